This design comes from an exercise in tuning for small area, a short achievable clock period and few clock cycles on the open sky130 flow, not from production work.
In this exercise RTL edits were held to simulation tests only and were not proved equivalent to the original.
The runs stand in the order in which they began. Some may have run side by side, so a run need not build on the results above it, and the first need not be the original design.
The series may have gaps, and a smaller design here may also do less where the tests do not look.
Power figures rest on the tool's default switching activity, not on a simulated workload.

==> flow/design.v <==
module multiplexer #(
    parameter  WIDTH    = 32,
    parameter  CHANNELS = 2) (
        input  [(CHANNELS * WIDTH) - 1:0]   in_bus,
        input  [$clog2(CHANNELS) - 1:0]     sel,
        output [WIDTH - 1:0]                out
);
    genvar ig;
    logic  [WIDTH - 1:0] input_array [0:CHANNELS - 1];
    assign out = input_array[sel];
    for(ig = 0; ig < CHANNELS; ig = ig + 1) begin: array_assignments
        assign input_array[(CHANNELS - 1) - ig] = in_bus[(ig * WIDTH) +: WIDTH];
    end
endmodule
module multiplexer2 #(
    parameter  WIDTH = 32
) (
    input  [WIDTH-1:0] in0,
    input  [WIDTH-1:0] in1,
    input              sel,
    output [WIDTH-1:0] out
);
    multiplexer #(
        .WIDTH(WIDTH),
        .CHANNELS(2)
    ) multiplexer (
        .in_bus({in0, in1}),
        .sel(sel),
        .out(out)
    );
endmodule
module multiplexer4 #(
    parameter  WIDTH = 32
) (
    input  [WIDTH-1:0] in0,
    input  [WIDTH-1:0] in1,
    input  [WIDTH-1:0] in2,
    input  [WIDTH-1:0] in3,
    input  [1:0]       sel,
    output [WIDTH-1:0] out
);
    multiplexer #(
        .WIDTH(WIDTH),
        .CHANNELS(4)
    ) multiplexer (
        .in_bus({in0, in1, in2, in3}),
        .sel(sel),
        .out(out)
    );
endmodule
module multiplexer8 #(
    parameter  WIDTH = 32
) (
    input  [WIDTH-1:0] in0,
    input  [WIDTH-1:0] in1,
    input  [WIDTH-1:0] in2,
    input  [WIDTH-1:0] in3,
    input  [WIDTH-1:0] in4,
    input  [WIDTH-1:0] in5,
    input  [WIDTH-1:0] in6,
    input  [WIDTH-1:0] in7,
    input  [2:0]       sel,
    output [WIDTH-1:0] out
);
    multiplexer #(
        .WIDTH(WIDTH),
        .CHANNELS(8)
    ) multiplexer (
        .in_bus({in0, in1, in2, in3, in4, in5, in6, in7}),
        .sel(sel),
        .out(out)
    );
endmodule
module alu (
    input        [4:0]  alu_function,
    input signed [31:0] operand_a,
    input signed [31:0] operand_b,
    output logic [31:0] result,
    output              result_equal_zero
);
    assign result_equal_zero = (result == 32'b0);
    always_comb begin
        result = 32'b0;
        case (alu_function)
            5'b00001:   result = operand_a +    operand_b;
            5'b00010:   result = operand_a -    operand_b;
            5'b00011:   result = operand_a <<   operand_b[4:0];
            5'b00100:   result = operand_a >>   operand_b[4:0];
            5'b00101:   result = operand_a >>>  operand_b[4:0];
            5'b00110:   result = {31'b0, operand_a == operand_b};
            5'b00111:   result = {31'b0, operand_a < operand_b};
            5'b01000:  result = {31'b0, $unsigned(operand_a) < $unsigned(operand_b)};
            5'b01001:   result = operand_a ^    operand_b;
            5'b01010:    result = operand_a |    operand_b;
            5'b01011:   result = operand_a &    operand_b;
            default:
                result = 32'b0;
        endcase
    end
endmodule
module alu_control (
    input        [1:0] alu_op_type,
    input        [2:0] inst_funct3,
    input        [6:0] inst_funct7,
    output logic [4:0] alu_function
);
    logic [4:0] default_funct;
    logic [4:0] secondary_funct;
    logic [4:0] op_funct;
    logic [4:0] op_imm_funct;
    logic [4:0] branch_funct;
    always_comb
        case (alu_op_type)
            2'b00:           alu_function = 5'b00001;
            2'b10:            alu_function = op_funct;
            2'b11:        alu_function = op_imm_funct;
            2'b01:        alu_function = branch_funct;
            default:                alu_function = 5'bx;
        endcase
    always_comb
        if (inst_funct7[5])     op_funct = secondary_funct;
        else                    op_funct = default_funct;
    always_comb
        if (inst_funct7[5] && inst_funct3[1:0] == 2'b01)
                op_imm_funct = secondary_funct;
        else    op_imm_funct = default_funct;
    always_comb
        case (inst_funct3)
            3'b000:    default_funct = 5'b00001;
            3'b001:        default_funct = 5'b00011;
            3'b010:        default_funct = 5'b00111;
            3'b011:       default_funct = 5'b01000;
            3'b100:        default_funct = 5'b01001;
            3'b101:     default_funct = 5'b00100;
            3'b110:         default_funct = 5'b01010;
            3'b111:        default_funct = 5'b01011;
            default:                default_funct = 5'bx;
        endcase
    always_comb
        case (inst_funct3)
            3'b000:    secondary_funct = 5'b00010;
            3'b101:     secondary_funct = 5'b00101;
            default:                secondary_funct = 5'bx;
        endcase
    always_comb
        case (inst_funct3)
            3'b000:  branch_funct = 5'b00110;
            3'b001:  branch_funct = 5'b00110;
            3'b100:  branch_funct = 5'b00111;
            3'b101:  branch_funct = 5'b00111;
            3'b110: branch_funct = 5'b01000;
            3'b111: branch_funct = 5'b01000;
            default:            branch_funct = 5'bx;
        endcase
endmodule
module control_transfer (
    input  result_equal_zero,
    input  [2:0] inst_funct3,
    output logic take_branch
);
    always_comb
        case (inst_funct3)
            3'b000:  take_branch = !result_equal_zero;
            3'b001:  take_branch = result_equal_zero;
            3'b100:  take_branch = !result_equal_zero;
            3'b101:  take_branch = result_equal_zero;
            3'b110: take_branch = !result_equal_zero;
            3'b111: take_branch = result_equal_zero;
            default: take_branch = 1'bx;
        endcase
endmodule
module immediate_generator (
    input        [31:0] inst,
    output logic [31:0] immediate
);
    always_comb begin
        immediate = 32'b0;
        case (inst[6:0])  
            7'b0000011,
            7'b0000111,
            7'b0010011,
            7'b1100111:    
                immediate = { {21{inst[31]}}, inst[30:25], inst[24:20] };
            7'b0100111,
            7'b0100011:   
                immediate = { {21{inst[31]}}, inst[30:25], inst[11:7] };
            7'b1100011:  
                immediate = { {20{inst[31]}}, inst[7], inst[30:25], inst[11:8], 1'b0 };
            7'b0010111,
            7'b0110111:     
                immediate = { {1{inst[31]}}, inst[30:20], inst[19:12], 12'b0 };
            7'b1101111:     
                immediate = { {12{inst[31]}}, inst[19:12], inst[20], inst[30:25], inst[24:21], 1'b0 };
            default: immediate = 32'b0;
        endcase
    end
endmodule
module instruction_decoder(
    input [31:0] inst,
    output [6:0] inst_opcode,
    output [2:0] inst_funct3,
    output [6:0] inst_funct7,
    output [4:0] inst_rd,
    output [4:0] inst_rs1,
    output [4:0] inst_rs2
);
    assign inst_opcode = inst[6:0];
    assign inst_funct3 = inst[14:12];
    assign inst_funct7 = inst[31:25];
    assign inst_rd     = inst[11:7];
    assign inst_rs1    = inst[19:15];
    assign inst_rs2    = inst[24:20];
endmodule
module regfile (
    input  clock,
    input  write_enable,
    input  [4:0] rd_address,
    input  [4:0] rs1_address,
    input  [4:0] rs2_address,
    input  [31:0] rd_data,
    output [31:0] rs1_data,
    output [31:0] rs2_data
);
    logic [31:0] register [1:31];
    assign rs1_data = rs1_address == 5'b0 ? 32'b0 : register[rs1_address];
    assign rs2_data = rs2_address == 5'b0 ? 32'b0 : register[rs2_address];
    always_ff @(posedge clock)
        if (write_enable)
            if (rd_address != 5'b0) register[rd_address] <= rd_data;
endmodule
module register #(
    parameter  WIDTH    = 32,
    parameter  INITIAL  = 0
) (
    input  clock,
    input  reset,
    input  write_enable,
    input  [WIDTH-1:0] next,
    output logic [WIDTH-1:0] value
);
   always_ff @ (posedge clock or posedge reset)
       if (reset) value <= INITIAL;
       else if (write_enable) value <= next;
endmodule
module data_memory_interface (
    input  clock,
    input  read_enable,
    input  write_enable,
    input  [2:0]  data_format,
    input  [31:0] address,
    input  [31:0] write_data,
    output [31:0] read_data,
    output       [31:0] bus_address,
    input        [31:0] bus_read_data,
    output       [31:0] bus_write_data,
    output logic [3:0]  bus_byte_enable,
    output              bus_read_enable,
    output              bus_write_enable
);
    logic [31:0] position_fix;
    logic [31:0] sign_fix;
    assign bus_address      = address;
    assign bus_write_enable = write_enable;
    assign bus_read_enable  = read_enable;
    assign bus_write_data   = write_data << (8*address[1:0]);
    always_comb begin
       bus_byte_enable = 4'b0000;
       case (data_format[1:0])
           2'b00:   bus_byte_enable = 4'b0001 << address[1:0];
           2'b01:   bus_byte_enable = 4'b0011 << address[1:0];
           2'b10:   bus_byte_enable = 4'b1111 << address[1:0];
           default: bus_byte_enable = 4'b0000;
       endcase
    end
    always_comb begin
       position_fix = bus_read_data >> (8*address[1:0]);
    end
    always_comb begin
       case (data_format[1:0])
           2'b00:   sign_fix = {{24{~data_format[2] & position_fix[7]}}, position_fix[7:0]};
           2'b01:   sign_fix = {{16{~data_format[2] & position_fix[15]}}, position_fix[15:0]};
           2'b10:   sign_fix = position_fix[31:0];
           default: sign_fix = 32'bx;
       endcase
    end
    assign read_data = sign_fix;
endmodule
module multicycle_control (
    input  clock,
    input  reset,
    input [6:0] inst_opcode,
    input take_branch,
    output logic [1:0] alu_op_type,
    output logic [1:0] alu_operand_a_select,
    output logic [1:0] alu_operand_b_select,
    output logic pc_write_enable,
    output logic last_pc_write_enable,
    output logic alu_out_write_enable,
    output logic inst_write_enable,
    output logic data_write_enable,
    output logic regfile_write_enable,
    output logic mem_write_enable,
    output logic mem_read_enable,
    output logic [2:0] reg_writeback_select,
    output logic inst_or_data,
    output logic next_pc_select
);
    logic [3:0] state;
    always_ff @(posedge clock or posedge reset)
        if (reset) state <= 4'd0;
        else case (state)
            4'd0: state <= 4'd1;
            4'd1:
                case (inst_opcode)
                    7'b0000011, 7'b0100011: state <= 4'd4;
                    7'b1100011: state <= 4'd8;
                    7'b1101111: state <= 4'd10;
                    7'b1100111: state <= 4'd11;
                    7'b0110011: state <= 4'd2;
                    7'b0010011: state <= 4'd12;
                    7'b0110111: state <= 4'd9;
                    7'b0010111: state <= 4'd3;
                    7'b0001111: state <= 4'd0;
                    default: state <= 4'bx;
                endcase
            4'd2: state <= 4'd3;
            4'd12: state <= 4'd3;
            4'd9: state <= 4'd0;
            4'd10: state <= 4'd0;
            4'd11: state <= 4'd0;
            4'd3: state <= 4'd0;
            4'd4: 
                case (inst_opcode)
                    7'b0000011: state <= 4'd5;
                    7'b0100011: state <= 4'd6;
                    default: state <= 4'bx;
                endcase
            4'd5: state <= 4'd7;
            4'd6: state <= 4'd0;
            4'd7: state <= 4'd0;
            4'd8: state <= 4'd0;
            default: state <= 4'bx;
        endcase
    always_comb
        case (state)
            4'd0:  pc_write_enable = 1'b1;
            4'd8: pc_write_enable = take_branch;
            4'd10:    pc_write_enable = 1'b1;
            4'd11:   pc_write_enable = 1'b1;
            default: pc_write_enable = 1'b0;
        endcase
    always_comb begin
        alu_op_type             = 2'bx;
        last_pc_write_enable    = 1'b0;
        alu_out_write_enable    = 1'b0;
        inst_write_enable       = 1'b0;
        data_write_enable       = 1'b0;
        regfile_write_enable    = 1'b0;
        mem_read_enable         = 1'b0;
        mem_write_enable        = 1'b0;
        reg_writeback_select    = 3'bx;
        inst_or_data            = 1'bx;
        alu_operand_a_select    = 2'bx;
        alu_operand_b_select    = 2'bx;
        next_pc_select          = 1'bx;
        case (state)
            4'd0: begin
                mem_read_enable         = 1'b1;
                inst_or_data            = 1'b0;
                inst_write_enable       = 1'b1;
                alu_op_type             = 2'b00;
                alu_operand_a_select    = 2'b01;
                alu_operand_b_select    = 2'b10;
                last_pc_write_enable    = 1'b1;
                next_pc_select          = 1'b0;
            end
            4'd1: begin
                alu_op_type             = 2'b00;
                alu_operand_a_select    = 2'b10;
                alu_operand_b_select    = 2'b01;
                alu_out_write_enable    = 1'b1;
            end
            4'd2: begin
                alu_out_write_enable    = 1'b1;
                alu_op_type             = 2'b10;
                alu_operand_a_select    = 2'b00;
                alu_operand_b_select    = 2'b00;
            end
            4'd12: begin
                alu_out_write_enable    = 1'b1;
                alu_op_type             = 2'b11;
                alu_operand_a_select    = 2'b00;
                alu_operand_b_select    = 2'b01;
            end
            4'd9: begin
                regfile_write_enable    = 1'b1;
                reg_writeback_select    = 3'b011;
            end
            4'd3: begin
                regfile_write_enable    = 1'b1;
                reg_writeback_select    = 3'b000;
            end
            4'd4: begin
                alu_out_write_enable    = 1'b1;
                alu_op_type             = 2'b00;
                alu_operand_a_select    = 2'b00;
                alu_operand_b_select    = 2'b01;
            end
            4'd6: begin
                inst_or_data            = 1'b1;
                mem_write_enable        = 1'b1;
            end
            4'd5: begin
                inst_or_data            = 1'b1;
                mem_read_enable         = 1'b1;
                data_write_enable       = 1'b1;
            end
            4'd7: begin
                regfile_write_enable    = 1'b1;
                reg_writeback_select    = 3'b001;
            end
            4'd8: begin
                alu_op_type             = 2'b01;
                alu_operand_a_select    = 2'b00;
                alu_operand_b_select    = 2'b00;
                next_pc_select          = 1'b1;
            end
            4'd10: begin
                regfile_write_enable    = 1'b1;
                reg_writeback_select    = 3'b010;
                next_pc_select          = 1'b1;
            end
            4'd11: begin
                regfile_write_enable    = 1'b1;
                reg_writeback_select    = 3'b010;
                alu_op_type             = 2'b00;
                alu_operand_a_select    = 2'b00;
                alu_operand_b_select    = 2'b01;
                next_pc_select          = 1'b0;
            end
            default: begin
                alu_out_write_enable    = 1'bx;
                inst_write_enable       = 1'bx;
                data_write_enable       = 1'bx;
                regfile_write_enable    = 1'bx;
            end
        endcase
    end
endmodule
module multicycle_ctlpath (
    input  clock,
    input  reset,
    input [6:0] inst_opcode,
    input [2:0] inst_funct3,
    input [6:0] inst_funct7,
    input alu_result_equal_zero,
    output [4:0] alu_function,
    output [1:0] alu_operand_a_select,
    output [1:0] alu_operand_b_select,
    output next_pc_select,
    output pc_write_enable,
    output last_pc_write_enable,
    output alu_out_write_enable,
    output inst_write_enable,
    output data_write_enable,
    output regfile_write_enable,
    output mem_read_enable,
    output mem_write_enable,
    output [2:0] reg_writeback_select,
    output inst_or_data,
    output [2:0] data_format
);
    logic [1:0] alu_op_type;
    logic take_branch;
    multicycle_control multicycle_control(
        .clock                  (clock),
        .reset                  (reset),
        .inst_opcode            (inst_opcode),
        .pc_write_enable        (pc_write_enable),
        .last_pc_write_enable   (last_pc_write_enable),
        .alu_out_write_enable   (alu_out_write_enable),
        .alu_operand_a_select   (alu_operand_a_select),
        .alu_operand_b_select   (alu_operand_b_select),
        .inst_write_enable      (inst_write_enable),
        .data_write_enable      (data_write_enable),
        .regfile_write_enable   (regfile_write_enable),
        .mem_read_enable        (mem_read_enable),
        .mem_write_enable       (mem_write_enable),
        .reg_writeback_select   (reg_writeback_select),
        .inst_or_data           (inst_or_data),
        .alu_op_type            (alu_op_type),
        .next_pc_select         (next_pc_select),
        .take_branch            (take_branch)
    );
    control_transfer control_transfer (
        .result_equal_zero  (alu_result_equal_zero),
        .inst_funct3        (inst_funct3),
        .take_branch        (take_branch)
    );
    alu_control alu_control(
        .alu_op_type        (alu_op_type),
        .inst_funct3        (inst_funct3),
        .inst_funct7        (inst_funct7),
        .alu_function       (alu_function)
    );
    assign data_format = inst_or_data ? inst_funct3 : 3'b010;
endmodule
module multicycle_datapath (
    input  clock,
    input  reset,
    input  [31:0] mem_read_data,
    output [31:0] mem_address,
    output [31:0] mem_write_data,
    output [31:0] inst,
    output [31:0] pc,
    output [6:0] inst_opcode,
    output [2:0] inst_funct3,
    output [6:0] inst_funct7,
    output alu_result_equal_zero,
    input [4:0] alu_function,
    input [1:0] alu_operand_a_select,
    input [1:0] alu_operand_b_select,
    input next_pc_select,
    input pc_write_enable,
    input last_pc_write_enable,
    input alu_out_write_enable,
    input inst_write_enable,
    input data_write_enable,
    input regfile_write_enable,
    input [2:0] reg_writeback_select,
    input inst_or_data
);
    logic [31:0] immediate;
    logic [31:0] alu_operand_a;
    logic [31:0] alu_operand_b;
    logic [31:0] alu_result;
    logic [31:0] alu_out;
    logic [4:0] inst_rd;
    logic [4:0] inst_rs1;
    logic [4:0] inst_rs2;
    logic [31:0] rd_data;
    logic [31:0] rs1_data;
    logic [31:0] rs2_data;
    logic [31:0] rs1_out;
    logic [31:0] rs2_out;
    logic [31:0] next_pc;
    logic [31:0] last_pc;
    logic [31:0] data;
    assign mem_write_data = rs2_out;
    immediate_generator immediate_generator(
        .inst                   (inst),
        .immediate              (immediate)
    );
    instruction_decoder instruction_decoder(
        .inst                   (inst),
        .inst_opcode            (inst_opcode),
        .inst_funct7            (inst_funct7),
        .inst_funct3            (inst_funct3),
        .inst_rd                (inst_rd),
        .inst_rs1               (inst_rs1),
        .inst_rs2               (inst_rs2)
    );
    alu alu(
        .alu_function       (alu_function),
        .operand_a          (alu_operand_a),
        .operand_b          (alu_operand_b),
        .result             (alu_result),
        .result_equal_zero  (alu_result_equal_zero)
    );
    register #(
        .WIDTH(32),
        .INITIAL(32'h00400000)
    ) program_counter(
        .clock              (clock),
        .reset              (reset),
        .write_enable       (pc_write_enable),
        .next               (next_pc),
        .value              (pc)
    );
    register #(
        .WIDTH(32),
        .INITIAL(32'h00400000)
    ) last_pc_register(
        .clock              (clock),
        .reset              (reset),
        .write_enable       (last_pc_write_enable),
        .next               (pc),
        .value              (last_pc)
    );
    register #(
        .WIDTH(32)
    ) alu_out_register(
        .clock              (clock),
        .reset              (reset),
        .write_enable       (alu_out_write_enable),
        .next               (alu_result),
        .value              (alu_out)
    );
    register #(
        .WIDTH(32)
    ) inst_register(
        .clock              (clock),
        .reset              (reset),
        .write_enable       (inst_write_enable),
        .next               (mem_read_data),
        .value              (inst)
    );
    register #(
        .WIDTH(32)
    ) data_register(
        .clock              (clock),
        .reset              (reset),
        .write_enable       (data_write_enable),
        .next               (mem_read_data),
        .value              (data)
    );
    register #(
        .WIDTH(32)
    ) rs1_register(
        .clock              (clock),
        .reset              (reset),
        .write_enable       (1'b1),
        .next               (rs1_data),
        .value              (rs1_out)
    );
    register #(
        .WIDTH(32)
    ) rs2_register(
        .clock              (clock),
        .reset              (reset),
        .write_enable       (1'b1),
        .next               (rs2_data),
        .value              (rs2_out)
    );
    multiplexer2 #(
        .WIDTH(32)
    ) mux_mem_address (
        .in0                (pc),
        .in1                (alu_out),
        .sel                (inst_or_data),
        .out                (mem_address)
    );
    multiplexer8 #(
        .WIDTH(32)
    ) mux_mem_to_reg (
        .in0                (alu_out),
        .in1                (data),
        .in2                (pc),
        .in3                (immediate),
        .in4                (32'b0),
        .in5                (32'b0),
        .in6                (32'b0),
        .in7                (32'b0),
        .sel                (reg_writeback_select),
        .out                (rd_data)
    );
    multiplexer4 #(
        .WIDTH(32)
    ) mux_alu_operand_a (
        .in0                (rs1_out),
        .in1                (pc),
        .in2                (last_pc),
        .in3                (32'b0),
        .sel                (alu_operand_a_select),
        .out                (alu_operand_a)
    );
    multiplexer4 #(
        .WIDTH(32)
    ) mux_alu_operand_b (
        .in0                (rs2_out),
        .in1                (immediate),
        .in2                (32'd4),
        .in3                (32'd0),
        .sel                (alu_operand_b_select),
        .out                (alu_operand_b)
    );
    multiplexer2 #(
        .WIDTH(32)
    ) mux_next_pc (
        .in0                ({alu_result[31:1], 1'b0}),
        .in1                (alu_out),
        .sel                (next_pc_select),
        .out                (next_pc)
    );
    regfile regfile(
        .clock              (clock),
        .write_enable       (regfile_write_enable),
        .rd_address         (inst_rd),
        .rs1_address        (inst_rs1),
        .rs2_address        (inst_rs2),
        .rd_data            (rd_data),
        .rs1_data           (rs1_data),
        .rs2_data           (rs2_data)
    );
endmodule
module riscv_core (
    input  clock,
    input  reset,
    output [31:0] bus_address,
    input  [31:0] bus_read_data,
    output [31:0] bus_write_data,
    output [3:0]  bus_byte_enable,
    output        bus_read_enable,
    output        bus_write_enable,
    output [31:0] inst,
    output [31:0] pc
);
    logic [4:0] alu_function;
    logic pc_write_enable;
    logic last_pc_write_enable;
    logic next_pc_select;
    logic alu_out_write_enable;
    logic [1:0] alu_operand_a_select;
    logic [1:0] alu_operand_b_select;
    logic inst_write_enable;
    logic data_write_enable;
    logic regfile_write_enable;
    logic [2:0] reg_writeback_select;
    logic inst_or_data;
    logic [6:0] inst_opcode;
    logic [2:0] inst_funct3;
    logic [6:0] inst_funct7;
    logic alu_result_equal_zero;
    logic [31:0] address;
    logic [31:0] read_data;
    logic [31:0] write_data;
    logic [2:0] data_format;
    logic read_enable;
    logic write_enable;
    multicycle_datapath multicycle_datapath (
        .clock                  (clock),
        .reset                  (reset),
        .alu_function           (alu_function),
        .alu_operand_a_select   (alu_operand_a_select),
        .alu_operand_b_select   (alu_operand_b_select),
        .next_pc_select         (next_pc_select),
        .pc_write_enable        (pc_write_enable),
        .last_pc_write_enable   (last_pc_write_enable),
        .alu_out_write_enable   (alu_out_write_enable),
        .inst_write_enable      (inst_write_enable),
        .data_write_enable      (data_write_enable),
        .regfile_write_enable   (regfile_write_enable),
        .reg_writeback_select   (reg_writeback_select),
        .inst_or_data           (inst_or_data),
        .mem_address            (address),
        .mem_read_data          (read_data),
        .mem_write_data         (write_data),
        .pc                     (pc),
        .inst                   (inst),
        .inst_opcode            (inst_opcode),
        .inst_funct3            (inst_funct3),
        .inst_funct7            (inst_funct7),
        .alu_result_equal_zero  (alu_result_equal_zero)
    );
    multicycle_ctlpath multicycle_ctlpath(
        .clock                  (clock),
        .reset                  (reset),
        .alu_function           (alu_function),
        .alu_operand_a_select   (alu_operand_a_select),
        .alu_operand_b_select   (alu_operand_b_select),
        .next_pc_select         (next_pc_select),
        .pc_write_enable        (pc_write_enable),
        .last_pc_write_enable   (last_pc_write_enable),
        .alu_out_write_enable   (alu_out_write_enable),
        .inst_write_enable      (inst_write_enable),
        .data_write_enable      (data_write_enable),
        .regfile_write_enable   (regfile_write_enable),
        .reg_writeback_select   (reg_writeback_select),
        .inst_or_data           (inst_or_data),
        .inst_opcode            (inst_opcode),
        .inst_funct3            (inst_funct3),
        .inst_funct7            (inst_funct7),
        .alu_result_equal_zero  (alu_result_equal_zero),
        .mem_read_enable        (read_enable),
        .mem_write_enable       (write_enable),
        .data_format            (data_format)
    );
    data_memory_interface data_memory_interface (
        .clock                  (clock),
        .read_enable            (read_enable),
        .write_enable           (write_enable),
        .data_format            (data_format),
        .address                (address),
        .write_data             (write_data),
        .read_data              (read_data),
        .bus_address            (bus_address),
        .bus_read_data          (bus_read_data),
        .bus_write_data         (bus_write_data),
        .bus_read_enable        (bus_read_enable),
        .bus_write_enable       (bus_write_enable),
        .bus_byte_enable        (bus_byte_enable)
    );
endmodule
module riscv_multicycle (
    input  clock,
    input  reset,
    output [31:0] bus_address,
    input  [31:0] bus_read_data,
    output [31:0] bus_write_data,
    output [3:0]  bus_byte_enable,
    output        bus_read_enable,
    output        bus_write_enable
);
    logic [31:0] inst;
    logic [31:0] pc;
    riscv_core riscv_core (
        .clock                  (clock),
        .reset                  (reset),
        .bus_address            (bus_address),
        .bus_read_data          (bus_read_data),
        .bus_write_data         (bus_write_data),
        .bus_byte_enable        (bus_byte_enable),
        .bus_read_enable        (bus_read_enable),
        .bus_write_enable       (bus_write_enable),
        .inst                   (inst),
        .pc                     (pc)
    );
endmodule
==> flow/run.sh <==
#!/bin/bash
# synth_recipe.tcl (not shown) runs the flow's synth.tcl, then flattens the netlist and writes it again
# the make line also repeats each setting of config.mk as NAME=value (left out here)
make -C /OpenROAD-flow-scripts/flow DESIGN_CONFIG=/design/flow/config.mk WORK_HOME=/design/flow/orfs CLKGATE_MAP_FILE= SYNTH_SCRIPT=/design/flow/synth_recipe.tcl finish
==> flow/config.mk <==
export PLATFORM = sky130hd
export DESIGN_NAME = riscv_multicycle
export DESIGN_NICKNAME = riscv_multicycle
export VERILOG_FILES = /design/flow/design.v
export SDC_FILE = /design/flow/constraint.sdc
export NUM_CORES = 8
export LEC_CHECK = 0
export CAP_MARGIN = 20
export CORE_MARGIN = 2
export CORE_UTILIZATION = 40
export SLEW_MARGIN = 20
==> flow/constraint.sdc <==
create_clock -name core_clock -period 9.0 [get_ports {clock}]
set_input_delay 1.8000 -clock core_clock [delete_from_list [all_inputs] [get_ports {clock}]]
set_output_delay 1.8000 -clock core_clock [all_outputs]
set_load 0.01 [all_outputs]
==> results of run 1 <==
registers in the layout (all words and copies together), names as in the netlist:
name,cells
riscv_core.multicycle_datapath.program_counter.value,32
riscv_core.multicycle_datapath.regfile.register,992
riscv_core.multicycle_datapath.alu_out_register.value,32
riscv_core.multicycle_datapath.last_pc_register.value,32
riscv_core.multicycle_datapath.rs2_register.value,32
riscv_core.multicycle_datapath.inst_register.value,32
riscv_core.multicycle_datapath.rs1_register.value,32
riscv_core.multicycle_datapath.data_register.value,32
riscv_core.multicycle_ctlpath.multicycle_control.state,4
layer usage:
layer,global-route usage,part of all wire,vias to the layer above
met5,0,0.00040,-
met4,0.144,0.051,18
met3,0.0732,0.11,580
met2,0.477,0.44,3191
met1,0.445,0.40,26152
li1,-,-,20214
cells in the mapped netlist (9+ instances only):
cell type and n:
sky130_fd_sc_hd__nor2_1 222, sky130_fd_sc_hd__a211oi_1 48, sky130_fd_sc_hd__a22oi_1 17, sky130_fd_sc_hd__o21ai_0 271, sky130_fd_sc_hd__a221oi_1 133, sky130_fd_sc_hd__edfxtp_1 992
sky130_fd_sc_hd__buf_6 12, sky130_fd_sc_hd__nand2_1 436, sky130_fd_sc_hd__nor2b_1 37, sky130_fd_sc_hd__a221o_1 38, sky130_fd_sc_hd__a211o_1 13, sky130_fd_sc_hd__a21oi_1 276
sky130_fd_sc_hd__mux2_4 29, sky130_fd_sc_hd__nor4_1 17, sky130_fd_sc_hd__buf_2 38, sky130_fd_sc_hd__nor3_1 121, sky130_fd_sc_hd__o31ai_1 15, sky130_fd_sc_hd__or3_1 13
sky130_fd_sc_hd__o22ai_1 22, sky130_fd_sc_hd__o21a_1 10, sky130_fd_sc_hd__mux2i_1 312, sky130_fd_sc_hd__a2111oi_0 9, sky130_fd_sc_hd__o211ai_1 25, sky130_fd_sc_hd__xnor2_1 12
sky130_fd_sc_hd__a31oi_1 31, sky130_fd_sc_hd__a22o_1 26, sky130_fd_sc_hd__ha_1 110, sky130_fd_sc_hd__inv_1 108, sky130_fd_sc_hd__mux4_2 448, sky130_fd_sc_hd__mux2_2 194
sky130_fd_sc_hd__buf_1 66, sky130_fd_sc_hd__o2111ai_1 10, sky130_fd_sc_hd__a21o_1 33, sky130_fd_sc_hd__o221ai_1 58, sky130_fd_sc_hd__o21bai_1 9, sky130_fd_sc_hd__nand3_1 53
sky130_fd_sc_hd__clkbuf_1 282, sky130_fd_sc_hd__dfrtp_1 226, sky130_fd_sc_hd__and2_1 36, sky130_fd_sc_hd__nand2b_1 24, sky130_fd_sc_hd__and3_1 49, sky130_fd_sc_hd__nand4_1 14
path summary, 6_finish.rpt:
path / startpoint / endpoint / slack, ps / depth (start not counted)
setup reg to reg: flip-flop / flip-flop / 530 / 25
hold / removal: flip-flop / flip-flop / 460 / 2
setup / recovery: flip-flop / flip-flop / 530 / 25
min in group asynchronous: reset / asynchronous set/reset pin / 1510 / 2
max in group asynchronous: reset / asynchronous set/reset pin / 5960 / 3
hold reg to reg: flip-flop / flip-flop / 460 / 2
cell usage in the layout (no fill, tap or decap), drive strengths merged, types with 103 or more instances in the layout:
| cell | netlist | final |
|---|---|---|
| edfxtp | 992 | 992 |
| mux4 | 448 | 448 |
| nand2 | 438 | 438 |
| mux2i | 318 | 318 |
| a21oi | 276 | 276 |
| o21ai | 273 | 273 |
| dfrtp | 226 | 226 |
| nor2 | 224 | 224 |
| mux2 | 223 | 223 |
| buf | 121 | 182 |
| clkbuf | 283 | 177 |
| a221oi | 133 | 133 |
| nor3 | 121 | 121 |
| inv | 113 | 118 |
| ha | 110 | 110 |
| clkdlybuf4s50 | 0 | 103 |
cells by family after synthesis:
| family | after synthesis | share of synthesized area |
|---|---|---|
| and+or+nand+nor | 1075 | 0.0738 |
| DFF | 1220 | 0.524 |
| xor gates and xnor gates | 13 | 0.00168 |
| AOI/OAI and AO/OA | 1127 | 0.112 |
| buffers and inverters | 521 | 0.0314 |
| adders and majority gates | 112 | 0.0209 |
| muxes | 989 | 0.235 |
metrics by stage:
stage | cells | hold WS [ps]
floorplan | 5057 | 438
global placement | 7141 | 449
detailed placement | 7141 | 457
CTS | 7390 | 465
global route | 7391 | 475
finish | 7393 | 463
cell type report:
class                      count  area, sq um  area share
inverter                     117          460     0.00604
sequential                  1220        35500       0.466
clock buffer                 177         3600      0.0472
timing repair buffer         285         2440      0.0321
multi-input combinational   3316        30600       0.401
tap                         2204         2760      0.0362
antenna                        2         5.00   0.0000656
clock inverter                72          897      0.0118
tightest hold or removal path, delay by kind of cell (launching register included):
family / cells / cell delay (ps)
and+or+nand+nor: 2 / 100
DFF: 1 / 370
==> summary.md, run 1 <==
| Metric | Value |
|---|---|
| Floorplan die area | `0.173 sq mm` |
| Buffers inserted during post-CTS setup optimization | `0` |
| CTS tree | `done` |
| Via Count | `50155` |
| Seq cells post-synth | `1220` |
| First-pass GRT wire length | `388000 um` |
| Die width | `415 um` |
| Placement Cell Area | `0.0717 sq mm` |
| CTS H-tree lvls | `4` |
| Routed WL per cell | `38.1 um` |
| PostCTS Resize Cnt | `0` |
| Hold bufs inserted after CTS | `0` |
| Number of standard cells after synthesis | `5057` |
| CTS Sinks | `1220` |
| Netlist cell types | `104` |
| Antenna violations before repair | `22` |
| Critical path class | `reg2reg` |
| Sum of buffers and inverters on the critical path | `5` |
| Most used flip-flop cell after synthesis | `sky130_fd_sc_hd__edfxtp_1` |
| Number of flops mapped to enable cells by yosys | `992` |
| Clock edge transition at the registers on the reported setup and hold paths | `60 ps` |
| Placeable Area | `0.168 sq mm` |
| Number of max-slew violations in the final report | `0` |
| Largest net degree at the start of global routing | `159` |
| Hold WC Path Type | `reg2reg` |
| Highest fanout seen on the critical path | `25` |
| Fraction of post-synthesis cell area in the top cell type by area | `0.440` |
| Crit path arrival time | `9110 ps` |
| FP Rows | `150` |
| Library cell occupying the most area in the post-synthesis netlist | `sky130_fd_sc_hd__edfxtp_1` |
| Placement-stage worst setup slack | `966 ps` |
| Clk buf depth | `3` |
| Final Net Count | `5221` |
| Minimum clock period | `8470 ps` |
| Part of the Yosys area used for sequential elements | `0.524` |
| Overflow left after global routing | `0` |
| Netlist area before placement | `0.0677 sq mm` |
| Effective utilization at floorplan | `0.404` |
| Share of layout cells above drive strength 1 | `0.227` |
| Count of antenna-violating nets left after detailed routing | `0` |
| Launching element type of the critical path | `flip-flop` |
| Setup crit end kind | `flip-flop` |
| Top cells by area, synth | `sky130_fd_sc_hd__edfxtp_1 44%, sky130_fd_sc_hd__mux4_2 15%, sky130_fd_sc_hd__dfrtp_1 8.4%` |
| Post-Route Utilization | `0.455` |
| Maximum clock frequency | `118 MHz` |
| # Max-Cap Violations | `0` |
| Setup TNS | `0 ps` |
| Total half-perimeter wirelength after legalization and detailed placement | `191000 um` |
| Setup repair after global routing missed its margin | `no` |
| Post-Syn Area per Cell | `13.4 sq um` |
| GR Util All Layers | `0.320` |
| Slew at the pin closest to its max-slew limit | `1280 ps` |
| Setup violations, final | `0` |
| Vias in the first global route | `48215` |
| Asr flop ratio synth | `0.187` |
| Fill count | `14926` |
| Count of port buffers added during placement | `103` |
| Library cell contributing the largest single delay on the critical path | `sky130_fd_sc_hd__nor3_1` |
| Outcome | `no timing/DRC/antenna violations` |
| Post-route fraction of the period consumed by the critical path | `0.941` |
| Number of warning messages in the yosys log | `15` |
| Final weighted congestion in routability-driven placement | `1.08` |
| Area of all placed cells without fillers | `0.0763 sq mm` |
| Count of pins on the block boundary | `104` |
| Clock tree root driver cell | `sky130_fd_sc_hd__clkbuf_16` |
| Worst path top cell family by delay | `simple AND/OR/NAND/NOR gates` |
| Clock insertion delay at the later pin of the skew report | `800 ps` |
| Worst-case setup margin in the final layout | `535 ps` |
| Remaining max-slew budget at the tightest pin | `0.140` |
| 1st-iter DRT viols | `7469` |
| DRT Pass-1 Iters | `6` |
| Die Y-Extent | `415 um` |
| Final wirelength | `282000 um` |
| Critical Path RT | `9650 ps` |
| DRC violations left | `0` |
| Layout area overhead | `12.6%` |
| Number of clock buffers inserted by TritonCTS | `135` |
| Final Hold Fails | `0` |
| Crit path largest cell delay | `880 ps` |
| Worst clock skew | `45.6 ps` |
| Vias per std cell | `6.78` |
Testbench counts, summed over its fixed seeds: cycles 454,543.
Power of run 1 is not shown: the default activity estimate is doubtful for this run.
==> inputs of run 2 (changes only) <==
==> flow/design.v (replaced) <==
module regfile (
    input  clock,
    input  write_enable,
    input  [4:0] rd_address,
    input  [4:0] rs1_address,
    input  [4:0] rs2_address,
    input  [31:0] rd_data,
    output [31:0] rs1_data,
    output [31:0] rs2_data
);
    logic [31:0] register [1:31];
    assign rs1_data = rs1_address == 5'b0 ? 32'b0 : register[rs1_address];
    assign rs2_data = rs2_address == 5'b0 ? 32'b0 : register[rs2_address];
    always_ff @(posedge clock)
        if (write_enable && rd_address != 5'b0) register[rd_address] <= rd_data;
endmodule
module riscv_multicycle (
    input  clock,
    input  reset,
    output [31:0] bus_address,
    input  [31:0] bus_read_data,
    output [31:0] bus_write_data,
    output [3:0]  bus_byte_enable,
    output        bus_read_enable,
    output        bus_write_enable
);
    logic [31:2] pc_f;
    logic [31:0] ir;
    logic [31:2] pc_d;
    logic        v_d;
    logic        v_e;
    logic [31:0] op_a, op_b, alt;
    logic [4:0]  rd_e;
    logic        e_wr;        
    logic        e_ldw;       
    logic        e_load, e_store, e_branch, e_jalr, e_pred;
    logic        e_sel_alt;   
    logic [2:0]  e_fn;        
    logic        e_sub;       
    logic        e_sra;       
    logic [2:0]  e_f3;        
    logic        fix_a, fix_b, fix_s;   
    logic        m_load, m_store;
    logic [31:2] m_addr;
    logic [1:0]  m_off;
    logic [2:0]  m_f3;
    logic [4:0]  m_rd;
    logic [3:0]  m_be;
    logic        w_we;
    logic [4:0]  w_rd;
    logic [31:0] w_val;
    wire m_act = m_load | m_store;
    wire adv = !m_act;
    assign bus_address      = m_act ? {m_addr, 2'b00} : {pc_f, 2'b00};
    assign bus_read_enable  = !m_store;
    assign bus_write_enable = m_store;
    assign bus_write_data   = w_val;
    assign bus_byte_enable  = m_be;
    logic [7:0]  ld_b;
    logic [15:0] ld_h;
    logic [31:0] ld_data;
    always_comb begin
        case (m_off)
            2'd0: ld_b = bus_read_data[7:0];
            2'd1: ld_b = bus_read_data[15:8];
            2'd2: ld_b = bus_read_data[23:16];
            default: ld_b = bus_read_data[31:24];
        endcase
        ld_h = m_off[1] ? bus_read_data[31:16] : bus_read_data[15:0];
        case (m_f3[1:0])
            2'b00:   ld_data = {{24{ld_b[7] & !m_f3[2]}}, ld_b};
            2'b01:   ld_data = {{16{ld_h[15] & !m_f3[2]}}, ld_h};
            default: ld_data = bus_read_data;
        endcase
    end
    wire [4:0] opc = ir[6:2];
    wire [4:0] rs1 = ir[19:15];
    wire [4:0] rs2 = ir[24:20];
    wire [4:0] rd  = ir[11:7];
    wire [2:0] f3  = ir[14:12];
    wire is_load   = opc == 5'b00000;
    wire is_opimm  = opc == 5'b00100;
    wire is_auipc  = opc == 5'b00101;
    wire is_store  = opc == 5'b01000;
    wire is_op     = opc == 5'b01100;
    wire is_lui    = opc == 5'b01101;
    wire is_branch = opc == 5'b11000;
    wire is_jalr   = opc == 5'b11001;
    wire is_jal    = opc == 5'b11011;
    wire [31:0] imm_i = {{21{ir[31]}}, ir[30:20]};
    wire [31:0] imm_s = {{21{ir[31]}}, ir[30:25], ir[11:7]};
    wire [31:0] imm_b = {{20{ir[31]}}, ir[7], ir[30:25], ir[11:8], 1'b0};
    wire [31:0] imm_u = {ir[31:12], 12'b0};
    wire [31:0] imm_j = {{12{ir[31]}}, ir[19:12], ir[20], ir[30:21], 1'b0};
    wire [31:0] t_imm  = is_branch ? imm_b : is_jal ? imm_j : imm_u;
    wire [31:2] t_base = is_lui ? 30'b0 : pc_d;
    wire [31:2] tadd   = t_base + t_imm[31:2];
    wire pred_taken = is_jal | (is_branch & ir[31]);
    logic [31:0] rf_rs1, rf_rs2;
    regfile regfile (
        .clock          (clock),
        .write_enable   (w_we),
        .rd_address     (w_rd),
        .rs1_address    (rs1),
        .rs2_address    (rs2),
        .rd_data        (w_val),
        .rs1_data       (rf_rs1),
        .rs2_data       (rf_rs2)
    );
    logic [31:0] e_result;
    wire e_fwd = v_e & e_wr;
    wire e_ldf = v_e & e_ldw;
    wire [31:0] byp1 = (e_fwd && rs1 == rd_e) ? e_result :
                       (w_we && rs1 == w_rd)  ? w_val : rf_rs1;
    wire [31:0] byp2 = (e_fwd && rs2 == rd_e) ? e_result :
                       (w_we && rs2 == w_rd)  ? w_val : rf_rs2;
    wire [32:0] as_sum = {1'b0, op_a} + {1'b0, op_b ^ {32{e_sub}}} + {32'b0, e_sub};
    wire [31:0] as_res = as_sum[31:0];
    wire ltu = !as_sum[32];
    wire lt  = (op_a[31] ^ op_b[31]) ? op_a[31] : as_sum[31];
    wire eq  = op_a == op_b;
    logic [31:0] sh_in, sh_rev, shl;
    always_comb
        for (int i = 0; i < 32; i++) sh_in[i] = e_fn[2] ? op_a[i] : op_a[31 - i];
    wire signed [32:0] sh_ext = {e_sra & e_fn[2] & op_a[31], sh_in};
    wire [32:0] shr = sh_ext >>> op_b[4:0];
    always_comb
        for (int i = 0; i < 32; i++) shl[i] = shr[31 - i];
    logic [31:0] alu;
    always_comb
        case (e_fn)
            3'b000:  alu = as_res;
            3'b001:  alu = shl;
            3'b010:  alu = {31'b0, lt};
            3'b011:  alu = {31'b0, ltu};
            3'b100:  alu = op_a ^ op_b;
            3'b101:  alu = shr[31:0];
            3'b110:  alu = op_a | op_b;
            default: alu = op_a & op_b;
        endcase
    wire [31:0] alt_v = !e_store     ? alt :
                        e_f3[1:0] == 2'b00 ? {4{alt[7:0]}} :
                        e_f3[1:0] == 2'b01 ? {2{alt[15:0]}} : alt;
    assign e_result = e_sel_alt ? alt_v : alu;
    wire cond  = e_f3[2] ? (e_f3[1] ? ltu : lt) : eq;
    wire taken = cond ^ e_f3[0];
    wire redir_e = adv & v_e & ((e_branch & (taken ^ e_pred)) | e_jalr);
    wire [31:2] e_target = e_jalr ? as_res[31:2] : alt[31:2];
    wire redir_d = adv & v_d & pred_taken;
    logic [3:0] st_be;
    always_comb
        case (e_f3[1:0])
            2'b00:   st_be = 4'b0001 << as_res[1:0];
            2'b01:   st_be = as_res[1] ? 4'b1100 : 4'b0011;
            default: st_be = 4'b1111;
        endcase
    always_ff @(posedge clock or posedge reset)
        if (reset) begin
            pc_f    <= 30'h00100000;    
            v_d     <= 1'b0;
            v_e     <= 1'b0;
            m_load  <= 1'b0;
            m_store <= 1'b0;
            w_we    <= 1'b0;
        end else begin
            if (adv) begin
                pc_f <= redir_e ? e_target : redir_d ? tadd : pc_f + 30'd1;
                v_d  <= !(redir_e | redir_d);
                v_e  <= v_d & !redir_e;
            end
            m_load  <= adv & v_e & e_load;
            m_store <= adv & v_e & e_store;
            w_we    <= adv ? e_fwd : (m_load && m_rd != 5'b0);
        end
    always_ff @(posedge clock)
        if (adv) begin
            ir   <= bus_read_data;
            pc_d <= pc_f;
        end
    always_ff @(posedge clock)
        if (adv) begin
            op_a      <= byp1;
            op_b      <= (is_op | is_branch) ? byp2 : is_store ? imm_s : imm_i;
            alt       <= is_store ? byp2 :
                         (is_jal | is_jalr | (is_branch & ir[31])) ? {pc_f, 2'b00} :
                         {tadd, 2'b00};
            rd_e      <= rd;
            e_wr      <= (is_op | is_opimm | is_lui | is_auipc | is_jal | is_jalr) && rd != 5'b0;
            e_ldw     <= is_load && rd != 5'b0;
            e_load    <= is_load;
            e_store   <= is_store;
            e_branch  <= is_branch;
            e_jalr    <= is_jalr;
            e_pred    <= ir[31];
            e_sel_alt <= is_lui | is_auipc | is_jal | is_jalr | is_store;
            e_fn      <= (is_op | is_opimm) ? f3 : 3'b000;
            e_sub     <= is_branch | ((is_op | is_opimm) & (f3 == 3'b010 || f3 == 3'b011)) |
                         (is_op & f3 == 3'b000 & ir[30]);
            e_sra     <= ir[30];
            e_f3      <= f3;
            fix_a     <= e_ldf && rs1 == rd_e;
            fix_b     <= e_ldf && rs2 == rd_e && (is_op | is_branch);
            fix_s     <= e_ldf && rs2 == rd_e && is_store;
        end else if (m_load) begin
            if (fix_a) op_a <= ld_data;
            if (fix_b) op_b <= ld_data;
            if (fix_s) alt  <= ld_data;
        end
    always_ff @(posedge clock)
        if (adv) begin
            m_addr <= as_res[31:2];
            m_off  <= as_res[1:0];
            m_f3   <= e_f3;
            m_rd   <= rd_e;
            m_be   <= st_be;
        end
    always_ff @(posedge clock)
        if (adv) begin
            w_rd  <= rd_e;
            w_val <= e_result;
        end else if (m_load) begin
            w_rd  <= m_rd;
            w_val <= ld_data;
        end
endmodule
==> run 2 against run 1 <==
Against the previous run: sequential cell count increased by 78; global-route usage shrank 3.9 points; first-iteration DRC count fell by 6.2%; die area is 4.3% higher; sequential share of layout area grew 2.3 points; final area increased by 3.9%; still clean on timing, DRC and antenna; via count is 3.6% lower; synthesized area is 4.3% higher; maximum frequency rose by 50%; wire length down 9.4%.
==> summary.md, run 2 <==
| Metric | Value |
|---|---|
| Placement Cell Area | `0.0746 sq mm` |
| Fill count | `15507` |
| Number of clock buffers inserted by TritonCTS | `143` |
| Maximum clock frequency | `177 MHz` |
| Vias per std cell | `6.53` |
| Largest net degree at the start of global routing | `104` |
| First-pass GRT wire length | `358000 um` |
| Most used flip-flop cell after synthesis | `sky130_fd_sc_hd__edfxtp_1` |
| Setup violations, final | `0` |
| Outcome | `no timing/DRC/antenna violations` |
| CTS Sinks | `1298` |
| Antenna violations before repair | `8` |
| Reg-to-Reg Start | `ir[4]` |
| Clock edge transition at the registers on the reported setup and hold paths | `60 ps` |
| Part of the Yosys area used for sequential elements | `0.548` |
| Clk buf depth | `3` |
| Critical Path RT | `7200 ps` |
| Setup repair after global routing missed its margin | `no` |
| Via Count | `48355` |
| Count of antenna-violating nets left after detailed routing | `0` |
| Hold bufs inserted after CTS | `0` |
| Proportion of synthesized area in mux cells | `0.232` |
| Asr flop ratio synth | `0.0270` |
| Crit path arrival time | `3860 ps` |
| DRT Pass-1 Iters | `8` |
| Start point of the critical path | `m_store` |
| Top reg by flops | `regfile.register` |
| Layout area overhead | `12.2%` |
| Total half-perimeter wirelength after legalization and detailed placement | `162000 um` |
| Number of max-slew violations in the final report | `0` |
| Setup TNS | `0 ps` |
| Number of flops mapped to enable cells by yosys | `1253` |
| Critical path class | `reg2out` |
| Area of all placed cells without fillers | `0.0793 sq mm` |
| Clock insertion delay at the later pin of the skew report | `810 ps` |
| PostCTS Resize Cnt | `0` |
| Number of standard cells after synthesis | `4913` |
| Top cells by area, synth | `sky130_fd_sc_hd__edfxtp_1 53%, sky130_fd_sc_hd__mux4_2 19%, sky130_fd_sc_hd__mux2i_1 3.1%` |
| Netlist area before placement | `0.0706 sq mm` |
| Adder and majority cell fraction of the synthesized area | `0.0227` |
| Count of pins on the block boundary | `104` |
| Largest family of logic cells by synthesized area | `multiplexers` |
| CTS H-tree lvls | `4` |
| Final wirelength | `255000 um` |
| Highest fanout seen on the critical path | `78` |
| Seq cells post-synth | `1298` |
| Die Y-Extent | `424 um` |
| Commonest cells post-synth | `1253 x sky130_fd_sc_hd__edfxtp_1, 607 x sky130_fd_sc_hd__mux4_2, 439 x sky130_fd_sc_hd__nand2_1` |
| Share of layout cells above drive strength 1 | `0.214` |
| Final weighted congestion in routability-driven placement | `1.02` |
| Launching element type of the critical path | `flip-flop` |
| Vias in the first global route | `46723` |
| Slew at the pin closest to its max-slew limit | `1240 ps` |
| Commonest cells after routing, fill and taps aside | `1253 x sky130_fd_sc_hd__edfxtp_1, 607 x sky130_fd_sc_hd__mux4_2, 438 x sky130_fd_sc_hd__nand2_1` |
| Count of port buffers added during placement | `101` |
| Fraction of post-synthesis cell area in the top cell type by area | `0.533` |
| Placeable Area | `0.176 sq mm` |
| Netlist cell types | `92` |
| DRC violations left | `0` |
| Most common cell after layout, fill and taps aside | `sky130_fd_sc_hd__edfxtp_1` |
| # Max-Cap Violations | `0` |
| Most common cell in the synthesized netlist | `sky130_fd_sc_hd__edfxtp_1` |
| Final Net Count | `5109` |
| CTS tree | `done` |
| Floorplan die area | `0.180 sq mm` |
| Startpoint of the most critical hold path | `e_store` |
| Setup crit end kind | `output port` |
| Library cell occupying the most area in the post-synthesis netlist | `sky130_fd_sc_hd__edfxtp_1` |
| Complex-gate fraction of the synthesized area | `0.0907` |
| Number of warning messages in the yosys log | `2` |
| Buffers inserted during post-CTS setup optimization | `0` |
| Overflow left after global routing | `0` |
| Post-route fraction of the period consumed by the critical path | `0.629` |
| Remaining max-slew budget at the tightest pin | `0.176` |
| Worst clock skew | `57.3 ps` |
| XOR/XNOR Fraction of Synth Area | `0.0155` |
| Flip-flop count of the largest register after layout | `992` |
| Clock tree root driver cell | `sky130_fd_sc_hd__clkbuf_16` |
| GR Util All Layers | `0.280` |
| FP Rows | `154` |
| Routed WL per cell | `34.5 um` |
| 1st-iter DRT viols | `7006` |
| Final Hold Fails | `0` |
| Effective utilization at floorplan | `0.402` |
| Hold WC Path Type | `reg2reg` |
| Die width | `424 um` |
| Post-Syn Area per Cell | `14.4 sq um` |
| Minimum clock period | `5660 ps` |
| Post-Synth Simple-Gate Area | `0.0641` |
run 2: cell types whose count changed after synthesis, moves of 51 or more:
| cell | delta |
|---|---|
| sky130_fd_sc_hd__xor2_1 | +79 |
| sky130_fd_sc_hd__edfxtp_1 | +261 |
| sky130_fd_sc_hd__mux2_2 | -154 |
| sky130_fd_sc_hd__mux4_2 | +159 |
| sky130_fd_sc_hd__mux2i_1 | -94 |
| sky130_fd_sc_hd__o21ai_0 | -53 |
| sky130_fd_sc_hd__dfrtp_1 | -192 |
| sky130_fd_sc_hd__nor2_1 | +68 |
| sky130_fd_sc_hd__nor3_1 | -86 |
| sky130_fd_sc_hd__a211oi_1 | +51 |
| sky130_fd_sc_hd__a221oi_1 | -113 |
run 2: cell type report:
type / count / area [sq um] / area share
Inverter: 117 / 447 / 0.00564
Multi-Input combinational cell: 3135 / 30300 / 0.382
Sequential cell: 1298 / 38700 / 0.489
Tap cell: 2340 / 2930 / 0.0369
Clock inverter: 77 / 768 / 0.00969
Timing Repair Buffer: 253 / 2240 / 0.0283
Clock buffer: 184 / 3840 / 0.0484
Antenna cell: 1 / 2.50 / 0.0000316
run 2: critical path, cell delays in order (launching register included):
cell	delay, ps
sky130_fd_sc_hd__dfrtp_1	540
sky130_fd_sc_hd__or2_4	510
sky130_fd_sc_hd__inv_8	470
sky130_fd_sc_hd__buf_4	630
sky130_fd_sc_hd__nand2_1	120
sky130_fd_sc_hd__nand2_1	160
sky130_fd_sc_hd__clkdlybuf4s50_1	560
run 2: layer usage:
metal / up-vias / global-route usage / share of wire
li1: 19772 / - / -
met1: 25066 / 0.372 / 0.38
met2: 2860 / 0.429 / 0.45
met3: 643 / 0.0634 / 0.099
met4: 14 / 0.152 / 0.064
met5: - / 0.00212 / 0.00051
run 2: cells by family after synthesis:
kind of cell / after synthesis
AOI/OAI and AO/OA: 993
xor gates and xnor gates: 125
adders and majority gates: 127
buffers and inverters: 481
DFF: 1298
muxes: 867
other: 1
and+or+nand+nor: 1021
run 2: final timing paths:
path | endpoint | slack (ps) | depth (start not counted)
setup / recovery | bus_address[29] | 3340 | 6
min in group asynchronous | pc_f[5] | 1440 | 3
hold reg to reg | m_store | 500 | 1
setup reg to reg | alt[29] | 3540 | 18
hold / removal | m_store | 500 | 1
max in group asynchronous | w_we | 7180 | 3
run 2: per-stage QoR:
step	util	setup slack, ps	cells	hold slack, ps
2_1_floorplan	-	3210	4914	420
3_3_place_gp	0.424	3600	7140	470
3_5_place_dp	0.424	3700	7141	480
4_1_cts	0.451	3360	7402	500
5_1_grt	0.451	3170	7404	531
6_report	0.451	3340	7405	496
Testbench counts for the RTL of run 2, summed over its fixed seeds: cycles 162,825.
Power of run 2 is not shown: the default activity estimate is doubtful for this run.
==> inputs of run 3 (changes only) <==
--- a/flow/design.v
+++ b/flow/design.v
@@ -26,6 +26,4 @@
 );
-    logic [31:2] pc_f;
-    logic [31:0] ir;
-    logic [31:2] pc_d;
-    logic        v_d;
+    logic [31:2] pc_f;        
+    logic [31:2] a_q;         
     logic        v_e;
@@ -43,3 +41,2 @@
     logic        m_load, m_store;
-    logic [31:2] m_addr;
     logic [1:0]  m_off;
@@ -53,3 +50,3 @@
     wire adv = !m_act;
-    assign bus_address      = m_act ? {m_addr, 2'b00} : {pc_f, 2'b00};
+    assign bus_address      = {a_q, 2'b00};
     assign bus_read_enable  = !m_store;
@@ -75,2 +72,3 @@
     end
+    wire [31:0] ir = bus_read_data;
     wire [4:0] opc = ir[6:2];
@@ -94,5 +92,5 @@
     wire [31:0] imm_j = {{12{ir[31]}}, ir[19:12], ir[20], ir[30:21], 1'b0};
-    wire [31:0] t_imm  = is_branch ? imm_b : is_jal ? imm_j : imm_u;
-    wire [31:2] t_base = is_lui ? 30'b0 : pc_d;
-    wire [31:2] tadd   = t_base + t_imm[31:2];
+    wire [31:0] t_imm = ir[6] ? (ir[3] ? imm_j : imm_b) : imm_u;
+    wire [31:2] tadd  = pc_f + t_imm[31:2];
+    wire [31:2] inc   = pc_f + 30'd1;
     wire pred_taken = is_jal | (is_branch & ir[31]);
@@ -121,3 +119,3 @@
     wire eq  = op_a == op_b;
-    logic [31:0] sh_in, sh_rev, shl;
+    logic [31:0] sh_in, shl;
     always_comb
@@ -146,5 +144,6 @@
     wire taken = cond ^ e_f3[0];
-    wire redir_e = adv & v_e & ((e_branch & (taken ^ e_pred)) | e_jalr);
+    wire redir_e = v_e & ((e_branch & (taken ^ e_pred)) | e_jalr);
     wire [31:2] e_target = e_jalr ? as_res[31:2] : alt[31:2];
-    wire redir_d = adv & v_d & pred_taken;
+    wire e_mem = v_e & (e_load | e_store);
+    wire [31:2] npc = redir_e ? e_target : pred_taken ? tadd : inc;
     logic [3:0] st_be;
@@ -159,3 +158,3 @@
             pc_f    <= 30'h00100000;    
-            v_d     <= 1'b0;
+            a_q     <= 30'h00100000;
             v_e     <= 1'b0;
@@ -166,6 +165,7 @@
             if (adv) begin
-                pc_f <= redir_e ? e_target : redir_d ? tadd : pc_f + 30'd1;
-                v_d  <= !(redir_e | redir_d);
-                v_e  <= v_d & !redir_e;
-            end
+                pc_f <= npc;
+                a_q  <= e_mem ? as_res[31:2] : npc;
+                v_e  <= !redir_e;
+            end else
+                a_q  <= pc_f;
             m_load  <= adv & v_e & e_load;
@@ -176,7 +176,2 @@
         if (adv) begin
-            ir   <= bus_read_data;
-            pc_d <= pc_f;
-        end
-    always_ff @(posedge clock)
-        if (adv) begin
             op_a      <= byp1;
@@ -184,4 +179,4 @@
             alt       <= is_store ? byp2 :
-                         (is_jal | is_jalr | (is_branch & ir[31])) ? {pc_f, 2'b00} :
-                         {tadd, 2'b00};
+                         (is_jal | is_jalr | (is_branch & ir[31])) ? {inc, 2'b00} :
+                         is_lui ? imm_u : {tadd, 2'b00};
             rd_e      <= rd;
@@ -208,18 +203,12 @@
         end
-    always_ff @(posedge clock)
-        if (adv) begin
-            m_addr <= as_res[31:2];
-            m_off  <= as_res[1:0];
-            m_f3   <= e_f3;
-            m_rd   <= rd_e;
-            m_be   <= st_be;
-        end
-    always_ff @(posedge clock)
-        if (adv) begin
-            w_rd  <= rd_e;
-            w_val <= e_result;
-        end else if (m_load) begin
-            w_rd  <= m_rd;
-            w_val <= ld_data;
-        end
+    always_ff @(posedge clock) begin
+        m_off <= as_res[1:0];
+        m_f3  <= e_f3;
+        m_rd  <= rd_e;
+        m_be  <= st_be;
+    end
+    always_ff @(posedge clock) begin
+        w_rd  <= adv ? rd_e : m_rd;
+        w_val <= adv ? e_result : ld_data;
+    end
 endmodule
--- a/flow/config.mk
+++ b/flow/config.mk
@@ -10,2 +10,3 @@
 export CORE_UTILIZATION = 40
+export SETUP_SLACK_MARGIN = 5
 export SLEW_MARGIN = 20
==> run 3 against run 2 <==
Against the previous run: still clean; maximum frequency grew 34%; final area is 3.8% higher; wire length up 4.8%; clock skew increased by 4.0 ps.
==> summary.md, run 3 <==
| Metric | Value |
|---|---|
| Launching element type of the critical path | `input port` |
| Final weighted congestion in routability-driven placement | `1.03` |
| Count of antenna-violating nets left after detailed routing | `0` |
| Setup repair after global routing missed its margin | `yes` |
| Post-Syn Area per Cell | `14.0 sq um` |
| Final Net Count | `5263` |
| Largest net degree at the start of global routing | `89` |
| FP Rows | `151` |
| CTS Sinks | `1227` |
| Fraction of post-synthesis cell area in the top cell type by area | `0.491` |
| Worst clock skew | `61.3 ps` |
| Met1 GRT Util | `0.408` |
| Cell leakage power | `28.4 nW` |
| First-pass GRT wire length | `370000 um` |
| Post-Route Utilization | `0.487` |
| Layout area overhead | `21.1%` |
| Final Hold Fails | `0` |
| Critical Path RT | `9650 ps` |
| CTS H-tree lvls | `4` |
| Most common cell after layout, fill and taps aside | `sky130_fd_sc_hd__edfxtp_1` |
| Antenna violations before repair | `9` |
| Total half-perimeter wirelength after legalization and detailed placement | `163000 um` |
| Placeable Area | `0.169 sq mm` |
| NetSw | `13.6 mW` |
| Gate power share | `0.527` |
| Part of the Yosys area used for sequential elements | `0.530` |
| 1st-iter DRT viols | `7403` |
| Remaining max-slew budget at the tightest pin | `0.227` |
| Setup TNS | `0 ps` |
| Minimum clock period | `4230 ps` |
| Met2 usage in global routing | `0.460` |
| Number of clock buffers inserted by TritonCTS | `137` |
| Most used flip-flop cell after synthesis | `sky130_fd_sc_hd__edfxtp_1` |
| Clk buf depth | `3` |
| Via Count | `49731` |
| DRC violations left | `0` |
| Number of flops mapped to enable cells by yosys | `1112` |
| Power density over the cells | `376 mW/mm^2` |
| Flip-flop count of the largest register after layout | `992` |
| Outcome | `no timing/DRC/antenna violations` |
| Die Y-Extent | `416 um` |
| Vias in the first global route | `47187` |
| Sequential cell area | `0.0360 sq mm` |
| Seq cells post-synth | `1227` |
| Number of max-slew violations in the final report | `0` |
| DRT Pass-1 Iters | `8` |
| Routed WL per cell | `36.0 um` |
| Overflow left after global routing | `0` |
| Fill count | `14371` |
| # Max-Cap Violations | `0` |
| Critical path class | `in2reg` |
| Most common cell in the synthesized netlist | `sky130_fd_sc_hd__edfxtp_1` |
| Hold WC Path Type | `reg2reg` |
| Sw Share | `0.440` |
| Vias per std cell | `6.69` |
| Asr flop ratio synth | `0.0522` |
| Commonest cells post-synth | `1112 x sky130_fd_sc_hd__edfxtp_1, 597 x sky130_fd_sc_hd__mux4_2, 383 x sky130_fd_sc_hd__nand2_1` |
| Met3 usage in global routing | `0.0642` |
| Library cell occupying the most area in the post-synthesis netlist | `sky130_fd_sc_hd__edfxtp_1` |
| Crit path largest cell delay | `420 ps` |
| Cell-internal power | `17.3 mW` |
| Maximum clock frequency | `236 MHz` |
| Peak supply drop | `0.286 mV` |
| Top cells by area, synth | `sky130_fd_sc_hd__edfxtp_1 49%, sky130_fd_sc_hd__mux4_2 20%, sky130_fd_sc_hd__mux2i_1 3.0%` |
| Setup violations, final | `0` |
| Clock tree root driver cell | `sky130_fd_sc_hd__clkbuf_16` |
| Power share of the sequential group | `0.286` |
| Floorplan die area | `0.173 sq mm` |
| GR Util All Layers | `0.302` |
| Highest fanout seen on the critical path | `7` |
| Post-route fraction of the period consumed by the critical path | `0.470` |
| Number of standard cells after synthesis | `4845` |
| Commonest cells after routing, fill and taps aside | `1112 x sky130_fd_sc_hd__edfxtp_1, 599 x sky130_fd_sc_hd__mux4_2, 362 x sky130_fd_sc_hd__nand2_1` |
| Netlist cell types | `99` |
| CP cell instances | `clkdlybuf4s18_2 -> o21ai_2 -> nand2_4 -> ha_4 -> and4_4 -> nand2_2 -> or3_4 -> a2111oi_4 -> o2111ai_4 -> a21bo_2 -> a31oi_4 -> xnor2_2 -> a221oi_2 -> o31ai_2` |
| Clock edge transition at the registers on the reported setup and hold paths | `60 ps` |
| Setup crit end kind | `flip-flop` |
| Clock Power Share | `0.187` |
| Netlist area before placement | `0.0679 sq mm` |
| CTS tree | `done` |
| Crit path arrival time | `4880 ps` |
| Top reg by flops | `regfile.register` |
| Count of port buffers added during placement | `101` |
| Clock insertion delay at the later pin of the skew report | `810 ps` |
| Count of pins on the block boundary | `104` |
| Slew at the pin closest to its max-slew limit | `1160 ps` |
| Die width | `416 um` |
| Worst Hold Margin | `437 ps` |
| Effective utilization at floorplan | `0.402` |
| Most Used Layer, Global Route | `met2` |
| Number of warning messages in the yosys log | `2` |
| Share of layout cells above drive strength 1 | `0.324` |
| Library cell contributing the largest single delay on the critical path | `sky130_fd_sc_hd__a2111oi_4` |
| Multi-input gate area in the final layout | `0.0330 sq mm` |
| Final wirelength | `267000 um` |
## run 3: cell types whose count changed after synthesis, moves of 19 or more
cell / previous run / this run
sky130_fd_sc_hd__edfxtp_1: 1253 / 1112
sky130_fd_sc_hd__nand2_1: 439 / 383
sky130_fd_sc_hd__a211oi_1: 99 / 57
sky130_fd_sc_hd__nor2b_1: 54 / 12
sky130_fd_sc_hd__dfxtp_1: 10 / 51
sky130_fd_sc_hd__dfrtp_1: 34 / 62
sky130_fd_sc_hd__a21oi_1: 299 / 326
sky130_fd_sc_hd__clkbuf_1: 243 / 220
sky130_fd_sc_hd__o31ai_1: 7 / 27
sky130_fd_sc_hd__o22ai_1: 8 / 27
## run 3: per-stage QoR
stage               std cells  power [mW]  cell area (sq um)  setup WS, ps
finish                   7431        30.9              82300          4770
global placement         6958        21.4              71800          2470
detailed placement       6958        21.5              71800          2410
global route             7427        31.9              82300          4680
CTS                      7332        29.0              80000          4690
floorplan                4846        16.1              68600          3860
## run 3: timing repair
item / CTS / global route
endpoints found under the setup margin: 194 / 145
pin swaps: 85 / 99
hold buffers: 0 / 0
gates cloned: 26 / 16
resized for setup: 492 / 277
setup buffers: 102 / 79
## run 3: power by group through the flow
stage | Clock [mW] | Sequential (mW) | Combinational (mW)
after CTS | 5.83 | 8.78 | 14.4
final | 5.79 | 8.85 | 16.3
after global routing | 6.06 | 8.84 | 17.0
after detailed placement | 0 | 9.03 | 12.5
after global placement | 0 | 9.03 | 12.4
after floorplan | 0 | 8.71 | 7.40
## run 3: routing by layer
layer | wire length (um) | vias to the layer above
met2 | 122000 | 3473
met3 | 30300 | 684
met4 | 15900 | 4
li1 | - | 19992
met1 | 99600 | 25578
met5 | 27 | -
## run 3: cell families after synthesis
group	count (synthesis)	synth area share
other	1	0.0000552
buffers and inverters	484	0.0295
multiplexers	854	0.239
flip-flops	1227	0.530
adder cells (fa/ha/maj)	127	0.0236
AO/OA/AOI/OAI	1060	0.0991
AND/OR/NAND/NOR	969	0.0624
XOR/XNOR	123	0.0159
## run 3: worst paths after layout
check,from,end,slack (ps),cells past startpoint
worst max-delay path,bus_read_data[13],a_q[31],4770,14
worst min-delay path,m_rd[1],w_rd[1],440,2
worst max register to register,e_sub,alt[19],4880,14
worst min register to register,m_rd[1],w_rd[1],440,2
max in group asynchronous,reset,a_q[27],6800,3
min in group asynchronous,reset,pc_f[15],1610,3
## run 3: layout make-up
type                    instances  share of cell area
flip-flops and latches       1227               0.438
multi-input cells            3137               0.401
repair buffers                469              0.0647
clock buffers                 169              0.0443
well taps                    2218              0.0337
clock inverters                77              0.0120
inverters                     130             0.00665
diodes                          4            0.000122
## run 3: critical path: cells and delay by family
family | cells | cell delay, ps
xor+xnor | 1 | 110
simple gates | 4 | 740
compound gates | 7 | 1590
fa+ha+maj | 1 | 270
buf+inv | 1 | 340
Testbench counts for the RTL of run 3, summed over its fixed seeds: cycles 139,551.
==> inputs of run 4 (changes only) <==
--- a/flow/design.v
+++ b/flow/design.v
@@ -37,2 +37,3 @@
     logic        e_sub;       
+    logic        e_add;       
     logic        e_sra;       
@@ -92,4 +93,5 @@
     wire [31:0] imm_j = {{12{ir[31]}}, ir[19:12], ir[20], ir[30:21], 1'b0};
-    wire [31:0] t_imm = ir[6] ? (ir[3] ? imm_j : imm_b) : imm_u;
-    wire [31:2] tadd  = pc_f + t_imm[31:2];
+    wire [31:2] tgt_b = pc_f + imm_b[31:2];
+    wire [31:2] tgt_j = pc_f + imm_j[31:2];
+    wire [31:2] tadd  = ir[3] ? tgt_j : tgt_b;
     wire [31:2] inc   = pc_f + 30'd1;
@@ -107,14 +109,21 @@
     );
-    logic [31:0] e_result;
+    logic [31:0] e_result, e_other, as_res;
     wire e_fwd = v_e & e_wr;
     wire e_ldf = v_e & e_ldw;
-    wire [31:0] byp1 = (e_fwd && rs1 == rd_e) ? e_result :
-                       (w_we && rs1 == w_rd)  ? w_val : rf_rs1;
-    wire [31:0] byp2 = (e_fwd && rs2 == rd_e) ? e_result :
-                       (w_we && rs2 == w_rd)  ? w_val : rf_rs2;
-    wire [32:0] as_sum = {1'b0, op_a} + {1'b0, op_b ^ {32{e_sub}}} + {32'b0, e_sub};
-    wire [31:0] as_res = as_sum[31:0];
-    wire ltu = !as_sum[32];
-    wire lt  = (op_a[31] ^ op_b[31]) ? op_a[31] : as_sum[31];
-    wire eq  = op_a == op_b;
+    wire e1 = e_fwd && rs1 == rd_e && !is_auipc;
+    wire e2 = e_fwd && rs2 == rd_e;
+    wire [31:0] nb1 = is_auipc ? {pc_f, 2'b00} : (w_we && rs1 == w_rd) ? w_val : rf_rs1;
+    wire [31:0] nb2 = (w_we && rs2 == w_rd) ? w_val : rf_rs2;
+    wire [31:0] byp1 = !e1 ? nb1 : e_add ? as_res : e_other;
+    wire [31:0] byp2 = !e2 ? nb2 : e_add ? as_res : e_other;
+    wire sub_next = is_op & f3 == 3'b000 & ir[30];
+    wire [31:0] imm_b_next = is_store ? imm_s : is_auipc ? imm_u : imm_i;
+    wire [31:0] opb_next = (is_op | is_branch) ? (byp2 ^ {32{sub_next}}) :
+                           (imm_b_next ^ {32{sub_next}});
+    assign as_res = op_a + op_b + {31'b0, e_sub};
+    wire lt31 = op_a[30:0] < op_b[30:0];
+    wire sdif = op_a[31] ^ op_b[31];
+    wire ltu  = sdif ? op_b[31] : lt31;
+    wire lt   = sdif ? op_a[31] : lt31;
+    wire eq   = op_a == op_b;
     logic [31:0] sh_in, shl;
@@ -129,3 +138,2 @@
         case (e_fn)
-            3'b000:  alu = as_res;
             3'b001:  alu = shl;
@@ -141,9 +149,13 @@
                         e_f3[1:0] == 2'b01 ? {2{alt[15:0]}} : alt;
-    assign e_result = e_sel_alt ? alt_v : alu;
+    assign e_other  = e_sel_alt ? alt_v : alu;
+    assign e_result = e_add ? as_res : e_other;
     wire cond  = e_f3[2] ? (e_f3[1] ? ltu : lt) : eq;
     wire taken = cond ^ e_f3[0];
-    wire redir_e = v_e & ((e_branch & (taken ^ e_pred)) | e_jalr);
-    wire [31:2] e_target = e_jalr ? as_res[31:2] : alt[31:2];
-    wire e_mem = v_e & (e_load | e_store);
-    wire [31:2] npc = redir_e ? e_target : pred_taken ? tadd : inc;
+    wire redir_b = v_e & e_branch & (taken ^ e_pred);
+    wire e_jr    = v_e & e_jalr;
+    wire e_mem   = v_e & (e_load | e_store);
+    wire redir_e = redir_b | e_jr;
+    wire [31:2] npc_f = e_jr ? as_res[31:2] : pred_taken ? tadd : inc;
+    wire [31:2] npc   = redir_b ? alt[31:2] : npc_f;
+    wire [31:2] na_q  = redir_b ? alt[31:2] : e_mem ? as_res[31:2] : npc_f;
     logic [3:0] st_be;
@@ -166,3 +178,3 @@
                 pc_f <= npc;
-                a_q  <= e_mem ? as_res[31:2] : npc;
+                a_q  <= na_q;
                 v_e  <= !redir_e;
@@ -177,6 +189,6 @@
             op_a      <= byp1;
-            op_b      <= (is_op | is_branch) ? byp2 : is_store ? imm_s : imm_i;
+            op_b      <= opb_next;
             alt       <= is_store ? byp2 :
                          (is_jal | is_jalr | (is_branch & ir[31])) ? {inc, 2'b00} :
-                         is_lui ? imm_u : {tadd, 2'b00};
+                         is_lui ? imm_u : {tgt_b, 2'b00};
             rd_e      <= rd;
@@ -189,9 +201,9 @@
             e_pred    <= ir[31];
-            e_sel_alt <= is_lui | is_auipc | is_jal | is_jalr | is_store;
-            e_fn      <= (is_op | is_opimm) ? f3 : 3'b000;
-            e_sub     <= is_branch | ((is_op | is_opimm) & (f3 == 3'b010 || f3 == 3'b011)) |
-                         (is_op & f3 == 3'b000 & ir[30]);
+            e_sel_alt <= is_lui | is_jal | is_jalr | is_store;
+            e_add     <= ((is_op | is_opimm) & f3 == 3'b000) | is_auipc;
+            e_fn      <= f3;
+            e_sub     <= sub_next;
             e_sra     <= ir[30];
             e_f3      <= f3;
-            fix_a     <= e_ldf && rs1 == rd_e;
+            fix_a     <= e_ldf && rs1 == rd_e && !is_auipc;
             fix_b     <= e_ldf && rs2 == rd_e && (is_op | is_branch);
@@ -200,3 +212,3 @@
             if (fix_a) op_a <= ld_data;
-            if (fix_b) op_b <= ld_data;
+            if (fix_b) op_b <= ld_data ^ {32{e_sub}};
             if (fix_s) alt  <= ld_data;
==> run 4 against run 3 <==
Against the previous run: power fell by 2.0%; register-to-register slack got worse by 90 ps; largest cell class unchanged; die area rose by 4.6%; combinational power fell by 2%.
==> summary.md, run 4 <==
| Metric | Value |
|---|---|
| Worst-case setup margin in the final layout | `4790 ps` |
| Cell leakage power | `29.0 nW` |
| Critical Path RT | `9590 ps` |
| CP cell instances | `inv_1 -> ha_4 -> o21ai_0 -> o21bai_2 -> a211oi_1 -> o31ai_2 -> mux2_2 -> nor4_4 -> a22oi_2 -> buf_4 -> a21oi_2 -> mux2_1 -> a22oi_2` |
| Netlist area before placement | `0.0711 sq mm` |
| Setup TNS | `0 ps` |
| Die Y-Extent | `426 um` |
| Library cell occupying the most area in the post-synthesis netlist | `sky130_fd_sc_hd__edfxtp_1` |
| Commonest cells after routing, fill and taps aside | `1110 x sky130_fd_sc_hd__edfxtp_1, 581 x sky130_fd_sc_hd__mux4_2, 385 x sky130_fd_sc_hd__a21oi_1` |
| Post-route fraction of the period consumed by the critical path | `0.468` |
| Antenna violations before repair | `9` |
| Minimum clock period | `4210 ps` |
| Clock insertion delay at the later pin of the skew report | `800 ps` |
| Peak supply drop | `0.226 mV` |
| FP Rows | `154` |
| Overall power after layout | `30.3 mW` |
| Layout area overhead | `19.4%` |
| Setup repair after global routing missed its margin | `yes` |
| DRC violations left | `0` |
| Hold WC Path Type | `reg2reg` |
| Power density over the cells | `357 mW/mm^2` |
| Placeable Area | `0.176 sq mm` |
| Largest net degree at the start of global routing | `67` |
| Vias in the first global route | `52445` |
| Number of standard cells after synthesis | `5400` |
| Number of max-slew violations in the final report | `0` |
| Fill count | `15164` |
| Finished Layout Cells | `8031` |
| Most common cell in the synthesized netlist | `sky130_fd_sc_hd__edfxtp_1` |
| Asr flop ratio synth | `0.0522` |
| Setup violations, final | `0` |
| Count of pins on the block boundary | `104` |
| 1st-iter DRT viols | `8635` |
| Die width | `426 um` |
| Highest fanout seen on the critical path | `13` |
| Number of clock buffers inserted by TritonCTS | `136` |
| Seq cells post-synth | `1225` |
| Top reg by flops | `regfile.register` |
| Placement Cell Area | `0.0751 sq mm` |
| Post-Route Utilization | `0.481` |
| Crit path largest cell delay | `540 ps` |
| Hold bufs inserted after CTS | `0` |
| # Max-Cap Violations | `0` |
| Critical path class | `reg2reg` |
| First-pass GRT wire length | `413000 um` |
| Netlist cell types | `99` |
| Count of placed standard cells including taps | `7585` |
| Final wirelength | `301000 um` |
| Crit path arrival time | `4790 ps` |
| Final Net Count | `5758` |
| Outcome | `no timing/DRC/antenna violations` |
| Final Hold Fails | `0` |
| CTS Sinks | `1225` |
| Effective utilization at floorplan | `0.403` |
| Worst clock skew | `49.9 ps` |
| Area of all placed cells without fillers | `0.0848 sq mm` |
| Share of layout cells above drive strength 1 | `0.284` |
| Top cells by area, synth | `sky130_fd_sc_hd__edfxtp_1 47%, sky130_fd_sc_hd__mux4_2 18%, sky130_fd_sc_hd__mux2i_1 3.1%` |
| Slew at the pin closest to its max-slew limit | `1090 ps` |
| Count of port buffers added during placement | `101` |
| CTS tree | `done` |
| DRT Pass-1 Iters | `9` |
| Final weighted congestion in routability-driven placement | `1.05` |
| Post-Syn Area per Cell | `13.2 sq um` |
| CTS H-tree lvls | `4` |
| Worst Hold Margin | `452 ps` |
| Number of flops mapped to enable cells by yosys | `1110` |
| Most used flip-flop cell after synthesis | `sky130_fd_sc_hd__edfxtp_1` |
| Floorplan die area | `0.181 sq mm` |
| Number of warning messages in the yosys log | `2` |
| Setup crit end kind | `flip-flop` |
| Clock tree root driver cell | `sky130_fd_sc_hd__clkbuf_16` |
| Clock edge transition at the registers on the reported setup and hold paths | `60 ps` |
| Launching element type of the critical path | `flip-flop` |
| Flip-flop count of the largest register after layout | `992` |
| Most common cell after layout, fill and taps aside | `sky130_fd_sc_hd__edfxtp_1` |
| Vias per std cell | `6.87` |
| GR Util All Layers | `0.323` |
| Critical Path Most Common Cell | `sky130_fd_sc_hd__a22oi_2` |
| Clk buf depth | `3` |
| Part of the Yosys area used for sequential elements | `0.506` |
| Placement-stage worst setup slack | `2740 ps` |
| Routed WL per cell | `37.5 um` |
| Overflow left after global routing | `0` |
| Via Count | `55201` |
| Total half-perimeter wirelength after legalization and detailed placement | `185000 um` |
| Library cell contributing the largest single delay on the critical path | `sky130_fd_sc_hd__edfxtp_1` |
| Maximum clock frequency | `238 MHz` |
| Count of antenna-violating nets left after detailed routing | `0` |
| Remaining max-slew budget at the tightest pin | `0.267` |
| Fraction of post-synthesis cell area in the top cell type by area | `0.469` |
| Commonest cells post-synth | `1110 x sky130_fd_sc_hd__edfxtp_1, 579 x sky130_fd_sc_hd__mux4_2, 428 x sky130_fd_sc_hd__a21oi_1` |
==> run 4: cell count changes in the layout (fill, tap and decap cells not counted), sizes merged, moves of 15 or more <==
cell    previous run  this run
a22oi             10        28
xnor2             47       101
o211ai            62        84
nand3             65        92
mux2i            201       218
nor2             307       399
a221oi            14        29
mux4             609       585
a211oi            58       124
nor2b             12        29
a21oi            327       430
inv              131       111
==> run 4: what timing repair did <==
action | CTS | global route
gates resized for setup | 388 | 245
cloned | 34 | 10
pin swaps | 58 | 56
buffers inserted | 95 | 61
setup endpoints to repair | 187 | 145
==> run 4: routing by layer <==
layer | wire, um | share of wire | vias to the layer above | global-route usage
li1 | - | - | 21897 | -
met1 | 109000 | 0.36 | 28228 | 0.418
met2 | 135000 | 0.45 | 4107 | 0.495
met3 | 35400 | 0.12 | 957 | 0.0836
met4 | 21000 | 0.070 | 12 | 0.178
met5 | 149 | 0.00050 | - | 0
==> run 4: path summary, 6_finish.rpt <==
path	start	to	slack, ps	cells past startpoint
worst max register to register	op_b[25]	op_b[31]	4790	13
worst max-delay path	op_b[25]	op_b[31]	4790	13
worst min-delay path	m_rd[3]	w_rd[3]	450	2
min in group asynchronous	reset	a_q[5]	1620	3
max in group asynchronous	reset	m_load	6710	3
worst min register to register	m_rd[3]	w_rd[3]	450	2
==> run 4: area by class of cell <==
| type | instances | area (sq um) | area share |
|---|---|---|---|
| multi-input cells | 3632 | 35300 | 0.416 |
| inverters | 112 | 455 | 0.00537 |
| diodes | 2 | 5.00 | 0.0000590 |
| repair buffers | 475 | 5720 | 0.0675 |
| well taps | 2340 | 2930 | 0.0345 |
| repair inverters | 1 | 5.00 | 0.0000590 |
| clock buffers | 165 | 3550 | 0.0419 |
| flip-flops and latches | 1225 | 36000 | 0.424 |
| clock inverters | 79 | 890 | 0.0105 |
==> run 4: where the power goes <==
group | internal, mW | total, mW | switching [mW]
Sequential | 7.73 | 8.79 | 1.06
Clock | 3.12 | 5.62 | 2.50
Combinational | 5.67 | 15.9 | 10.2
==> run 4: cell families (layout without fill, tap and decap cells) <==
family,after synthesis,in the layout,share of synthesized area
AOI/OAI and AO/OA,1331,1331,0.121
DFF,1225,1225,0.506
and+or+nand+nor,1152,1153,0.0723
muxes,836,836,0.222
buffers and inverters,545,832,0.0335
xor gates and xnor gates,169,169,0.0208
adders and majority gates,141,141,0.0252
other,1,4,0.0000528
==> run 4: worst max-delay path, delay by kind of cell, from the launching register on <==
family / cells / cell delay [ps]
simple gates: 1 / 400
buf+inv: 2 / 360
flops: 1 / 540
mux: 2 / 780
compound gates: 7 / 1550
fa+ha+maj: 1 / 390
Testbench counts for the RTL of run 4, summed over its fixed seeds: cycles 139,551.
==> inputs of run 5 (changes only) <==
--- a/flow/design.v
+++ b/flow/design.v
@@ -7,8 +7,19 @@
     input  [31:0] rd_data,
-    output [31:0] rs1_data,
-    output [31:0] rs2_data
+    output logic [31:0] rs1_data,
+    output logic [31:0] rs2_data
 );
     logic [31:0] register [1:31];
-    assign rs1_data = rs1_address == 5'b0 ? 32'b0 : register[rs1_address];
-    assign rs2_data = rs2_address == 5'b0 ? 32'b0 : register[rs2_address];
+    logic [31:0] t1 [0:3];
+    logic [31:0] t2 [0:3];
+    always_comb begin
+        for (int q = 0; q < 4; q++) begin
+            t1[q] = 32'b0; t2[q] = 32'b0;
+            for (int k = 8*q; k < 8*q+8; k++) if (k > 0) begin
+                t1[q] = t1[q] | ({32{rs1_address == 5'(k)}} & register[k]);
+                t2[q] = t2[q] | ({32{rs2_address == 5'(k)}} & register[k]);
+            end
+        end
+        rs1_data = (t1[0] | t1[1]) | (t1[2] | t1[3]);
+        rs2_data = (t2[0] | t2[1]) | (t2[2] | t2[3]);
+    end
     always_ff @(posedge clock)
@@ -37,6 +48,5 @@
     logic        e_sub;       
-    logic        e_add;       
     logic        e_sra;       
     logic [2:0]  e_f3;        
-    logic        fix_a, fix_b, fix_s;   
+    logic        fwd_a, fwd_b, fwd_s;   
     logic        m_load, m_store;
@@ -93,7 +103,7 @@
     wire [31:0] imm_j = {{12{ir[31]}}, ir[19:12], ir[20], ir[30:21], 1'b0};
-    wire [31:2] tgt_b = pc_f + imm_b[31:2];
-    wire [31:2] tgt_j = pc_f + imm_j[31:2];
-    wire [31:2] tadd  = ir[3] ? tgt_j : tgt_b;
+    wire [31:0] t_imm = ir[6] ? (ir[3] ? imm_j : imm_b) : imm_u;
+    wire [31:2] tadd  = pc_f + t_imm[31:2];
     wire [31:2] inc   = pc_f + 30'd1;
     wire pred_taken = is_jal | (is_branch & ir[31]);
+    wire is_sub = is_op & f3 == 3'b000 & ir[30];
     logic [31:0] rf_rs1, rf_rs2;
@@ -109,26 +119,22 @@
     );
-    logic [31:0] e_result, e_other, as_res;
+    logic [31:0] e_result;
     wire e_fwd = v_e & e_wr;
-    wire e_ldf = v_e & e_ldw;
-    wire e1 = e_fwd && rs1 == rd_e && !is_auipc;
-    wire e2 = e_fwd && rs2 == rd_e;
-    wire [31:0] nb1 = is_auipc ? {pc_f, 2'b00} : (w_we && rs1 == w_rd) ? w_val : rf_rs1;
-    wire [31:0] nb2 = (w_we && rs2 == w_rd) ? w_val : rf_rs2;
-    wire [31:0] byp1 = !e1 ? nb1 : e_add ? as_res : e_other;
-    wire [31:0] byp2 = !e2 ? nb2 : e_add ? as_res : e_other;
-    wire sub_next = is_op & f3 == 3'b000 & ir[30];
-    wire [31:0] imm_b_next = is_store ? imm_s : is_auipc ? imm_u : imm_i;
-    wire [31:0] opb_next = (is_op | is_branch) ? (byp2 ^ {32{sub_next}}) :
-                           (imm_b_next ^ {32{sub_next}});
-    assign as_res = op_a + op_b + {31'b0, e_sub};
-    wire lt31 = op_a[30:0] < op_b[30:0];
-    wire sdif = op_a[31] ^ op_b[31];
-    wire ltu  = sdif ? op_b[31] : lt31;
-    wire lt   = sdif ? op_a[31] : lt31;
-    wire eq   = op_a == op_b;
+    wire e_any = v_e & (e_wr | e_ldw);
+    wire [31:0] byp1 = (w_we && rs1 == w_rd) ? w_val : rf_rs1;
+    wire [31:0] byp2 = (w_we && rs2 == w_rd) ? w_val : rf_rs2;
+    wire [31:0] a_e = fwd_a ? w_val : op_a;
+    wire [31:0] b_e = fwd_b ? w_val : op_b;
+    wire [31:0] s_e = fwd_s ? w_val : alt;
+    wire [31:0] b_add = fwd_b ? (w_val ^ {32{e_sub}}) : op_b;
+    wire [31:0] as_res = a_e + b_add + {31'b0, e_sub};
+    wire lt31 = a_e[30:0] < b_e[30:0];
+    wire sdif = a_e[31] ^ b_e[31];
+    wire ltu  = sdif ? b_e[31] : lt31;
+    wire lt   = sdif ? a_e[31] : lt31;
+    wire eq   = a_e == b_e;
     logic [31:0] sh_in, shl;
     always_comb
-        for (int i = 0; i < 32; i++) sh_in[i] = e_fn[2] ? op_a[i] : op_a[31 - i];
-    wire signed [32:0] sh_ext = {e_sra & e_fn[2] & op_a[31], sh_in};
-    wire [32:0] shr = sh_ext >>> op_b[4:0];
+        for (int i = 0; i < 32; i++) sh_in[i] = e_fn[2] ? a_e[i] : a_e[31 - i];
+    wire signed [32:0] sh_ext = {e_sra & e_fn[2] & a_e[31], sh_in};
+    wire [32:0] shr = sh_ext >>> b_e[4:0];
     always_comb
@@ -138,2 +144,3 @@
         case (e_fn)
+            3'b000:  alu = as_res;
             3'b001:  alu = shl;
@@ -141,12 +148,11 @@
             3'b011:  alu = {31'b0, ltu};
-            3'b100:  alu = op_a ^ op_b;
+            3'b100:  alu = a_e ^ b_e;
             3'b101:  alu = shr[31:0];
-            3'b110:  alu = op_a | op_b;
-            default: alu = op_a & op_b;
+            3'b110:  alu = a_e | b_e;
+            default: alu = a_e & b_e;
         endcase
     wire [31:0] alt_v = !e_store     ? alt :
-                        e_f3[1:0] == 2'b00 ? {4{alt[7:0]}} :
-                        e_f3[1:0] == 2'b01 ? {2{alt[15:0]}} : alt;
-    assign e_other  = e_sel_alt ? alt_v : alu;
-    assign e_result = e_add ? as_res : e_other;
+                        e_f3[1:0] == 2'b00 ? {4{s_e[7:0]}} :
+                        e_f3[1:0] == 2'b01 ? {2{s_e[15:0]}} : s_e;
+    assign e_result = e_sel_alt ? alt_v : alu;
     wire cond  = e_f3[2] ? (e_f3[1] ? ltu : lt) : eq;
@@ -159,3 +165,3 @@
     wire [31:2] npc   = redir_b ? alt[31:2] : npc_f;
-    wire [31:2] na_q  = redir_b ? alt[31:2] : e_mem ? as_res[31:2] : npc_f;
+    wire [31:2] na_q  = redir_b ? alt[31:2] : (e_jr | e_mem) ? as_res[31:2] : pred_taken ? tadd : inc;
     logic [3:0] st_be;
@@ -189,6 +195,6 @@
             op_a      <= byp1;
-            op_b      <= opb_next;
+            op_b      <= (is_op | is_branch) ? (byp2 ^ {32{is_sub}}) : is_store ? imm_s : imm_i;
             alt       <= is_store ? byp2 :
                          (is_jal | is_jalr | (is_branch & ir[31])) ? {inc, 2'b00} :
-                         is_lui ? imm_u : {tgt_b, 2'b00};
+                         is_lui ? imm_u : {tadd, 2'b00};
             rd_e      <= rd;
@@ -201,15 +207,10 @@
             e_pred    <= ir[31];
-            e_sel_alt <= is_lui | is_jal | is_jalr | is_store;
-            e_add     <= ((is_op | is_opimm) & f3 == 3'b000) | is_auipc;
-            e_fn      <= f3;
-            e_sub     <= sub_next;
+            e_sel_alt <= is_lui | is_auipc | is_jal | is_jalr | is_store;
+            e_fn      <= (is_op | is_opimm) ? f3 : 3'b000;
+            e_sub     <= is_sub;
             e_sra     <= ir[30];
             e_f3      <= f3;
-            fix_a     <= e_ldf && rs1 == rd_e && !is_auipc;
-            fix_b     <= e_ldf && rs2 == rd_e && (is_op | is_branch);
-            fix_s     <= e_ldf && rs2 == rd_e && is_store;
-        end else if (m_load) begin
-            if (fix_a) op_a <= ld_data;
-            if (fix_b) op_b <= ld_data ^ {32{e_sub}};
-            if (fix_s) alt  <= ld_data;
+            fwd_a     <= e_any && rs1 == rd_e;
+            fwd_b     <= e_any && rs2 == rd_e && (is_op | is_branch);
+            fwd_s     <= e_any && rs2 == rd_e && is_store;
         end
==> run 5 against run 4 <==
Against the previous run: still clean on timing, DRC and antenna; utilization is 2.6 points higher; synthesized area fell by 9.7%; global-route usage grew 9.7 points; worst setup slack got worse by 20 ps; final area decreased by 4.3%; register-to-register slack gained 30 ps; first-iteration DRC count grew 54%; sequential cell count grew 2; die area down 9.6%; non-clock buffer count grew 175; critical path type is now in2reg.
==> summary.md, run 5 <==
| Metric | Value |
|---|---|
| Top reg by flops | `regfile.register` |
| Post-Syn Area per Cell | `11.8 sq um` |
| Number of max-slew violations in the final report | `0` |
| Number of warning messages in the yosys log | `4` |
| Worst clock skew | `87.9 ps` |
| Finished Layout Cells | `8030` |
| # Max-Cap Violations | `0` |
| Power density over the cells | `429 mW/mm^2` |
| Hold bufs inserted after CTS | `0` |
| Placeable Area | `0.160 sq mm` |
| Area of all placed cells without fillers | `0.0812 sq mm` |
| Most used flip-flop cell after synthesis | `sky130_fd_sc_hd__edfxtp_1` |
| Asr flop ratio synth | `0.0522` |
| Seq cells post-synth | `1227` |
| Vias per std cell | `7.64` |
| Setup violations, final | `0` |
| Worst path top cell family by delay | `compound AO/OA/AOI/OAI gates` |
| Worst Hold Margin | `442 ps` |
| Setup crit end kind | `flip-flop` |
| Vias in the first global route | `55945` |
| Power share of the sequential group | `0.253` |
| Overflow left after global routing | `0` |
| Fill count | `13692` |
| Number of flops mapped to enable cells by yosys | `1128` |
| Count of port buffers added during placement | `101` |
| Cell leakage power | `28.5 nW` |
| Cell-internal power | `18.4 mW` |
| Reg-to-Reg Start | `fwd_b` |
| Count of antenna-violating nets left after detailed routing | `0` |
| Overall power after layout | `34.8 mW` |
| Highest fanout seen on the critical path | `5` |
| Count of pins on the block boundary | `104` |
| Effective utilization at floorplan | `0.401` |
| Placement-stage worst setup slack | `1840 ps` |
| Hold WC Path Type | `reg2reg` |
| FP Rows | `147` |
| Worst reg-to-reg path cell count | `14` |
| Commonest cells after routing, fill and taps aside | `1128 x sky130_fd_sc_hd__edfxtp_1, 445 x sky130_fd_sc_hd__a22oi_1, 376 x sky130_fd_sc_hd__buf_4` |
| Number of standard cells after synthesis | `5424` |
| Floorplan die area | `0.164 sq mm` |
| Peak supply drop | `0.707 mV` |
| Start point of the critical path | `bus_read_data[29]` |
| Clock edge transition at the registers on the reported setup and hold paths | `60 ps` |
| Die Y-Extent | `405 um` |
| Most common cell after layout, fill and taps aside | `sky130_fd_sc_hd__edfxtp_1` |
| Sum of buffers and inverters on the critical path | `2` |
| Clock insertion delay at the later pin of the skew report | `830 ps` |
| Largest net degree at the start of global routing | `67` |
| CTS tree | `done` |
| Worst r2r dst | `pc_f[2]` |
| Slew at the pin closest to its max-slew limit | `1150 ps` |
| Netlist area before placement | `0.0642 sq mm` |
| Critical Path Most Common Cell | `sky130_fd_sc_hd__o21a_1` |
| Sw Share | `0.470` |
| Top cells by area, synth | `sky130_fd_sc_hd__edfxtp_1 53%, sky130_fd_sc_hd__a22oi_1 5.2%, sky130_fd_sc_hd__a221oi_1 3.4%` |
| Fraction of post-synthesis cell area in the top cell type by area | `0.527` |
| Outcome | `no timing/DRC/antenna violations` |
| Final Hold Fails | `0` |
| Critical path class | `in2reg` |
| Clk buf depth | `3` |
| Most common cell in the synthesized netlist | `sky130_fd_sc_hd__edfxtp_1` |
| Commonest cells post-synth | `1128 x sky130_fd_sc_hd__edfxtp_1, 446 x sky130_fd_sc_hd__a22oi_1, 434 x sky130_fd_sc_hd__nor2_1` |
| Die width | `405 um` |
| Placement Cell Area | `0.0690 sq mm` |
| DRC violations left | `0` |
| Worst-case setup margin in the final layout | `4770 ps` |
| 1st-iter DRT viols | `13330` |
| Clock tree root driver cell | `sky130_fd_sc_hd__clkbuf_16` |
| Final weighted congestion in routability-driven placement | `1.07` |
| Layout area overhead | `26.4%` |
| Final wirelength | `358000 um` |
| Clock Power Share | `0.173` |
| Library cell contributing the largest single delay on the critical path | `sky130_fd_sc_hd__a311oi_2` |
| Netlist cell types | `96` |
| Via Count | `61320` |
| CTS H-tree lvls | `4` |
| DRT Pass-1 Iters | `17` |
| Worst reg2reg setup slack | `4820 ps` |
| Final Net Count | `6005` |
| Crit path arrival time | `4710 ps` |
| Setup repair after global routing missed its margin | `yes` |
| Flip-flop count of the largest register after layout | `992` |
| GR Util All Layers | `0.419` |
| Total half-perimeter wirelength after legalization and detailed placement | `214000 um` |
| CP cell instances | `buf_2 -> clkinvlp_4 -> nor2_2 -> ha_1 -> o21a_1 -> o21a_1 -> o32a_1 -> a31oi_4 -> o211ai_1 -> a311oi_2 -> xnor2_2 -> mux2i_4 -> a21oi_2` |
| Count of placed standard cells including taps | `7437` |
| Setup TNS | `0 ps` |
| Crit path largest cell delay | `380 ps` |
| CP Depth | `13` |
| CTS Sinks | `1227` |
| Termination of the worst setup path | `alt[26]` |
| Number of clock buffers inserted by TritonCTS | `138` |
| Antenna violations before repair | `24` |
| Maximum clock frequency | `237 MHz` |
| Critical Path RT | `9480 ps` |
| First-pass GRT wire length | `471000 um` |
| Remaining max-slew budget at the tightest pin | `0.234` |
| Share of layout cells above drive strength 1 | `0.249` |
| Library cell occupying the most area in the post-synthesis netlist | `sky130_fd_sc_hd__edfxtp_1` |
| Post-Route Utilization | `0.507` |
| Routed WL per cell | `44.6 um` |
| Post-route fraction of the period consumed by the critical path | `0.470` |
| Gate power share | `0.575` |
| Part of the Yosys area used for sequential elements | `0.563` |
| Launching element type of the critical path | `input port` |
| NetSw | `16.4 mW` |
| Minimum clock period | `4230 ps` |
[run 5: cell types whose count changed in the layout (fill, tap and decap cells not counted), moves of 54 or more]
cell	change
sky130_fd_sc_hd__a211oi_1	-74
sky130_fd_sc_hd__buf_4	+124
sky130_fd_sc_hd__mux4_2	-544
sky130_fd_sc_hd__a22oi_1	+425
sky130_fd_sc_hd__nor2_4	+57
sky130_fd_sc_hd__o21ai_0	-81
sky130_fd_sc_hd__nand2_1	-99
sky130_fd_sc_hd__nand4_1	+112
sky130_fd_sc_hd__a221oi_1	+208
sky130_fd_sc_hd__a21oi_1	-157
sky130_fd_sc_hd__a22o_1	+240
sky130_fd_sc_hd__a222oi_1	+65
sky130_fd_sc_hd__buf_6	+54
[run 5: how the worst min path moves through the flow]
stage	from	endpoint	slack [ps]	cells past startpoint
3_5_place_dp	m_rd[2]	w_rd[2]	440	2
5_1_grt	m_rd[3]	w_rd[3]	460	2
6_report	m_rd[3]	w_rd[3]	440	2
3_3_place_gp	m_rd[3]	w_rd[3]	440	2
2_1_floorplan	e_f3[2]	m_f3[2]	390	0
4_1_cts	m_rd[3]	w_rd[3]	430	2
[run 5: repair_timing]
item                                    4_1_cts  5_1_grt
endpoints found under the setup margin      211      176
cloned                                       17        9
buffers inserted                            211       85
resized for setup                           641      343
pin swaps                                   133      169
endpoints found under the hold margin         0        0
[run 5: cell families after synthesis]
logic type	count (synthesis)	synth area share
buf+inv	529	0.0324
fa+ha+maj	158	0.0311
flops	1227	0.563
compound gates	1815	0.207
other cells	1	0.0000584
simple gates	1255	0.0908
mux	310	0.0579
xor+xnor	129	0.0176
[run 5: worst register-to-register path, delay by kind of cell, from the launching register on]
kind | cells | cell delay, ps
AO/OA/AOI/OAI | 6 | 1390
AND/OR/NAND/NOR | 3 | 730
adder cells (fa/ha/maj) | 1 | 320
flip-flops | 1 | 410
multiplexers | 1 | 370
buffers and inverters | 3 | 830
[run 5: layer usage]
metal  GRT usage  up-vias  wire, um  share of wire
met5     0.00803        -       688         0.0019
met1       0.499    29474    118000           0.33
met3       0.191     2246     59400           0.17
li1            -    22585         -              -
met2       0.590     6977    143000           0.40
met4       0.317       38     37300           0.10
[run 5: layout make-up]
cell class | count | area (sq um) | share of cell area
diodes | 16 | 40.0 | 0.000493
clock buffers | 158 | 3580 | 0.0441
clock inverters | 97 | 1190 | 0.0146
inverters | 119 | 495 | 0.00611
multi-input cells | 3675 | 30300 | 0.373
flip-flops and latches | 1227 | 36200 | 0.446
well taps | 2086 | 2610 | 0.0322
repair buffers | 650 | 6750 | 0.0832
repair inverters | 2 | 13.8 | 0.000170
[run 5: power by group through the flow]
| stage | Sequential, mW | Clock, mW | Combinational, mW |
|---|---|---|---|
| floorplan | 8.63 | 0 | 8.37 |
| global placement | 8.80 | 0 | 14.9 |
| detailed placement | 8.79 | 0 | 15.0 |
| CTS | 8.68 | 5.99 | 17.6 |
| global route | 8.76 | 6.21 | 20.4 |
| finish | 8.79 | 6.00 | 20.0 |
Testbench counts for the RTL of run 5, summed over its fixed seeds: cycles 139,551.
==> inputs of run 6 (changes only) <==
==> flow/flow/run.sh (new file) <==
#!/bin/bash
# Own layout flow: the standard flow (standard.sh, unchanged synthesis,
# floorplan, placement, CTS and routing), except that the input and output
# ports are buffered with sky130_fd_sc_hd__buf_8 rather than the delay buffer
# that buffer_ports picks by default. Every port still gets its own buffer.
set -euo pipefail
export BUFFER_PORTS_ARGS="-buffer_cell sky130_fd_sc_hd__buf_8"
bash standard.sh finish > standard_sh.log 2>&1
==> flow/standard.sh (new file) <==
#!/bin/bash
# synth_recipe.tcl (not shown) runs the flow's synth.tcl, then flattens the netlist and writes it again
# the make line also repeats each setting of config.mk as NAME=value (left out here)
make -C /OpenROAD-flow-scripts/flow DESIGN_CONFIG=/design/flow/config.mk WORK_HOME=/design/flow/orfs CLKGATE_MAP_FILE= SYNTH_SCRIPT=/design/flow/synth_recipe.tcl "${@:-finish}"
--- a/flow/config.mk
+++ b/flow/config.mk
@@ -10,2 +10,3 @@
 export CORE_UTILIZATION = 40
+export PLACE_DENSITY = 0.7
 export SETUP_SLACK_MARGIN = 5
removed: flow/run.sh
==> run 6 against run 5 <==
Against the previous run: power shrank 7.4%; sequential cell count unchanged; critical path type is now reg2reg; critical path depth grew 2; wire length fell by 6.8%; first-iteration DRC count up 16%; critical endpoint is now a_q[9]; synthesized area unchanged; count of clock-buffer cells in the layout down 20; combinational power is 9% lower; global-route usage shrank 2.9 points; highest routed layer unchanged; clock power decreased by 9.7%; synthesized cell count unchanged; maximum frequency shrank 1.0%.
==> summary.md, run 6 <==
| Metric | Value |
|---|---|
| Most common cell after layout, fill and taps aside | `sky130_fd_sc_hd__edfxtp_1` |
| Launching element type of the critical path | `flip-flop` |
| Most common cell in the synthesized netlist | `sky130_fd_sc_hd__edfxtp_1` |
| Minimum clock period | `4270 ps` |
| GR Util All Layers | `0.391` |
| Number of max-slew violations in the final report | `0` |
| Post-route fraction of the period consumed by the critical path | `0.475` |
| Most used flip-flop cell after synthesis | `sky130_fd_sc_hd__edfxtp_1` |
| Top cells by area, synth | `sky130_fd_sc_hd__edfxtp_1 53%, sky130_fd_sc_hd__a22oi_1 5.2%, sky130_fd_sc_hd__a221oi_1 3.4%` |
| DRT Pass-1 Iters | `17` |
| Final wirelength | `334000 um` |
| Count of pins on the block boundary | `104` |
| Floorplan die area | `0.164 sq mm` |
| Outcome | `no timing/DRC/antenna violations` |
| Number of standard cells after synthesis | `5424` |
| Count of placed standard cells including taps | `7429` |
| CTS H-tree lvls | `3` |
| Top reg by flops | `regfile.register` |
| Crit path largest cell delay | `510 ps` |
| Final Net Count | `5869` |
| Finished Layout Cells | `7879` |
| Seq cells post-synth | `1227` |
| Power density over the cells | `411 mW/mm^2` |
| Library cell contributing the largest single delay on the critical path | `sky130_fd_sc_hd__a2111o_1` |
| Final weighted congestion in routability-driven placement | `1.04` |
| Worst Hold Margin | `446 ps` |
| CTS tree | `done` |
| Part of the Yosys area used for sequential elements | `0.563` |
| Layout area overhead | `22.0%` |
| Crit path arrival time | `4910 ps` |
| Die width | `405 um` |
| Total half-perimeter wirelength after legalization and detailed placement | `200000 um` |
| Commonest cells post-synth | `1128 x sky130_fd_sc_hd__edfxtp_1, 446 x sky130_fd_sc_hd__a22oi_1, 434 x sky130_fd_sc_hd__nor2_1` |
| FP Rows | `147` |
| Antenna violations before repair | `20` |
| Overflow left after global routing | `0` |
| 1st-iter DRT viols | `15424` |
| CP cell instances | `buf_4 -> buf_12 -> clkbuf_16 -> mux2i_4 -> ha_4 -> nor4_4 -> buf_4 -> a221oi_2 -> o31ai_1 -> a2111o_1 -> nand3b_1 -> a211o_4 -> buf_12 -> or2_4 -> o31a_1` |
| Setup TNS | `0 ps` |
| Worst-case setup margin in the final layout | `4730 ps` |
| Peak supply drop | `0.282 mV` |
| Setup violations, final | `0` |
| Clock insertion delay at the later pin of the skew report | `830 ps` |
| # Max-Cap Violations | `0` |
| Critical Path RT | `9640 ps` |
| Clk buf depth | `3` |
| Netlist area before placement | `0.0642 sq mm` |
| DRC violations left | `0` |
| Highest fanout seen on the critical path | `10` |
| Placeable Area | `0.160 sq mm` |
| Netlist cell types | `96` |
| Commonest cells after routing, fill and taps aside | `1128 x sky130_fd_sc_hd__edfxtp_1, 445 x sky130_fd_sc_hd__a22oi_1, 359 x sky130_fd_sc_hd__buf_4` |
| Via Count | `60299` |
| Routed WL per cell | `42.4 um` |
| Share of layout cells above drive strength 1 | `0.228` |
| Fraction of post-synthesis cell area in the top cell type by area | `0.527` |
| Slew at the pin closest to its max-slew limit | `1170 ps` |
| Asr flop ratio synth | `0.0522` |
| Post-Syn Area per Cell | `11.8 sq um` |
| Number of warning messages in the yosys log | `4` |
| Cell leakage power | `27.3 nW` |
| Number of clock buffers inserted by TritonCTS | `121` |
| First-pass GRT wire length | `445000 um` |
| Final Hold Fails | `0` |
| Critical path class | `reg2reg` |
| Library cell occupying the most area in the post-synthesis netlist | `sky130_fd_sc_hd__edfxtp_1` |
| Hold WC Path Type | `reg2reg` |
| Remaining max-slew budget at the tightest pin | `0.219` |
| CTS Sinks | `1227` |
| Placement-stage worst setup slack | `3180 ps` |
| Effective utilization at floorplan | `0.401` |
| Die Y-Extent | `405 um` |
| Maximum clock frequency | `234 MHz` |
| Count of antenna-violating nets left after detailed routing | `0` |
| Largest net degree at the start of global routing | `82` |
| Setup repair after global routing missed its margin | `yes` |
| Vias in the first global route | `55627` |
| Count of port buffers added during placement | `101` |
| Worst clock skew | `72.0 ps` |
| Placement Cell Area | `0.0693 sq mm` |
| Setup crit end kind | `flip-flop` |
| Number of flops mapped to enable cells by yosys | `1128` |
| Flip-flop count of the largest register after layout | `992` |
| Area of all placed cells without fillers | `0.0783 sq mm` |
| Vias per std cell | `7.65` |
| Clock tree root driver cell | `sky130_fd_sc_hd__clkbuf_16` |
| Clock edge transition at the registers on the reported setup and hold paths | `70 ps` |
## run 6: cell count changes in the layout (fill, tap and decap cells not counted), moves of 12 or more
cell | before | now
sky130_fd_sc_hd__clkbuf_16 | 148 | 128
sky130_fd_sc_hd__clkdlybuf4s50_1 | 71 | 0
sky130_fd_sc_hd__a221oi_2 | 27 | 7
sky130_fd_sc_hd__nor3_4 | 32 | 19
sky130_fd_sc_hd__buf_12 | 66 | 22
sky130_fd_sc_hd__a21oi_4 | 21 | 9
sky130_fd_sc_hd__a221oi_1 | 222 | 244
sky130_fd_sc_hd__buf_8 | 15 | 99
sky130_fd_sc_hd__buf_4 | 376 | 359
sky130_fd_sc_hd__a21oi_1 | 228 | 256
sky130_fd_sc_hd__a21oi_2 | 66 | 50
sky130_fd_sc_hd__buf_6 | 77 | 31
## run 6: final cells by class
class	count	area, sq um
clock buffers	138	3100
multi-input cells	3673	29300
flip-flops and latches	1227	36200
inverters	119	500
clock inverters	87	1040
repair inverters	1	5.00
diodes	14	35.0
fillers	13840	81700
well taps	2086	2610
repair buffers	534	5570
## run 6: metal layers
metal / wire length, um / share of wire / global-route usage / up-vias
li1: - / - / - / 22287
met1: 106000 / 0.32 / 0.457 / 28588
met2: 131000 / 0.39 / 0.543 / 6980
met3: 58300 / 0.17 / 0.192 / 2412
met4: 37400 / 0.11 / 0.301 / 32
met5: 754 / 0.0023 / 0.0259 / -
## run 6: final timing paths
path,start,slack (ps),cells past startpoint,end
setup reg to reg,fwd_b,4730,15,a_q[9]
hold reg to reg,m_rd[4],450,2,w_rd[4]
setup / recovery,fwd_b,4730,15,a_q[9]
min in group asynchronous,reset,1280,3,a_q[28]
max in group asynchronous,reset,7010,3,pc_f[6]
hold / removal,m_rd[4],450,2,w_rd[4]
## run 6: cell families after synthesis
family	after synthesis	share of synthesized area
buffers and inverters	529	0.0324
flip-flops	1227	0.563
XOR/XNOR	129	0.0176
multiplexers	310	0.0579
other	1	0.0000584
adder cells (fa/ha/maj)	158	0.0311
AO/OA/AOI/OAI	1815	0.207
AND/OR/NAND/NOR	1255	0.0908
## run 6: report_power, final
| group | switching [mW] | leakage (nW) | internal, mW |
|---|---|---|---|
| clock network | 2.42 | 2.01 | 3.00 |
| logic | 11.5 | 13.8 | 6.55 |
| registers | 0.923 | 11.5 | 7.78 |
| total | 14.9 | 27.3 | 17.3 |
## run 6: what timing repair did
item / 4_1_cts / 5_1_grt
pin swaps: 63 / 102
hold buffers: 0 / 0
gates resized for setup: 248 / 330
cloned: 10 / 9
setup endpoints to repair: 179 / 149
setup buffers: 101 / 90
## run 6: worst max-delay path: cells and delay by family (launching register included)
kind,cells,cell delay [ps]
AO/OA/AOI/OAI,5,1650
buffers and inverters,5,830
AND/OR/NAND/NOR,3,600
flip-flops,1,440
adder cells (fa/ha/maj),1,340
multiplexers,1,220
## run 6: per-stage QoR
step,utilization,total power [mW]
2_1_floorplan,-,17.0
6_report,0.490,32.2
5_1_grt,0.489,32.9
4_1_cts,0.474,29.8
3_3_place_gp,0.433,23.2
3_5_place_dp,0.433,23.2
==> inputs of run 7 (changes only) <==
--- a/flow/config.mk
+++ b/flow/config.mk
@@ -10,2 +10,4 @@
 export CORE_UTILIZATION = 40
+export CTS_CLUSTER_DIAMETER = 60
+export CTS_CLUSTER_SIZE = 30
 export PLACE_DENSITY = 0.7
==> run 7 against run 6 <==
Against the previous run: first-iteration DRC count decreased by 0.43%; via count decreased by 0.58%; die area stayed put; power grew 0.20%; utilization increased by 0.095 points; count of clock-buffer cells in the layout down 36; critical endpoint is now alt[26].
==> summary.md, run 7 <==
| Metric | Value |
|---|---|
| CTS H-tree lvls | `3` |
| Outcome | `no timing/DRC/antenna violations` |
| Remaining max-slew budget at the tightest pin | `0.168` |
| Largest family of logic cells by synthesized area | `compound AO/OA/AOI/OAI gates` |
| Post-Syn Area per Cell | `11.8 sq um` |
| Highest fanout seen on the critical path | `5` |
| Critical Path RT | `9490 ps` |
| Effective utilization at floorplan | `0.401` |
| Total half-perimeter wirelength after legalization and detailed placement | `200000 um` |
| Share of layout cells above drive strength 1 | `0.234` |
| Asr flop ratio synth | `0.0522` |
| CP cell instances | `buf_8 -> inv_1 -> nor2_1 -> ha_1 -> o21a_1 -> o21a_1 -> o32a_1 -> a31oi_4 -> o211ai_1 -> a311oi_2 -> xnor2_2 -> mux2i_1 -> a21oi_1` |
| Placeable Area | `0.160 sq mm` |
| Setup repair after global routing missed its margin | `yes` |
| Library cell occupying the most area in the post-synthesis netlist | `sky130_fd_sc_hd__edfxtp_1` |
| Clock edge transition at the registers on the reported setup and hold paths | `80 ps` |
| Largest net degree at the start of global routing | `82` |
| Peak supply drop | `0.293 mV` |
| Commonest cells after routing, fill and taps aside | `1128 x sky130_fd_sc_hd__edfxtp_1, 445 x sky130_fd_sc_hd__a22oi_1, 334 x sky130_fd_sc_hd__nor2_1` |
| DRT Pass-1 Iters | `17` |
| Setup crit end kind | `flip-flop` |
| Fill count | `13777` |
| Worst reg-to-reg path cell count | `17` |
| CTS tree | `done` |
| Post-route fraction of the period consumed by the critical path | `0.471` |
| Routed WL per cell | `42.7 um` |
| Crit path arrival time | `4730 ps` |
| GR Util All Layers | `0.389` |
| Die width | `405 um` |
| Adder and majority cell fraction of the synthesized area | `0.0311` |
| Clock tree root driver cell | `sky130_fd_sc_hd__clkbuf_16` |
| Most common cell after layout, fill and taps aside | `sky130_fd_sc_hd__edfxtp_1` |
| Clk buf depth | `3` |
| Power density over the cells | `411 mW/mm^2` |
| Critical path class | `in2reg` |
| Top reg by flops | `regfile.register` |
| Count of pins on the block boundary | `104` |
| Commonest cells post-synth | `1128 x sky130_fd_sc_hd__edfxtp_1, 446 x sky130_fd_sc_hd__a22oi_1, 434 x sky130_fd_sc_hd__nor2_1` |
| Floorplan die area | `0.164 sq mm` |
| Final Net Count | `5842` |
| Overall power after layout | `32.3 mW` |
| Final weighted congestion in routability-driven placement | `1.04` |
| Count of antenna-violating nets left after detailed routing | `0` |
| Number of flops mapped to enable cells by yosys | `1128` |
| Number of standard cells after synthesis | `5424` |
| Multi-input gate area in the final layout | `0.0295 sq mm` |
| FP Rows | `147` |
| Flip-flop count of the largest register after layout | `992` |
| First-pass GRT wire length | `443000 um` |
| Cell leakage power | `27.2 nW` |
| Part of the Yosys area used for sequential elements | `0.563` |
| Number of max-slew violations in the final report | `0` |
| Worst Hold Margin | `453 ps` |
| Post-Synth Simple-Gate Area | `0.0908` |
| Number of clock buffers inserted by TritonCTS | `96` |
| Library cell contributing the largest single delay on the critical path | `sky130_fd_sc_hd__a311oi_2` |
| Clock insertion delay at the later pin of the skew report | `830 ps` |
| Top cells by area, synth | `sky130_fd_sc_hd__edfxtp_1 53%, sky130_fd_sc_hd__a22oi_1 5.2%, sky130_fd_sc_hd__a221oi_1 3.4%` |
| CP Depth | `13` |
| 1st-iter DRT viols | `15358` |
| Launching element type of the critical path | `input port` |
| Post-Route Utilization | `0.490` |
| Minimum clock period | `4240 ps` |
| Maximum clock frequency | `236 MHz` |
| Crit path largest cell delay | `370 ps` |
| Complex-gate fraction of the synthesized area | `0.207` |
| Seq cells post-synth | `1227` |
| Layout area overhead | `22.2%` |
| Fraction of post-synthesis cell area in the top cell type by area | `0.527` |
| Worst clock skew | `110 ps` |
| Netlist area before placement | `0.0642 sq mm` |
| Setup TNS | `0 ps` |
| DRC violations left | `0` |
| Final wirelength | `335000 um` |
| Slew at the pin closest to its max-slew limit | `1250 ps` |
| Vias in the first global route | `55363` |
| Hold WC Path Type | `reg2reg` |
| Die Y-Extent | `405 um` |
| Overflow left after global routing | `0` |
| Antenna violations before repair | `23` |
| Count of cells along the worst hold path | `2` |
| Worst path top cell family by delay | `compound AO/OA/AOI/OAI gates` |
| Number of warning messages in the yosys log | `4` |
| Sequential cell area | `0.0362 sq mm` |
| CTS Sinks | `1227` |
| # Max-Cap Violations | `0` |
| Proportion of synthesized area in mux cells | `0.0579` |
| Netlist cell types | `96` |
| Final Hold Fails | `0` |
| Most used flip-flop cell after synthesis | `sky130_fd_sc_hd__edfxtp_1` |
| Setup violations, final | `0` |
| XOR/XNOR Fraction of Synth Area | `0.0176` |
| Most common cell in the synthesized netlist | `sky130_fd_sc_hd__edfxtp_1` |
| Vias per std cell | `7.66` |
| Sum of buffers and inverters on the critical path | `2` |
| Critical Path Most Common Cell | `sky130_fd_sc_hd__o21a_1` |
| Count of port buffers added during placement | `101` |
| Via Count | `59952` |
==> run 7: cell counts after synthesis <==
No cell type changed its count.
==> run 7: path summary, 6_finish.rpt <==
path	endpoint	slack [ps]	startpoint
worst max-delay path	alt[26]	4760	bus_read_data[29]
worst min-delay path	w_rd[4]	450	m_rd[4]
worst max register to register	a_q[18]	4840	fwd_b
worst min register to register	w_rd[4]	450	m_rd[4]
max in group asynchronous	pc_f[8]	7030	reset
min in group asynchronous	a_q[24]	1260	reset
==> run 7: report_power, final <==
part | internal, mW | switching, mW | total, mW
Sequential | 7.77 | 0.935 | 8.71
Clock | 2.30 | 2.66 | 4.96
Combinational | 6.86 | 11.8 | 18.6
Total | 16.9 | 15.4 | 32.3
==> run 7: metal layers <==
metal | part of all wire | track usage | up-vias
li1 | - | - | 22247
met1 | 0.32 | 0.456 | 28319
met2 | 0.39 | 0.540 | 6939
met3 | 0.18 | 0.187 | 2417
met4 | 0.11 | 0.310 | 30
met5 | 0.0013 | 0.0104 | -
==> run 7: cells by family after synthesis <==
| kind of cell | count (synthesis) |
|---|---|
| muxes | 310 |
| other | 1 |
| buffers and inverters | 529 |
| adders and majority gates | 158 |
| DFF | 1227 |
| xor gates and xnor gates | 129 |
| AOI/OAI and AO/OA | 1815 |
| and+or+nand+nor | 1255 |
==> run 7: area by class of cell <==
type,count,area share
Timing Repair Buffer,533,0.0750
Clock inverter,80,0.0162
Clock buffer,102,0.0313
Inverter,119,0.00635
Tap cell,2086,0.0333
Antenna cell,10,0.000319
Sequential cell,1227,0.461
Multi-Input combinational cell,3672,0.376
Timing Repair inverter,1,0.0000638
==> run 7: per-stage QoR <==
stage               instances  setup WS (ps)  area (sq um)
finish                   7830           4760         78500
CTS                      7705           4780         75400
global placement         7429           3150         69300
global route             7820           4750         78500
detailed placement       7429           3180         69300
floorplan                5425           4450         64400
==> run 7: worst register-to-register path, stage by stage, from the launching register on <==
cell,delay [ps]
sky130_fd_sc_hd__edfxtp_1,420
sky130_fd_sc_hd__buf_6,150
sky130_fd_sc_hd__buf_12,160
sky130_fd_sc_hd__clkbuf_16,210
sky130_fd_sc_hd__mux2i_4,220
sky130_fd_sc_hd__ha_4,320
sky130_fd_sc_hd__nor4_4,50
sky130_fd_sc_hd__buf_4,130
sky130_fd_sc_hd__a221oi_2,250
sky130_fd_sc_hd__o31ai_2,120
sky130_fd_sc_hd__a2111o_1,460
sky130_fd_sc_hd__nand3b_1,270
sky130_fd_sc_hd__a211o_4,420
sky130_fd_sc_hd__buf_12,160
sky130_fd_sc_hd__or2_4,310
sky130_fd_sc_hd__buf_8,170
sky130_fd_sc_hd__a21oi_1,110
sky130_fd_sc_hd__a21oi_1,80
==> run 7: what timing repair did <==
item,CTS,global route
buffers inserted,83,95
resized for setup,264,381
hold buffers,0,0
gates cloned,11,19
endpoints found under the setup margin,177,142
pin swaps,69,112
==> inputs of run 8 (changes only) <==
--- a/flow/config.mk
+++ b/flow/config.mk
@@ -9,5 +9,3 @@
 export CORE_MARGIN = 2
-export CORE_UTILIZATION = 40
-export CTS_CLUSTER_DIAMETER = 60
-export CTS_CLUSTER_SIZE = 30
+export CORE_UTILIZATION = 50
 export PLACE_DENSITY = 0.7
==> run 8 against run 7 <==
Against the previous run: largest power group unchanged; synthesized area stayed put; hold slack better by 9.4 ps; via count is 0.34% lower; highest routed layer unchanged; clock power is 11% higher; critical endpoint is now op_a[9]; power is 0.64% higher.
==> summary.md, run 8 <==
| Metric | Value |
|---|---|
| Outcome | `no timing/DRC/antenna violations` |
| 1st-iter DRT viols | `15678` |
| CTS tree | `done` |
| Placeable Area | `0.128 sq mm` |
| Placement Cell Area | `0.0685 sq mm` |
| Final Net Count | `5782` |
| Area of all placed cells without fillers | `0.0770 sq mm` |
| Vias per std cell | `8.11` |
| Die width | `362 um` |
| Setup crit end kind | `flip-flop` |
| Library cell occupying the most area in the post-synthesis netlist | `sky130_fd_sc_hd__edfxtp_1` |
| Worst path top cell family by delay | `simple AND/OR/NAND/NOR gates` |
| Number of max-slew violations in the final report | `0` |
| Top cells by area, synth | `sky130_fd_sc_hd__edfxtp_1 53%, sky130_fd_sc_hd__a22oi_1 5.2%, sky130_fd_sc_hd__a221oi_1 3.4%` |
| Cell leakage power | `26.8 nW` |
| Netlist cell types | `96` |
| Via Count | `59751` |
| Floorplan die area | `0.131 sq mm` |
| Crit path arrival time | `4880 ps` |
| Most common cell in the synthesized netlist | `sky130_fd_sc_hd__edfxtp_1` |
| Flip-flop count of the largest register after layout | `992` |
| Highest fanout seen on the critical path | `17` |
| Final wirelength | `323000 um` |
| Post-Syn Area per Cell | `11.8 sq um` |
| # Max-Cap Violations | `0` |
| Total half-perimeter wirelength after legalization and detailed placement | `191000 um` |
| Part of the Yosys area used for sequential elements | `0.563` |
| Crit path largest cell delay | `1030 ps` |
| Slew at the pin closest to its max-slew limit | `1300 ps` |
| Critical path class | `in2reg` |
| Remaining max-slew budget at the tightest pin | `0.131` |
| Setup repair after global routing missed its margin | `yes` |
| Power density over the cells | `422 mW/mm^2` |
| Fill count | `9932` |
| CP cell instances | `buf_8 -> nand3b_1 -> nor2_4 -> buf_4 -> a22o_1 -> a221oi_1 -> nand4_1 -> nor3_1 -> a21oi_1` |
| Most common cell after layout, fill and taps aside | `sky130_fd_sc_hd__edfxtp_1` |
| Asr flop ratio synth | `0.0522` |
| Number of warning messages in the yosys log | `4` |
| Antenna violations before repair | `24` |
| CTS H-tree lvls | `4` |
| Peak supply drop | `0.379 mV` |
| Clock tree root driver cell | `sky130_fd_sc_hd__clkbuf_16` |
| Maximum clock frequency | `234 MHz` |
| Layout area overhead | `19.9%` |
| Setup violations, final | `0` |
| Count of port buffers added during placement | `101` |
| Setup TNS | `0 ps` |
| Top reg by flops | `regfile.register` |
| Commonest cells after routing, fill and taps aside | `1128 x sky130_fd_sc_hd__edfxtp_1, 445 x sky130_fd_sc_hd__a22oi_1, 337 x sky130_fd_sc_hd__nor2_1` |
| Number of standard cells after synthesis | `5424` |
| Most used flip-flop cell after synthesis | `sky130_fd_sc_hd__edfxtp_1` |
| Clock insertion delay at the later pin of the skew report | `800 ps` |
| Largest net degree at the start of global routing | `149` |
| Count of pins on the block boundary | `104` |
| Effective utilization at floorplan | `0.504` |
| Hold WC Path Type | `reg2reg` |
| GR Util All Layers | `0.477` |
| Post-route fraction of the period consumed by the critical path | `0.474` |
| Number of flops mapped to enable cells by yosys | `1128` |
| Sum of buffers and inverters on the critical path | `2` |
| Final weighted congestion in routability-driven placement | `1.16` |
| Overflow left after global routing | `0` |
| Launching element type of the critical path | `input port` |
| Fraction of post-synthesis cell area in the top cell type by area | `0.527` |
| Number of clock buffers inserted by TritonCTS | `130` |
| DRC violations left | `0` |
| Clk buf depth | `3` |
| Vias in the first global route | `54513` |
| Worst clock skew | `38.8 ps` |
| Critical Path RT | `9610 ps` |
| Worst reg2reg setup slack | `4870 ps` |
| Commonest cells post-synth | `1128 x sky130_fd_sc_hd__edfxtp_1, 446 x sky130_fd_sc_hd__a22oi_1, 434 x sky130_fd_sc_hd__nor2_1` |
| Final Hold Fails | `0` |
| Minimum clock period | `4270 ps` |
| DRT Pass-1 Iters | `23` |
| Seq cells post-synth | `1227` |
| Clock edge transition at the registers on the reported setup and hold paths | `60 ps` |
| FP Rows | `131` |
| Library cell contributing the largest single delay on the critical path | `sky130_fd_sc_hd__nor2_4` |
| CTS Sinks | `1227` |
| Routed WL per cell | `43.8 um` |
| Count of antenna-violating nets left after detailed routing | `0` |
| First-pass GRT wire length | `435000 um` |
| Die Y-Extent | `362 um` |
| Share of layout cells above drive strength 1 | `0.210` |
| Netlist area before placement | `0.0642 sq mm` |
-- run 8: cell counts after synthesis --
Identical to the previous run, type by type.
-- run 8: per-layer routing --
layer / up-vias / GRT usage / part of all wire
met5: - / 0.0203 / 0.0017
met4: 32 / 0.368 / 0.11
met3: 2465 / 0.243 / 0.18
met2: 7143 / 0.653 / 0.39
met1: 27970 / 0.562 / 0.31
li1: 22141 / - / -
-- run 8: what timing repair did --
item | in CTS | in global routing
gates resized for setup | 253 | 305
hold buffers | 0 | 0
endpoints found under the hold margin | 0 | 0
cloned | 6 | 7
setup buffers | 62 | 80
pin swaps | 60 | 107
endpoints found under the setup margin | 177 | 154
-- run 8: final cells by class --
cell class,count,area [sq um],area share
Sequential cell,1227,36200,0.470
Timing Repair inverter,1,5.00,0.0000650
Clock buffer,162,3540,0.0460
Antenna cell,15,37.5,0.000487
Timing Repair Buffer,438,4740,0.0616
Tap cell,1662,2080,0.0270
Multi-Input combinational cell,3673,29200,0.379
Inverter,119,502,0.00651
Clock inverter,75,744,0.00967
-- run 8: where the power goes --
| group | internal [mW] | total, mW | switching, mW |
|---|---|---|---|
| sequential | 7.78 | 8.77 | 0.990 |
| clock | 3.06 | 5.52 | 2.46 |
| combinational | 6.42 | 18.2 | 11.8 |
| total | 17.3 | 32.5 | 15.2 |
-- run 8: kinds of logic after synthesis --
family / synth area share
fa+ha+maj: 0.0311
buf+inv: 0.0324
other cells: 0.0000584
mux: 0.0579
simple gates: 0.0908
xor+xnor: 0.0176
flops: 0.563
compound gates: 0.207
-- run 8: metrics by stage --
stage	hold WS, ps	worst slack [ps]	total power, mW	utilization	instances
CTS	458	4910	29.8	0.586	7268
floorplan	385	4450	17.0	-	5425
detailed placement	441	2930	23.3	0.537	6963
finish	462	4730	32.5	0.604	7372
global placement	442	2900	23.2	0.537	6962
global route	468	4780	33.0	0.604	7358
-- run 8: worst reg2reg max path: stages, from the launching register on --
cell	delay, ps
sky130_fd_sc_hd__edfxtp_1	440
sky130_fd_sc_hd__buf_6	180
sky130_fd_sc_hd__clkbuf_16	210
sky130_fd_sc_hd__xnor2_1	170
sky130_fd_sc_hd__a21oi_2	370
sky130_fd_sc_hd__ha_4	290
sky130_fd_sc_hd__a21o_1	150
sky130_fd_sc_hd__a21o_1	180
sky130_fd_sc_hd__a211oi_2	260
sky130_fd_sc_hd__a31oi_4	160
sky130_fd_sc_hd__buf_4	190
sky130_fd_sc_hd__xnor2_4	350
sky130_fd_sc_hd__nor2_1	210
sky130_fd_sc_hd__o221ai_4	300
sky130_fd_sc_hd__o221ai_1	330
-- run 8: worst paths after layout --
kind | startpoint | end | depth (start not counted)
max | bus_read_data[17] | op_a[9] | 9
min | m_rd[2] | w_rd[2] | 2
max reg2reg | e_sub | w_val[21] | 14
min reg2reg | m_rd[2] | w_rd[2] | 2
max in group asynchronous | reset | pc_f[10] | 3
min in group asynchronous | reset | a_q[17] | 3
==> inputs of run 9 (changes only) <==
==> flow/run.sh (new file) <==
#!/bin/bash
# synth_recipe.tcl (not shown) runs the flow's synth.tcl, then flattens the netlist and writes it again
# the make line also repeats each setting of config.mk as NAME=value (left out here)
make -C /OpenROAD-flow-scripts/flow DESIGN_CONFIG=/design/flow/config.mk WORK_HOME=/design/flow/orfs CLKGATE_MAP_FILE= SYNTH_SCRIPT=/design/flow/synth_recipe.tcl finish
removed: flow/flow/run.sh
removed: flow/standard.sh
==> run 9 against run 8 <==
Against the previous run: global-route usage grew 2.5 points; via count grew 2.8%; combinational power grew 13%; sequential cell count is the same; power grew 8.6%; hold slack lost 5.4 ps; highest routed layer unchanged; sequential power grew 2%; wire length grew 6.5%; clock power grew 3.8%; count of clock-buffer cells in the layout shrank 24; first-iteration DRC count shrank 4.7%.
==> summary.md, run 9 <==
| Metric | Value |
|---|---|
| Library cell contributing the largest single delay on the critical path | `sky130_fd_sc_hd__mux2i_1` |
| Number of max-slew violations in the final report | `0` |
| 1st-iter DRT viols | `14946` |
| Count of port buffers added during placement | `101` |
| Most common cell in the synthesized netlist | `sky130_fd_sc_hd__edfxtp_1` |
| Routed WL per cell | `45.6 um` |
| Clock edge transition at the registers on the reported setup and hold paths | `60 ps` |
| Reg-to-Reg Start | `e_fn[2]` |
| Worst reg2reg setup slack | `4710 ps` |
| GR Util All Layers | `0.502` |
| Launching element type of the critical path | `flip-flop` |
| Remaining max-slew budget at the tightest pin | `0.141` |
| Floorplan die area | `0.131 sq mm` |
| Hold bufs inserted after CTS | `0` |
| Die Y-Extent | `362 um` |
| Gate power share | `0.584` |
| Maximum clock frequency | `233 MHz` |
| Slew at the pin closest to its max-slew limit | `1280 ps` |
| Sum of buffers and inverters on the critical path | `2` |
| Most used flip-flop cell after synthesis | `sky130_fd_sc_hd__edfxtp_1` |
| Vias per std cell | `8.15` |
| Count of cells along the worst hold path | `2` |
| Top reg by flops | `regfile.register` |
| Setup crit end kind | `flip-flop` |
| Cell leakage power | `28.0 nW` |
| Post-Syn Area per Cell | `11.8 sq um` |
| Layout area overhead | `24.9%` |
| Die width | `362 um` |
| # Max-Cap Violations | `0` |
| Fraction of post-synthesis cell area in the top cell type by area | `0.527` |
| Clock insertion delay at the later pin of the skew report | `830 ps` |
| Finished Layout Cells | `7537` |
| Power density over the cells | `440 mW/mm^2` |
| CP cell instances | `buf_4 -> buf_4 -> nand3_1 -> a21oi_1 -> o21ai_0 -> nand2_1 -> o21ai_0 -> mux2i_1 -> a21oi_1 -> a222oi_1` |
| Worst reg-to-reg path cell count | `10` |
| First-pass GRT wire length | `454000 um` |
| Vias in the first global route | `55474` |
| Placeable Area | `0.128 sq mm` |
| CTS tree | `done` |
| Count of placed standard cells including taps | `7000` |
| Commonest cells after routing, fill and taps aside | `1128 x sky130_fd_sc_hd__edfxtp_1, 445 x sky130_fd_sc_hd__a22oi_1, 353 x sky130_fd_sc_hd__buf_4` |
| Count of pins on the block boundary | `104` |
| Number of clock buffers inserted by TritonCTS | `121` |
| Setup violations, final | `0` |
| Number of standard cells after synthesis | `5424` |
| Overflow left after global routing | `0` |
| Library cell occupying the most area in the post-synthesis netlist | `sky130_fd_sc_hd__edfxtp_1` |
| Share of layout cells above drive strength 1 | `0.256` |
| Crit path arrival time | `4790 ps` |
| Worst hold endpoint | `w_rd[2]` |
| Final weighted congestion in routability-driven placement | `1.05` |
| Effective utilization at floorplan | `0.504` |
| Critical Path RT | `9500 ps` |
| DRT Pass-1 Iters | `14` |
| FP Rows | `131` |
| Post-route fraction of the period consumed by the critical path | `0.477` |
| DRC violations left | `0` |
| Final Net Count | `5952` |
| Startpoint of the most critical hold path | `m_rd[2]` |
| Worst r2r dst | `w_val[28]` |
| Setup TNS | `0 ps` |
| Peak supply drop | `0.427 mV` |
| Largest net degree at the start of global routing | `65` |
| Crit path largest cell delay | `590 ps` |
| Clk buf depth | `3` |
| Multi-input gate area in the final layout | `0.0307 sq mm` |
| Sw Share | `0.469` |
| Critical path class | `reg2reg` |
| Sequential cell area | `0.0362 sq mm` |
| Asr flop ratio synth | `0.0522` |
| Count of antenna-violating nets left after detailed routing | `0` |
| Total half-perimeter wirelength after legalization and detailed placement | `205000 um` |
| Number of warning messages in the yosys log | `4` |
| Clock Power Share | `0.162` |
| Netlist area before placement | `0.0642 sq mm` |
| Via Count | `61432` |
| Seq cells post-synth | `1227` |
| Antenna violations before repair | `17` |
| Start point of the critical path | `e_fn[2]` |
| NetSw | `16.5 mW` |
| Final wirelength | `344000 um` |
| Fill count | `9572` |
| Top cells by area, synth | `sky130_fd_sc_hd__edfxtp_1 53%, sky130_fd_sc_hd__a22oi_1 5.2%, sky130_fd_sc_hd__a221oi_1 3.4%` |
| CTS H-tree lvls | `3` |
| Cell-internal power | `18.7 mW` |
| Commonest cells post-synth | `1128 x sky130_fd_sc_hd__edfxtp_1, 446 x sky130_fd_sc_hd__a22oi_1, 434 x sky130_fd_sc_hd__nor2_1` |
| CTS Sinks | `1227` |
| Hold WC Path Type | `reg2reg` |
| Highest fanout seen on the critical path | `41` |
| Clock tree root driver cell | `sky130_fd_sc_hd__clkbuf_16` |
| Part of the Yosys area used for sequential elements | `0.563` |
| Worst Hold Margin | `457 ps` |
| Flip-flop count of the largest register after layout | `992` |
| Number of flops mapped to enable cells by yosys | `1128` |
| Minimum clock period | `4290 ps` |
| Netlist cell types | `96` |
| Worst clock skew | `86.1 ps` |
| Worst path top cell family by delay | `compound AO/OA/AOI/OAI gates` |
| Most common cell after layout, fill and taps aside | `sky130_fd_sc_hd__edfxtp_1` |
| Setup repair after global routing missed its margin | `yes` |
| Final Hold Fails | `0` |
| Power share of the sequential group | `0.253` |
| Outcome | `no timing/DRC/antenna violations` |
[run 9: cell count changes in the layout (fill, tap and decap cells not counted), moves of 17 or more]
cell	delta
sky130_fd_sc_hd__buf_4	+91
sky130_fd_sc_hd__buf_8	-85
sky130_fd_sc_hd__clkdlybuf4s50_1	+71
sky130_fd_sc_hd__a21oi_1	-40
sky130_fd_sc_hd__buf_6	+37
sky130_fd_sc_hd__buf_12	+32
sky130_fd_sc_hd__a21oi_4	+28
sky130_fd_sc_hd__and3_1	-21
sky130_fd_sc_hd__o21ai_0	-21
sky130_fd_sc_hd__and3_4	+19
sky130_fd_sc_hd__bufinv_16	+17
[run 9: routing by layer]
layer	vias to the layer above	wire length, um	global-route usage
met4	24	40000	0.400
met3	2474	61300	0.235
met1	29072	108000	0.595
li1	22478	-	-
met2	7384	134000	0.694
met5	-	443	0.0152
[run 9: area by class of cell]
type / instances / share of cell area
inverter: 119 / 0.00611
sequential: 1227 / 0.451
tap: 1662 / 0.0259
timing repair buffer: 616 / 0.0782
multi-input combinational: 3675 / 0.383
clock buffer: 138 / 0.0397
clock inverter: 90 / 0.0158
antenna: 10 / 0.000312
[run 9: per-stage QoR]
stage / power (mW) / area (sq um) / worst slack, ps / util
floorplan: 17.0 / 64400 / 4450 / -
global placement: 23.5 / 68300 / 1810 / 0.535
detailed placement: 23.5 / 68300 / 1910 / 0.536
CTS: 31.9 / 77200 / 4740 / 0.605
global route: 35.7 / 80200 / 4630 / 0.629
finish: 35.3 / 80200 / 4710 / 0.629
[run 9: power by group through the flow]
| stage | sequential (mW) | clock (mW) | combinational [mW] |
|---|---|---|---|
| final | 8.93 | 5.73 | 20.6 |
| after detailed placement | 8.84 | 0 | 14.6 |
| after CTS | 8.76 | 5.69 | 17.4 |
| after global routing | 8.88 | 5.90 | 21.0 |
| after global placement | 8.84 | 0 | 14.6 |
| after floorplan | 8.63 | 0 | 8.37 |
[run 9: worst max-delay path by stage]
stage | depth (start not counted) | slack [ps] | endpoint
detailed placement | 11 | 1910 | alt[30]
global placement | 11 | 1810 | alt[31]
CTS | 17 | 4740 | pc_f[2]
finish | 10 | 4710 | w_val[28]
floorplan | 14 | 4450 | alt[26]
global route | 18 | 4630 | w_val[28]
[run 9: logic make-up after synthesis]
| logic type | share of synthesized area |
|---|---|
| AOI/OAI and AO/OA | 0.207 |
| xor gates and xnor gates | 0.0176 |
| adders and majority gates | 0.0311 |
| buffers and inverters | 0.0324 |
| DFF | 0.563 |
| muxes | 0.0579 |
| other | 0.0000584 |
| and+or+nand+nor | 0.0908 |
[run 9: timing repair]
| action | CTS | global route |
|---|---|---|
| pin swaps | 149 | 169 |
| buffers inserted | 188 | 87 |
| cloned | 14 | 10 |
| gates resized for setup | 608 | 461 |
| setup endpoints to repair | 201 | 178 |
[run 9: worst register-to-register path, stage by stage, from the launching register on]
cell                       delay, ps
sky130_fd_sc_hd__edfxtp_1        350
sky130_fd_sc_hd__buf_4           470
sky130_fd_sc_hd__buf_4           600
sky130_fd_sc_hd__nand3_1         510
sky130_fd_sc_hd__a21oi_1         350
sky130_fd_sc_hd__o21ai_0         130
sky130_fd_sc_hd__nand2_1          90
sky130_fd_sc_hd__o21ai_0         330
sky130_fd_sc_hd__mux2i_1         590
sky130_fd_sc_hd__a21oi_1         140
sky130_fd_sc_hd__a222oi_1        470

-- separate check: timing with driven ports --
No port has a modelled driver above. Below, the same layouts with a new extraction and two added sets of constraints.
Step 1 (the two cells are an assumption about what drives the block):
set clk [get_ports {clock}]
set_driving_cell -lib_cell sky130_fd_sc_hd__clkbuf_16 $clk
set_driving_cell -lib_cell sky130_fd_sc_hd__buf_2 [delete_from_list [all_inputs] $clk]
Step 2 times the ports against the registers' clock, not the clock port: input delays grow and output delays shrink by t, the midpoint of the rising clock arrivals with the driver on.
a / b / c = ideal ports / drivers / drivers and shift; a / b = the first two.
run	shift t [ns]	slack for setup (ns)	worst setup path at the end
run 1	0.849	0.535 / 0.535 / 0.535	register to register
run 2	0.871	3.342 / 3.256 / 3.544	register to register
run 3	0.863	4.769 / 4.673 / 3.809	input to register
run 4	0.867	4.792 / 4.758 / 3.891	input to register
run 5	0.871	4.772 / 4.699 / 3.829	input to register
run 6	0.879	4.728 / 4.728 / 3.934	input to register
run 7	0.869	4.760 / 4.703 / 3.835	input to register
run 8	0.859	4.730 / 4.602 / 3.742	input to register
run 9	0.862	4.707 / 4.707 / 3.939	input to register
After both steps every run listed still meets setup and hold. The setup slack of run 8, which loses most, moves by -0.128 ns with the drivers and by -0.988 ns with both steps.
